Background: an optimization exercise with open tools, aiming at small area. Do not read the settings as production practice.
RTL that was checked went through simulation tests only; none was proved equivalent to the original.
Order is by start time. A run may have started before the one above it ended, and the first run may already hold edits.
Some runs may be left out. An edit can pass the tests and still lose a function that they never use.
Only the layout flow was run in run 2; the RTL was not checked for function there.
In runs 8 to 14 the design's own scripts or RTL, not TritonCTS, make the clock network.
The flow treats the clock pin as an ideal source. Dropping or thinning the clock tree relies on that and would not hold on a real chip.
Power and IR drop assume default switching activity.

==> flow/design.v <==
module ChangingLED (
    input clk_24M,
    input rst,           
    output wire led_r,
    output wire led_g,
    output wire led_b,
    input wire btn_a_i,
    input wire btn_b_i
);
reg [1:0] ph;
always @(posedge clk_24M) begin
    if (rst) ph <= 2'b00;
    else     ph <= {ph[0], ~ph[1]};
end
wire tick = ~ph[1] & ph[0];
reg [6:0] a;
reg [2:0] b;
wire aEnd = a[6] & a[5] & a[1] & a[0];           
wire [6:0] aT = {&a[5:0], &a[4:0], &a[3:0], &a[2:0], &a[1:0], a[0], 1'b1};
always @(posedge clk_24M) begin
    if (rst) begin
        a <= 7'd0;
        b <= 3'd0;
    end else if (tick) begin
        a <= aEnd ? 7'd0 : a ^ aT;
        if (aEnd) b <= b[2] ? 3'd0 : {b[1] & b[0], b[1] ^ b[0], ~b[0]};
    end
end
wire slow = tick & ((a == 7'd62 && b == 3'd0) || (a == 7'd87 && b == 3'd1) ||
                    (a == 7'd12 && b == 3'd3) || (a == 7'd37 && b == 3'd4));
reg [3:0] sr;
reg [9:0] cnt;       
reg       btn;       
wire dirB = sr[0];
wire cntTop = (&cnt[9:5]) & (&cnt[2:0]);         
wire cntBot = ~(|cnt);
wire cntDone = dirB ? cntTop : cntBot;
wire stable = (&sr) | ~(|sr);
wire [9:0] cx = dirB ? cnt : ~cnt;
wire [9:0] cT = {&cx[8:0], &cx[7:0], &cx[6:0], &cx[5:0], &cx[4:0], &cx[3:0], &cx[2:0], &cx[1:0], cx[0], 1'b1};
always @(posedge clk_24M) begin
    if (rst) begin
        sr  <= 4'b1111;
        cnt <= 10'd999;
        btn <= 1'b1;
    end else if (tick) begin
        sr <= {sr[2:0], btn_b_i};
        if (!cntDone) cnt <= cnt ^ cT;
        if (cntDone && stable) btn <= dirB;
    end
end
reg [2:0] bin;
wire [2:0] gray = {bin[2], bin[2:1] ^ bin[1:0]};
wire [2:0] jsel = bin[0] ? 3'b001 : bin[1] ? 3'b010 : 3'b100;
wire xIn = |(jsel & gray);
wire yUsed = bin[2] | bin[1];
reg [5:0] rx, ry;
wire dirX = btn & xIn;
wire dirY = btn;
wire dX = dirX ? (rx[5] & rx[4] & rx[1]) : ~(|rx);
wire dY = dirY ? (ry[5] & ry[4] & ry[1]) : ~(|ry);
wire [5:0] xx = dirX ? rx : ~rx;
wire [5:0] xy = dirY ? ry : ~ry;
wire [5:0] tx = {&xx[4:0], &xx[3:0], &xx[2:0], &xx[1:0], xx[0], 1'b1};
wire [5:0] ty = {&xy[4:0], &xy[3:0], &xy[2:0], &xy[1:0], xy[0], 1'b1};
wire step = btn & dX & (dY | ~yUsed);
wire [2:0] nbin = bin ^ {bin[1] & bin[0], bin[0], 1'b1};
wire nxIn = (nbin == 3'd1) | (nbin == 3'd2) | (nbin == 3'd4) | (nbin == 3'd5);
always @(posedge clk_24M) begin
    if (rst) begin
        rx <= 6'd0;
        ry <= 6'd0;
        bin <= 3'd0;
    end else if (slow) begin
        if (step) begin
            bin <= nbin;
            rx <= nxIn ? 6'd0 : 6'd50;
            ry <= 6'd50;
        end else begin
            if (!dX) rx <= rx ^ tx;
            if (!dY) ry <= ry ^ ty;
        end
    end
end
wire [5:0] lx, ly;
assign lx[0] = ~a[0] & rx[0];
assign ly[0] = ~a[0] & ry[0];
genvar i;
generate
    for (i = 1; i < 6; i = i + 1) begin : cmp
        assign lx[i] = (~a[i] & rx[i]) | (~a[i] & lx[i-1]) | (rx[i] & lx[i-1]);
        assign ly[i] = (~a[i] & ry[i]) | (~a[i] & ly[i-1]) | (ry[i] & ly[i-1]);
    end
endgenerate
wire px = ~a[6] & lx[5];
wire py = ~a[6] & ly[5];
reg [2:0] pwm;
always @(posedge clk_24M) begin
    if (rst) pwm <= 3'b000;
    else if (tick) pwm <= (jsel & {3{px}}) | (~jsel & gray & {3{py}});
end
assign led_r = ~pwm[2];
assign led_g = ~pwm[1];
assign led_b = ~pwm[0];
endmodule
==> flow/run.sh <==
#!/bin/bash
# synth_recipe.tcl (not shown) runs the flow's synth.tcl, then flattens the netlist and writes it again
# the make line also repeats each setting of config.mk as NAME=value (left out here)
make -C /OpenROAD-flow-scripts/flow DESIGN_CONFIG=/design/flow/config.mk WORK_HOME=/design/flow/orfs CLKGATE_MAP_FILE= SYNTH_SCRIPT=/design/flow/synth_recipe.tcl finish
==> flow/config.mk <==
export PLATFORM = sky130hd
export DESIGN_NAME = ChangingLED
export DESIGN_NICKNAME = ChangingLED
export VERILOG_FILES = /design/flow/design.v
export SDC_FILE = /design/flow/constraint.sdc
export NUM_CORES = 4
export LEC_CHECK = 0
export CAP_MARGIN = 20
export CORE_MARGIN = 2
export CORE_UTILIZATION = 40
export SLEW_MARGIN = 20
==> flow/constraint.sdc <==
create_clock -name core_clock -period 20.0 [get_ports {clk_24M}]
set_input_delay 4.0000 -clock core_clock [delete_from_list [all_inputs] [get_ports {clk_24M}]]
set_output_delay 4.0000 -clock core_clock [all_outputs]
set_load 0.01 [all_outputs]
==> qor.txt, run 1 <==
DIE HEIGHT = 88.1 um
period utilisation layout = 26.9%
Mapped Nets = 364
critical path peak fanout = 29
fraction of layout cells with a size suffix above 1 = 7.02%
initial antenna violation count = 0
FF+latch count, synth = 45
final WL = 5960 um
grt met1 use = 22.2%
Area Overhead vs Synth = 7.07%
Gate power share = 12.5%
switching portion of total power = 28.5%
# diodes = 0
Post-Syn Area = 2830 um^2
endpoints failing hold = 0
H-tree levels = 2
CP Data Arrival Time = 5.61 ns
Avg Inst Size Synth = 8.20 um^2
initial DRC count = 75
first-pass GRT wire length = 9830 um
largest net degree at the start of global routing = 30
core area = 6830 um^2
most frequent cell after synthesis = dfxtp_1
worst hold slack = 0.439 ns
grt total ovfl = 0
Final min period = 5.38 ns
clock sink count = 45
Die Wd = 88.1 um
register clock-pin slew on the reported worst setup and hold paths = 0.09 ns
WS Path Type = input port to flip-flop
DR WL/cell = 13.6 um
clock buffer count from CTS = 5
vias per inst = 5.51
CP Launch Point = rst
clock latency on the worst-skew pair = 0.30 ns
Reg power frac = 55.2%
Post-CTS Hold Fix Bufs = 0
unrepaired setup endpoints after global routing = false
min-delay worst type = flip-flop to flip-flop
Setup crit end kind = flip-flop
f_max = 0.186 GHz
met3 usage = 3.68%
Total Power = 0.000178 W
# IOs = 7
Clock Tree Root = clkbuf_8
total number of vias = 2412
number of gates resized after CTS = 0
Post-synth EDFFs = 0
Longest Clk Path Bufs = 2
clock power share = 32.2%
drt pass-1 iters = 4
Die ar. = 7760 um^2
Startpoint Class = input port
Core Rows = 30
slew margin rel. = 53.0%
vias in the first global route = 2053
busiest metal layer after global routing = met2
register area share after synthesis = 31.8%
leak pwr = 1.09 nW
CTS tree = built
Post-DRT Antenna Nets = 0
Int Power = 0.000127 W
# DRC = 0
Synth area leaders = dfxtp_1 (32%), ha_1 (6.6%), a21oi_1 (5.0%), nand2_1 (4.9%), xnor2_1 (4.6%)
Worst R2R Start = bin[0]$_SDFFE_PP0P_
count of cell types in the netlist = 55
Port Buf Inserts = 5
Fin Setup TNS = 0 ns
Synth top area share = 31.8%
Mapped Cells = 345
area leader, netlist = dfxtp_1
status = finished clean
Async S/R FF share, synth = 0%
Worst Path Required = 20.23 ns
Worst-Margin Slew = 0.706 ns
Peak VDD IR = 0.0420 mV
total track usage = 16.1%
final setup fails = 0
Setup Skew = 0.00609 ns
PwrDens = 58.7 nW/um^2
top cells by count, synth = dfxtp_1 (45), nand2_1 (37), a21oi_1 (28)
Ys Warns = 1
Net Sw Power = 0.0000507 W
HPWL after DPL = 4210 um
GR Util met2 = 25.5%
Initial Utilization = 41.4%
fin cells = 438
dpl cells = 430
pins over their slew limit = 0
routability cong. = 0.864
MaxCap Viol Count = 0
Post-CTS Setup Bufs = 0
Nets = 360
Top FF cell, synth = dfxtp_1
hold path startpoint = ph[1]$_SDFF_PP0_
## final timing paths
| path | endpoint | slack, ns | depth (start not counted) |
|---|---|---|---|
| setup / recovery | a[2]$_SDFFE_PP0P_ | 14.62 | 5 |
| hold reg to reg | ph[0]$_SDFF_PP0_ | 0.44 | 1 |
| setup reg to reg | rx[3]$_SDFFE_PP0P_ | 17.14 | 8 |
| hold / removal | ph[0]$_SDFF_PP0_ | 0.44 | 1 |
## metrics by stage
| step | util [%] | cell area, um^2 | setup slack, ns |
|---|---|---|---|
| final | 44.4 | 3030 | 14.62 |
| after global routing | 44.4 | 3030 | 14.46 |
| after CTS | 44.4 | 3030 | 14.60 |
| after detailed placement | 43.0 | 2940 | 14.28 |
| after global placement | 43.0 | 2940 | 14.29 |
| after floorplan | - | 2830 | 15.24 |
## registers in the layout, summed over array words and instances, names as in the netlist
| signal | count |
|---|---|
| ph | 2 |
| ry | 6 |
| sr | 4 |
| rx | 6 |
| cnt | 10 |
| btn | 1 |
| bin | 3 |
| a | 7 |
| pwm | 3 |
| b | 3 |
## critical path, stage by stage
cell	delay, ns
clkdlybuf4s50_1	0.39
buf_4	0.24
inv_1	0.43
o21ai_0	0.35
a21oi_1	0.19
## layer usage
layer	share of wire (%)	up-vias
met5	0	-
met4	1.1	0
met3	5.2	6
met2	46	55
li1	-	1219
met1	48	1132
## logic make-up after synthesis
group,Yosys count,synth area share (%)
compound gates,75,19.9
xor+xnor,26,8.05
fa+ha+maj,15,6.63
buf+inv,40,5.75
flops,45,31.8
mux,6,2.17
simple gates,138,25.7
## power by group through the flow
stage	clock (W)	sequential [W]	combinational (W)
global route	0.0000633	0.0000989	0.0000253
global placement	0	0.000100	0.0000222
CTS	0.0000612	0.0000982	0.0000226
detailed placement	0	0.000100	0.0000224
finish	0.0000574	0.0000983	0.0000223
floorplan	0	0.0000977	0.0000194
## cell type report
type	count	area, um^2
Inverter	21	78.8
Clock inverter	3	22.5
Clock buffer	5	68.8
Sequential cell	45	901
Tap cell	96	120
Timing Repair Buffer	8	72.6
Fill cell	725	3800
Multi-Input combinational cell	260	1770
## cells in the final DEF (no fill, tap or decap), drive strengths merged, types with 6 or more instances in the layout
cell type	Yosys	final
ha	15	15
o21ai	12	12
dfxtp	45	45
xor2	11	11
nand3	6	6
nand2	37	37
nor2b	10	10
xnor2	15	15
nor3	17	17
inv	21	21
nor2	23	23
nor4	6	6
and3	8	8
nand2b	8	8
nand4	8	8
a21oi	28	28
==> inputs of run 2 (changes only) <==
--- a/flow/design.v
+++ b/flow/design.v
@@ -7,45 +7,44 @@
     input wire btn_a_i,
     input wire btn_b_i
 );
-reg [1:0] ph;
+reg [8:0] A;
+wire [6:0] a = A[8:2];
+wire tick = A[1] & A[0];
+wire aEnd = A[8] & A[7] & A[3] & A[2] & tick;    
+wire [8:0] AT = {&A[7:0], &A[6:0], &A[5:0], &A[4:0], &A[3:0], &A[2:0], &A[1:0], A[0], 1'b1};
 always @(posedge clk_24M) begin
-    if (rst) ph <= 2'b00;
-    else     ph <= {ph[0], ~ph[1]};
+    if (rst)       A <= 9'd2;
+    else if (aEnd) A <= 9'd0;
+    else           A <= A ^ AT;
 end
-wire tick = ~ph[1] & ph[0];
-reg [6:0] a;
-reg [2:0] b;
-wire aEnd = a[6] & a[5] & a[1] & a[0];           
-wire [6:0] aT = {&a[5:0], &a[4:0], &a[3:0], &a[2:0], &a[1:0], a[0], 1'b1};
+wire m = (a[5] & ~a[4] & ~a[3] & a[2] & ~a[1] & a[0]) |           
+         (a[5] & a[4] & a[3] & a[2] & a[1] & ~a[0]) |             
+         (a[6] & a[4] & ~a[3] & a[2] & a[1] & a[0]) |             
+         (~a[6] & ~a[5] & ~a[4] & a[3] & a[2] & ~a[1] & ~a[0]);   
+reg [2:0] c;
 always @(posedge clk_24M) begin
-    if (rst) begin
-        a <= 7'd0;
-        b <= 3'd0;
-    end else if (tick) begin
-        a <= aEnd ? 7'd0 : a ^ aT;
-        if (aEnd) b <= b[2] ? 3'd0 : {b[1] & b[0], b[1] ^ b[0], ~b[0]};
-    end
+    if (rst)           c <= 3'b000;
+    else if (tick & m) c <= {c[1], c[0], ~c[2] & ~c[1]};
 end
-wire slow = tick & ((a == 7'd62 && b == 3'd0) || (a == 7'd87 && b == 3'd1) ||
-                    (a == 7'd12 && b == 3'd3) || (a == 7'd37 && b == 3'd4));
+wire slow = tick & m & c[1] & c[0];
 reg [3:0] sr;
-reg [9:0] cnt;       
+reg [9:0] cnt;
 reg       btn;       
 wire dirB = sr[0];
-wire cntTop = (&cnt[9:5]) & (&cnt[2:0]);         
-wire cntBot = ~(|cnt);
+wire cntTop = ~cnt[0] & ~cnt[2] & ~cnt[3] & cnt[4] & ~cnt[5] & ~cnt[6] & ~cnt[8] & ~cnt[9];   
+wire cntBot = ~cnt[0] & ~cnt[2] & ~cnt[3] & ~cnt[4] & ~cnt[6] & ~cnt[7] & cnt[8] & ~cnt[9];   
 wire cntDone = dirB ? cntTop : cntBot;
 wire stable = (&sr) | ~(|sr);
-wire [9:0] cx = dirB ? cnt : ~cnt;
-wire [9:0] cT = {&cx[8:0], &cx[7:0], &cx[6:0], &cx[5:0], &cx[4:0], &cx[3:0], &cx[2:0], &cx[1:0], cx[0], 1'b1};
+wire [9:0] cntUp = {cnt[8:0], cnt[9] ^ cnt[6]};
+wire [9:0] cntDn = {cnt[0] ^ cnt[7], cnt[9:1]};
 always @(posedge clk_24M) begin
     if (rst) begin
         sr  <= 4'b1111;
-        cnt <= 10'd999;
+        cnt <= 10'h092;      
         btn <= 1'b1;
     end else if (tick) begin
         sr <= {sr[2:0], btn_b_i};
-        if (!cntDone) cnt <= cnt ^ cT;
+        if (!cntDone) cnt <= dirB ? cntUp : cntDn;
         if (cntDone && stable) btn <= dirB;
     end
 end
==> qor.txt, run 2 <==
f_max = 0.191 GHz (+3.0%)
most common cell after layout, fill and taps aside = dfxtp_1
DR WL/cell = 13.8 um (+1.2%)
HPWL after DPL = 3790 um (-10%)
Fin Setup TNS = 0 ns (unchanged)
H-tree levels = 2 (unchanged)
vias in the first global route = 1985 (-3.3%)
critical path peak fanout = 2 (-93%)
Core Rows = 29 (-3.3%)
clock sink count = 45 (unchanged)
DR top layer = met4
drt pass-1 iters = 4 (unchanged)
min-delay worst type = flip-flop to flip-flop
Post-DRT Antenna Nets = 0 (unchanged)
dpl cells = 380 (-12%)
# DRC = 0 (unchanged)
Startpoint Class = flip-flop
Initial Utilization = 41.3% (-0.17 points)
Longest Clk Path Bufs = 2 (unchanged)
Clock Tree Root = clkbuf_8
fraction of layout cells with a size suffix above 1 = 6.43% (-0.59 points)
fin cells = 388 (-11%)
Post-CTS Setup Bufs = 0 (unchanged)
slew margin rel. = 46.5% (-6.5 points)
# IOs = 7 (unchanged)
first-pass GRT wire length = 9320 um (-5.2%)
initial DRC count = 93 (+24%)
Worst Path Required = 16.00 ns (-4.23 ns)
Synth top area share = 34.4% (+2.6 points)
worst-path cell chain = inv_1 -> clkdlybuf4s50_1
Ys Warns = 1 (unchanged)
Mapped Nets = 327 (-10%)
DIE HEIGHT = 84.9 um (-3.6%)
MaxCap Viol Count = 0 (unchanged)
clock latency on the worst-skew pair = 0.31 ns (about the same)
# diodes = 0 (unchanged)
met3 WL post-DR = 120 um (-61%)
Worst-Margin Slew = 0.802 ns (+0.0969 ns)
Setup Skew = 0.0106 ns (+0.00449 ns)
total number of vias = 2113 (-12%)
worst hold slack = 0.426 ns (-0.0128 ns)
leak pwr = 0.965 nW (-11%)
final WL = 5340 um (-10%)
fin util = 44.3% (-0.083 points)
area leader, netlist = dfxtp_1
met2 WL = 2520 um (-7.3%)
Post-synth EDFFs = 0 (unchanged)
top cells by count, synth = dfxtp_1 (45), nor2_1 (38), nand2_1 (20)
Area Overhead vs Synth = 7.31%
largest net degree at the start of global routing = 39 (+30%)
filler instances = 629 (-13%)
Setup crit end kind = primary output
R2R Setup Slk = 17.01 ns (-0.13 ns)
PwrDens = 70.2 nW/um^2 (+19%)
grt total ovfl = 0 (unchanged)
core area = 6350 um^2 (-7.1%)
most frequent cells in the layout = dfxtp_1 (45), nor2_1 (38), nand2_1 (20)
clock buffer count from CTS = 5 (unchanged)
Port Buf Inserts = 5 (unchanged)
most frequent cell after synthesis = dfxtp_1
total track usage = 15.8% (-0.28 points)
Biggest register = cnt
CP Data Arrival Time = 1.23 ns (-4.38 ns)
initial antenna violation count = 0 (unchanged)
Avg Inst Size Synth = 8.32 um^2 (+1.4%)
largest registers = cnt (10), A (9)
WS Path Type = flip-flop to primary output
Nets = 322 (-11%)
CTS tree = built
final setup fails = 0 (unchanged)
routability cong. = 0.802 (-7.2%)
Die ar. = 7210 um^2 (-7.1%)
vias per inst = 5.45 (-1.1%)
Post-Syn Area = 2620 um^2 (-7.4%)
FF+latch count, synth = 45 (unchanged)
number of gates resized after CTS = 0 (unchanged)
max incr delay on CP = 0.53 ns (+0.10 ns)
endpoints failing hold = 0 (unchanged)
Post-CTS Hold Fix Bufs = 0 (unchanged)
status = finished clean
Mapped Cells = 315 (-8.7%)
placed inst area = 2700 um^2 (-8.3%)
pins over their slew limit = 0 (unchanged)
Async S/R FF share, synth = 0% (unchanged)
register area share after synthesis = 34.4% (+2.6 points)
design area = 2810 um^2 (-7.2%)
unrepaired setup endpoints after global routing = false
register clock-pin slew on the reported worst setup and hold paths = 0.08 ns (about the same)
Synth area leaders = dfxtp_1 (34%), nor2_1 (5.4%), xnor2_1 (5.0%), mux2i_1 (4.2%), ha_1 (3.8%)
Peak VDD IR = 0.0353 mV (-16%)
Top FF cell, synth = dfxtp_1
slowest CP cell = clkdlybuf4s50_1
max FFs per register = 10 (unchanged)
period utilisation layout = 26.1% (-0.78 points)
Final min period = 5.23 ns (-0.157 ns)
count of cell types in the netlist = 57 (+3.6%)
Die Wd = 84.9 um (-3.6%)
met1 wire length = 2650 um (-7.2%)
[run 2: cell types whose count changed after synthesis, sizes merged, moves of 5 or more]
cell,previous run,this run
nor2,23,38
xor2,11,2
a211o,0,9
and3,8,3
nand3,6,1
a21oi,28,17
nand2,37,20
a31oi,1,6
inv,21,16
mux2i,5,11
nor3,17,8
ha,15,8
[run 2: kinds of logic after synthesis]
group	count (synthesis)	share of synthesized area (%)
buf+inv	35	5.54
mux	11	4.20
xor+xnor	17	5.68
flops	45	34.4
simple gates	120	24.3
fa+ha+maj	12	5.35
compound gates	75	20.5
[run 2: layout make-up]
class	count	area (um^2)	share of cell area, %
inverters	16	60.1	2.14
clock buffers	5	68.8	2.45
multi-input cells	235	1570	56.0
well taps	77	96.3	3.43
flip-flops and latches	45	901	32.0
clock inverters	3	46.3	1.65
repair buffers	7	65.1	2.31
[run 2: worst paths after layout]
check | from | to | cells after the start
max reg2reg | bin[0]$_SDFFE_PP0P_ | ry[5]$_SDFFE_PP0P_ | 8
min reg2reg | A[0]$_SDFF_PP0_ | A[0]$_SDFF_PP0_ | 1
min | A[0]$_SDFF_PP0_ | A[0]$_SDFF_PP0_ | 1
max | pwm[2]$_SDFFE_PP0P_ | led_r | 2
[run 2: power by group]
| part | leakage [nW] | switching (W) | internal [W] |
|---|---|---|---|
| Clock | 0.0543 | 0.0000328 | 0.0000374 |
| Sequential | 0.366 | 0.00000687 | 0.0000948 |
| Combinational | 0.545 | 0.0000133 | 0.0000121 |
[run 2: metal layers]
| layer | GRT usage [%] | vias up |
|---|---|---|
| li1 | - | 1124 |
| met3 | 4.18 | 6 |
| met1 | 20.5 | 965 |
| met5 | 0 | - |
| met4 | 3.90 | 0 |
| met2 | 26.2 | 18 |
[run 2: metrics by stage]
step	power (W)	setup slack, ns
after floorplan	0.000124	15.27
final	0.000197	14.77
after CTS	0.000201	14.75
after global routing	0.000209	14.72
after global placement	0.000129	14.65
after detailed placement	0.000130	14.65
[run 2: worst max-delay path: cells and delay by family, from the launching register on]
kind / cells / cell delay, ns
buf+inv: 2 / 0.61
flops: 1 / 0.32
==> inputs of run 3 (changes only) <==
--- a/flow/design.v
+++ b/flow/design.v
@@ -17,16 +17,16 @@
     else if (aEnd) A <= 9'd0;
     else           A <= A ^ AT;
 end
-wire m = (a[5] & ~a[4] & ~a[3] & a[2] & ~a[1] & a[0]) |           
-         (a[5] & a[4] & a[3] & a[2] & a[1] & ~a[0]) |             
-         (a[6] & a[4] & ~a[3] & a[2] & a[1] & a[0]) |             
-         (~a[6] & ~a[5] & ~a[4] & a[3] & a[2] & ~a[1] & ~a[0]);   
+wire m = (a[5] & ~a[4] & ~a[3] & a[2] & a[1] & ~a[0]) |           
+         (a[5] & a[4] & a[3] & a[2] & a[1] & a[0]) |              
+         (a[6] & a[4] & a[3] & ~a[2] & ~a[1] & ~a[0]) |           
+         (~a[6] & ~a[5] & ~a[4] & a[3] & a[2] & ~a[1] & a[0]);    
 reg [2:0] c;
 always @(posedge clk_24M) begin
     if (rst)           c <= 3'b000;
     else if (tick & m) c <= {c[1], c[0], ~c[2] & ~c[1]};
 end
-wire slow = tick & m & c[1] & c[0];
+wire step1 = tick & m & c[1] & c[0];
 reg [3:0] sr;
 reg [9:0] cnt;
 reg       btn;       
@@ -48,21 +48,26 @@
         if (cntDone && stable) btn <= dirB;
     end
 end
+reg btnD;
+always @(posedge clk_24M) begin
+    if (rst)       btnD <= 1'b1;
+    else if (tick) btnD <= btn;
+end
 reg [2:0] bin;
 wire [2:0] gray = {bin[2], bin[2:1] ^ bin[1:0]};
 wire [2:0] jsel = bin[0] ? 3'b001 : bin[1] ? 3'b010 : 3'b100;
 wire xIn = |(jsel & gray);
 wire yUsed = bin[2] | bin[1];
 reg [5:0] rx, ry;
-wire dirX = btn & xIn;
-wire dirY = btn;
+wire dirX = btnD & xIn;
+wire dirY = btnD;
 wire dX = dirX ? (rx[5] & rx[4] & rx[1]) : ~(|rx);
 wire dY = dirY ? (ry[5] & ry[4] & ry[1]) : ~(|ry);
 wire [5:0] xx = dirX ? rx : ~rx;
 wire [5:0] xy = dirY ? ry : ~ry;
 wire [5:0] tx = {&xx[4:0], &xx[3:0], &xx[2:0], &xx[1:0], xx[0], 1'b1};
 wire [5:0] ty = {&xy[4:0], &xy[3:0], &xy[2:0], &xy[1:0], xy[0], 1'b1};
-wire step = btn & dX & (dY | ~yUsed);
+wire step = btnD & dX & (dY | ~yUsed);
 wire [2:0] nbin = bin ^ {bin[1] & bin[0], bin[0], 1'b1};
 wire nxIn = (nbin == 3'd1) | (nbin == 3'd2) | (nbin == 3'd4) | (nbin == 3'd5);
 always @(posedge clk_24M) begin
@@ -70,7 +75,7 @@
         rx <= 6'd0;
         ry <= 6'd0;
         bin <= 3'd0;
-    end else if (slow) begin
+    end else if (step1) begin
         if (step) begin
             bin <= nbin;
             rx <= nxIn ? 6'd0 : 6'd50;
@@ -82,8 +87,8 @@
     end
 end
 wire [5:0] lx, ly;
-assign lx[0] = ~a[0] & rx[0];
-assign ly[0] = ~a[0] & ry[0];
+assign lx[0] = ~a[0] | rx[0];
+assign ly[0] = ~a[0] | ry[0];
 genvar i;
 generate
     for (i = 1; i < 6; i = i + 1) begin : cmp
@@ -91,13 +96,10 @@
         assign ly[i] = (~a[i] & ry[i]) | (~a[i] & ly[i-1]) | (ry[i] & ly[i-1]);
     end
 endgenerate
-wire px = ~a[6] & lx[5];
-wire py = ~a[6] & ly[5];
-reg [2:0] pwm;
-always @(posedge clk_24M) begin
-    if (rst) pwm <= 3'b000;
-    else if (tick) pwm <= (jsel & {3{px}}) | (~jsel & gray & {3{py}});
-end
+wire aPos = ~a[6] & (|a[5:0]);
+wire px = aPos & lx[5];
+wire py = aPos & ly[5];
+wire [2:0] pwm = (jsel & {3{px}}) | (~jsel & gray & {3{py}});
 assign led_r = ~pwm[2];
 assign led_g = ~pwm[1];
 assign led_b = ~pwm[0];
==> qor.txt, run 3 <==
Fin Setup TNS = 0 ns (unchanged)
Net Sw Power = 0.0000526 W (-0.79%)
clock power share = 34.8% (-0.8 points)
total number of vias = 2114 (+0.047%)
Clock Tree Root = clkbuf_8
Post-CTS Setup Bufs = 0 (unchanged)
Setup crit end kind = primary output
Mapped Cells = 302 (-4.1%)
Post-Syn Area = 2540 um^2 (-2.9%)
Final min period = 6.37 ns (+1.14 ns)
vias per inst = 5.68 (+4.4%)
Synth top area share = 33.8% (-0.54 points)
Port Buf Inserts = 5 (unchanged)
Hold Path Depth = 1 (unchanged)
critical path peak fanout = 9 (+7)
WS Path Type = flip-flop to primary output
status = finished clean
register clock-pin slew on the reported worst setup and hold paths = 0.08 ns (about the same)
most frequent cell after synthesis = dfxtp_1
Post-CTS Hold Fix Bufs = 0 (unchanged)
Setup Skew = 0.00721 ns (-0.00337 ns)
drt pass-1 iters = 8 (+4)
PwrDens = 71.5 nW/um^2 (+1.9%)
core area = 6240 um^2 (-1.7%)
min-delay worst type = flip-flop to flip-flop
CTS tree = built
Ys Warns = 1 (unchanged)
DIE HEIGHT = 83.7 um (-1.4%)
top cells by count, synth = dfxtp_1 (43), nor2_1 (31), a21oi_1 (19)
Mapped Nets = 315 (-3.7%)
pins over their slew limit = 0 (unchanged)
grt total ovfl = 0 (unchanged)
initial DRC count = 149 (+60%)
clock buffer count from CTS = 5 (unchanged)
unrepaired setup endpoints after global routing = false
Avg Inst Size Synth = 8.42 um^2 (+1.3%)
Biggest register = cnt
FF-to-FF path depth = 8 (unchanged)
Async S/R FF share, synth = 0% (unchanged)
fraction of layout cells with a size suffix above 1 = 6.10% (-0.33 points)
clock sink count = 43 (-4.4%)
Core Rows = 29 (unchanged)
Die ar. = 7010 um^2 (-2.8%)
most frequent cells in the layout = dfxtp_1 (43), nor2_1 (31), a21oi_1 (19)
leak pwr = 1.01 nW (+4.4%)
HPWL after DPL = 3450 um (-8.9%)
Nets = 308 (-4.3%)
# IOs = 7 (unchanged)
initial antenna violation count = 0 (unchanged)
largest net degree at the start of global routing = 39 (unchanged)
max FFs per register = 10 (unchanged)
FF+latch count, synth = 43 (-4.4%)
Worst-Margin Slew = 0.826 ns (+0.0237 ns)
Startpoint Class = flip-flop
period utilisation layout = 31.8% (+5.7 points)
slew margin rel. = 44.8% (-1.7 points)
first-pass GRT wire length = 9200 um (-1.3%)
clock latency on the worst-skew pair = 0.30 ns (about the same)
Post-synth EDFFs = 0 (unchanged)
Top FF cell, synth = dfxtp_1
H-tree levels = 2 (unchanged)
final setup fails = 0 (unchanged)
Longest Clk Path Bufs = 2 (unchanged)
endpoints failing hold = 0 (unchanged)
Int Power = 0.000141 W (-2.1%)
total track usage = 15.8% (+0.020 points)
Reg power frac = 50.5% (-1.0 points)
final WL = 5210 um (-2.4%)
Die Wd = 83.7 um (-1.4%)
Worst Path Required = 16.00 ns (about the same)
MaxCap Viol Count = 0 (unchanged)
# DRC = 0 (unchanged)
routability cong. = 0.768 (-4.2%)
count of cell types in the netlist = 56 (-1.8%)
# diodes = 0 (unchanged)
number of gates resized after CTS = 0 (unchanged)
DR WL/cell = 14.0 um (+1.8%)
worst hold slack = 0.424 ns (-0.00183 ns)
Initial Utilization = 40.8% (-0.50 points)
register area share after synthesis = 33.8% (-0.54 points)
area leader, netlist = dfxtp_1
vias in the first global route = 1887 (-4.9%)
largest registers = cnt (10), A (9)
Area Overhead vs Synth = 6.54%
CP Data Arrival Time = 2.37 ns (+1.14 ns)
most common cell after layout, fill and taps aside = dfxtp_1
Synth area leaders = dfxtp_1 (34%), xnor2_1 (5.9%), mux2i_1 (5.1%), nor2_1 (4.6%), ha_1 (4.4%)
f_max = 0.157 GHz (-18%)
Peak VDD IR = 0.0369 mV (+4.5%)
switching portion of total power = 27.1% (+0.26 points)
Gate power share = 14.7% (+1.8 points)
Post-DRT Antenna Nets = 0 (unchanged)
-- run 3: worst paths after layout --
path	start	endpoint	slack, ns
setup / recovery	A[2]$_SDFF_PP0_	led_b	13.63
setup reg to reg	bin[0]$_SDFFE_PP0P_	bin[2]$_SDFFE_PP0P_	17.21
hold / removal	A[0]$_SDFF_PP0_	A[0]$_SDFF_PP0_	0.42
hold reg to reg	A[0]$_SDFF_PP0_	A[0]$_SDFF_PP0_	0.42
-- run 3: kinds of logic (layout without fill, tap and decap cells) --
family | Yosys count | in the layout | synth area share (%)
and+or+nand+nor | 113 | 113 | 23.7
AOI/OAI and AO/OA | 71 | 71 | 20.3
DFF | 43 | 43 | 33.8
buffers and inverters | 33 | 26 | 5.61
xor gates and xnor gates | 19 | 19 | 6.54
muxes | 14 | 14 | 5.56
adders and majority gates | 9 | 9 | 4.43
-- run 3: through the flow --
stage | area, um^2 | util (%) | setup slack, ns | instances | total power [W]
after detailed placement | 2600 | 41.7 | 13.98 | 365 | 0.000128
after CTS | 2710 | 43.4 | 13.64 | 372 | 0.000196
after floorplan | 2540 | - | 14.57 | 302 | 0.000122
after global routing | 2710 | 43.4 | 13.43 | 372 | 0.000205
final | 2710 | 43.4 | 13.63 | 372 | 0.000194
after global placement | 2600 | 41.7 | 13.98 | 365 | 0.000127
-- run 3: final cells by class --
cell class              instances  area [um^2]
multi-input cells             226         1540
clock inverters                 2         37.5
inverters                      13         48.8
clock buffers                   5         68.8
repair buffers                  6         57.6
flip-flops and latches         43          861
well taps                      77         96.3
fillers                       633         3530
-- run 3: per-layer routing --
metal	GRT usage, %	part of all wire [%]	vias to the layer above
met3	3.26	3.1	8
met5	0	0	-
li1	-	-	1075
met4	4.84	1.3	0
met2	23.9	45	35
met1	22.6	51	996
-- run 3: power by group through the flow --
stage / sequential (W) / clock [W] / combinational [W]
floorplan: 0.0000961 / 0 / 0.0000258
global placement: 0.0000995 / 0 / 0.0000279
detailed placement: 0.0000996 / 0 / 0.0000284
CTS: 0.0000977 / 0.0000700 / 0.0000286
global route: 0.0000989 / 0.0000738 / 0.0000323
finish: 0.0000978 / 0.0000675 / 0.0000285
-- run 3: worst max-delay path, cell delays in order, from the launching register on --
cell	delay, ns
dfxtp_1	0.48
nor2b_1	0.18
a221o_1	0.14
o221ai_1	0.10
a2bb2oi_1	0.31
nor2_1	0.11
a22oi_1	0.19
clkdlybuf4s50_1	0.56
==> inputs of run 4 (changes only) <==
==> flow/flow/run.sh (new file) <==
#!/bin/bash
# Own layout flow: the standard flow (standard.sh) with these changes to
# how the layout is made:
#  - synthesis maps the logic with an area-oriented ABC script
#    (flow/abc_area.script, in place of ORFS's abc_speed.script) and without
#    ORFS's separate half/full-adder cell step (ADDER_MAP_FILE empty);
#    registers, their names and cell types are those of the standard synthesis;
#  - the port buffers are buf_1 cells;
#  - clock tree synthesis adds no dummy loads.
# Each tool's output goes to ORFS's per-step logs under orfs/logs/, and make's
# output to flow_make.log here.
set -euo pipefail
W=$(pwd)
rm -rf "$W/scripts_area"
cp -r "$FLOW_HOME/scripts" "$W/scripts_area"
cp "$W/flow/abc_area.script" "$W/scripts_area/abc_speed.script"
export SCRIPTS_DIR="$W/scripts_area"
export ADDER_MAP_FILE=
export BUFFER_PORTS_ARGS="-buffer_cell sky130_fd_sc_hd__buf_1"
export CTS_ARGS="-sink_clustering_enable -repair_clock_nets -dont_use_dummy_load"
EXTRA=${EXTRA:-}
bash standard.sh SCRIPTS_DIR="$SCRIPTS_DIR" ADDER_MAP_FILE= \
    BUFFER_PORTS_ARGS="$BUFFER_PORTS_ARGS" CTS_ARGS="$CTS_ARGS" $EXTRA finish \
    > "$W/flow_make.log" 2>&1
==> flow/flow/abc_area.script (new file) <==
strash
ifraig
dc2
dch -f
amap
topo
==> flow/standard.sh (new file) <==
#!/bin/bash
# synth_recipe.tcl (not shown) runs the flow's synth.tcl, then flattens the netlist and writes it again
# the make line also repeats each setting of config.mk as NAME=value (left out here)
make -C /OpenROAD-flow-scripts/flow DESIGN_CONFIG=/design/flow/config.mk WORK_HOME=/design/flow/orfs CLKGATE_MAP_FILE= SYNTH_SCRIPT=/design/flow/synth_recipe.tcl "${@:-finish}"
removed: flow/run.sh
==> qor.txt, run 4 <==
status = finished clean
Reg power frac = 56.3% (+5.8 points)
register area share after synthesis = 41.0% (+7.2 points)
Startpoint Class = flip-flop
critical path peak fanout = 7 (-2)
vias in the first global route = 1734 (-8.1%)
Int Power = 0.000122 W (-14%)
area leader, netlist = dfxtp_1
DIE HEIGHT = 76.4 um (-8.7%)
Gate power share = 14.8% (about the same)
number of gates resized after CTS = 0 (unchanged)
period utilisation layout = 31.1% (-0.71 points)
Setup crit end kind = primary output
Post-DRT Antenna Nets = 0 (unchanged)
Worst R2R Start = A[0]$_SDFF_PP0_
# IOs = 7 (unchanged)
Worst Path Required = 16.00 ns (about the same)
# diodes = 0 (unchanged)
endpoints failing hold = 0 (unchanged)
most frequent cells in the layout = nor2_1 (55), dfxtp_1 (43), clkinv_1 (43)
clock latency on the worst-skew pair = 0.29 ns (about the same)
Post-Syn Area = 2100 um^2 (-18%)
Worst Path Buf+Inv = 2 (+1)
final setup fails = 0 (unchanged)
initial antenna violation count = 0 (unchanged)
Die Wd = 76.4 um (-8.7%)
DR WL/cell = 12.9 um (-8.0%)
PwrDens = 73.2 nW/um^2 (+2.3%)
max incr delay on CP = 0.46 ns (-0.10 ns)
Net Sw Power = 0.0000452 W (-14%)
Avg Inst Size Synth = 7.36 um^2 (-13%)
Port Buf Inserts = 5 (unchanged)
# DRC = 0 (unchanged)
Top delay family on crit path = compound AO/OA/AOI/OAI gates
slowest CP cell = dfxtp_1
Setup Skew = 0.00915 ns (+0.00194 ns)
final WL = 4720 um (-9.5%)
grt total ovfl = 0 (unchanged)
slew margin rel. = 54.0% (+9.2 points)
Hold Path Depth = 1 (unchanged)
count of cell types in the netlist = 27 (-52%)
pins over their slew limit = 0 (unchanged)
setup ws final = 13.78 ns (+0.141 ns)
Async S/R FF share, synth = 0% (unchanged)
WS Path Type = flip-flop to primary output
core area = 5070 um^2 (-19%)
vias per inst = 5.51 (-3.0%)
drt pass-1 iters = 4 (-4)
first-pass GRT wire length = 7870 um (-14%)
FF-to-FF End = ry[5]$_SDFFE_PP0P_
leak pwr = 0.745 nW (-26%)
R2R Setup Slk = 16.54 ns (-0.67 ns)
routability cong. = 0.857 (+12%)
clock sink count = 43 (unchanged)
Synth area leaders = dfxtp_1 (41%), nor2_1 (9.8%), clkinv_1 (7.7%), a21oi_1 (5.0%), o221ai_1 (4.6%)
Nets = 302 (-1.9%)
most frequent cell after synthesis = nor2_1
Mapped Nets = 289 (-8.3%)
Die ar. = 5840 um^2 (-17%)
Post-CTS Setup Bufs = 0 (unchanged)
dpl cells = 361 (-1.1%)
worst-path cell chain = clkinv_1 -> o22ai_1 -> o221ai_1 -> a31oi_1 -> a211oi_1 -> a21oi_1 -> or2_0 -> nor2_1 -> a22oi_1 -> buf_1
initial DRC count = 101 (-32%)
Final min period = 6.22 ns (-0.141 ns)
Post-CTS Hold Fix Bufs = 0 (unchanged)
Peak VDD IR = 0.0344 mV (-6.9%)
Core Rows = 26 (-10%)
Post-synth EDFFs = 0 (unchanged)
Initial Utilization = 41.3% (+0.59 points)
total track usage = 16.6% (+0.77 points)
Ys Warns = 1 (unchanged)
max FFs per register = 10 (unchanged)
largest registers = cnt (10), A (9)
worst hold slack = 0.449 ns (+0.0242 ns)
Clock Tree Root = clkbuf_8
unrepaired setup endpoints after global routing = false
H-tree levels = 2 (unchanged)
Top FF cell, synth = dfxtp_1
filler instances = 547 (-14%)
top cells by count, synth = nor2_1 (55), clkinv_1 (43), dfxtp_1 (43)
fraction of layout cells with a size suffix above 1 = 2.03% (-4.1 points)
min-delay worst type = flip-flop to flip-flop
clock buffer count from CTS = 5 (unchanged)
FF-to-FF path depth = 16 (+8)
largest net degree at the start of global routing = 24 (-38%)
CTS tree = built
Mapped Cells = 285 (-5.6%)
f_max = 0.161 GHz (+2.3%)
most common cell after layout, fill and taps aside = nor2_1
Area Overhead vs Synth = 8.71%
CP Data Arrival Time = 2.22 ns (-0.15 ns)
Total Power = 0.000167 W (-14%)
Worst-Margin Slew = 0.687 ns (-0.139 ns)
fin cells = 366 (-1.6%)
Synth top area share = 41.0% (+7.2 points)
Biggest register = cnt
clock power share = 28.8% (-6.0 points)
FF+latch count, synth = 43 (unchanged)
hold path startpoint = A[0]$_SDFF_PP0_
MaxCap Viol Count = 0 (unchanged)
total number of vias = 2017 (-4.6%)
Fin Setup TNS = 0 ns (unchanged)
HPWL after DPL = 3390 um (-1.7%)
Longest Clk Path Bufs = 2 (unchanged)
switching portion of total power = 27.0% (-0.066 points)
register clock-pin slew on the reported worst setup and hold paths = 0.08 ns (about the same)
hold endpoint = A[0]$_SDFF_PP0_
Setup WS pre-CTS = 14.07 ns (+0.0925 ns)
-- run 4: changes by cell type in the layout (fill, tap and decap cells not counted), sizes merged, moves of 11 or more --
cell,previous run,this run
mux2i,13,0
clkinv,0,43
o22ai,1,14
o21ai,6,17
inv,13,0
nor2,31,55
xnor2,17,0
-- run 4: power by group through the flow --
stage / Sequential, W / Combinational [W] / Clock (W)
floorplan: 0.0000950 / 0.0000193 / 0
global placement: 0.0000959 / 0.0000247 / 0
detailed placement: 0.0000959 / 0.0000248 / 0
CTS: 0.0000939 / 0.0000248 / 0.0000501
global route: 0.0000946 / 0.0000284 / 0.0000542
finish: 0.0000941 / 0.0000247 / 0.0000482
-- run 4: metrics by stage --
stage	area, um^2	util [%]
6_report	2280	44.9
3_3_place_gp	2210	43.6
4_1_cts	2280	44.9
5_1_grt	2280	44.9
3_5_place_dp	2210	43.6
2_1_floorplan	2100	-
-- run 4: how the worst max path moves through the flow --
stage	start	endpoint	slack [ns]	cells after the start
5_1_grt	A[3]$_SDFF_PP0_	led_g	13.55	10
6_report	A[3]$_SDFF_PP0_	led_g	13.78	10
3_3_place_gp	A[3]$_SDFF_PP0_	led_g	14.09	10
3_5_place_dp	A[3]$_SDFF_PP0_	led_g	14.07	10
2_1_floorplan	A[3]$_SDFF_PP0_	led_g	14.45	9
4_1_cts	A[3]$_SDFF_PP0_	led_g	13.74	10
-- run 4: layout make-up --
cell class	count	area (um^2)	area share, %
clock buffer	5	68.8	3.02
inverter	43	161	7.08
multi-input combinational	199	1080	47.2
sequential	43	861	37.7
tap	70	87.6	3.84
timing repair buffer	6	26.3	1.15
-- run 4: worst reg2reg max path: cells and delay by family (launching register included) --
| kind | cells | cell delay (ns) |
|---|---|---|
| AND/OR/NAND/NOR | 10 | 1.86 |
| AO/OA/AOI/OAI | 5 | 1.05 |
| flip-flops | 1 | 0.35 |
| buffers and inverters | 1 | 0.11 |
-- run 4: cell families after synthesis --
group / Yosys count / share of synthesized area, %
AO/OA/AOI/OAI: 102 / 32.1
AND/OR/NAND/NOR: 97 / 19.2
flip-flops: 43 / 41.0
buffers and inverters: 43 / 7.69
-- run 4: layer usage --
layer / global-route usage, % / part of all wire (%) / vias up
li1: - / - / 1066
met1: 23.8 / 52 / 902
met2: 24.0 / 41 / 42
met3: 4.27 / 5.2 / 7
met4: 5.82 / 1.4 / 0
met5: 0 / 0 / -
==> inputs of run 5 (changes only) <==
--- a/flow/flow/run.sh
+++ b/flow/flow/run.sh
@@ -17,8 +17,9 @@
 export SCRIPTS_DIR="$W/scripts_area"
 export ADDER_MAP_FILE=
 export BUFFER_PORTS_ARGS="-buffer_cell sky130_fd_sc_hd__buf_1"
-export CTS_ARGS="-sink_clustering_enable -repair_clock_nets -dont_use_dummy_load"
-EXTRA=${EXTRA:-}
+export CTS_ARGS="-repair_clock_nets -dont_use_dummy_load -buf_list sky130_fd_sc_hd__clkbuf_16"
+export RECOVER_POWER=100
+EXTRA="RECOVER_POWER=100"
 bash standard.sh SCRIPTS_DIR="$SCRIPTS_DIR" ADDER_MAP_FILE= \
     BUFFER_PORTS_ARGS="$BUFFER_PORTS_ARGS" CTS_ARGS="$CTS_ARGS" $EXTRA finish \
     > "$W/flow_make.log" 2>&1
==> qor.txt, run 5 <==
status = finished clean
register clock-pin slew on the reported worst setup and hold paths = 0.06 ns (-0.02 ns)
pins over their slew limit = 0 (unchanged)
Setup WS pre-CTS = 14.07 ns (unchanged)
H-tree levels = 2 (unchanged)
worst hold slack = 0.443 ns (-0.00554 ns)
Initial Utilization = 41.3% (unchanged)
final WL = 4700 um (-0.30%)
Setup Skew = 0.00659 ns (-0.00255 ns)
HPWL after DPL = 3390 um (unchanged)
Biggest register = cnt
critical path peak fanout = 7 (unchanged)
final setup fails = 0 (unchanged)
Worst-Margin Slew = 1.14 ns (+0.452 ns)
Die ar. = 5840 um^2 (unchanged)
most common cell after layout, fill and taps aside = nor2_1
Top FF cell, synth = dfxtp_1
# IOs = 7 (unchanged)
placed inst area = 2210 um^2 (unchanged)
Top delay family on crit path = compound AO/OA/AOI/OAI gates
Int Power = 0.000143 W (+18%)
top cells by count, synth = nor2_1 (55), clkinv_1 (43), dfxtp_1 (43)
unrepaired setup endpoints after global routing = false
worst-path cell chain = clkinv_1 -> o22ai_1 -> o221ai_1 -> a31oi_1 -> a211oi_1 -> a21oi_1 -> or2_0 -> nor2_1 -> a22oi_1 -> buf_1
f_max = 0.161 GHz (+0.34%)
Avg Inst Size Synth = 7.36 um^2 (unchanged)
Fin Setup TNS = 0 ns (unchanged)
Worst Path Required = 16.00 ns (about the same)
Mapped Cells = 285 (unchanged)
core area = 5070 um^2 (unchanged)
vias in the first global route = 1721 (-0.75%)
DR WL/cell = 12.9 um (-0.30%)
switching portion of total power = 24.9% (-2.1 points)
Startpoint Class = flip-flop
GR Util met2 = 23.9% (-0.088 points)
Synth area leaders = dfxtp_1 (41%), nor2_1 (9.8%), clkinv_1 (7.7%), a21oi_1 (5.0%), o221ai_1 (4.6%)
Setup crit end kind = primary output
Synth top area share = 41.0% (unchanged)
# DRC = 0 (unchanged)
Post-Syn Area = 2100 um^2 (unchanged)
Peak VDD IR = 0.0567 mV (+65%)
PwrDens = 81.9 nW/um^2 (+12%)
setup ws final = 13.80 ns (+0.0213 ns)
design area = 2330 um^2 (+2.3%)
clock power share = 37.7% (+8.9 points)
clock latency on the worst-skew pair = 0.27 ns (-0.02 ns)
Clock Tree Root = clkbuf_16
drt pass-1 iters = 4 (unchanged)
leak pwr = 0.767 nW (+3.0%)
first-pass GRT wire length = 7870 um (unchanged)
vias per inst = 5.50 (-0.25%)
Core Rows = 26 (unchanged)
fraction of layout cells with a size suffix above 1 = 1.69% (-0.34 points)
Post-synth EDFFs = 0 (unchanged)
Reg area = 861 um^2 (unchanged)
Final min period = 6.20 ns (-0.0213 ns)
Post-DRT Antenna Nets = 0 (unchanged)
largest net degree at the start of global routing = 24 (unchanged)
Net Sw Power = 0.0000476 W (+5.5%)
slew margin rel. = 24.0% (-30 points)
Async S/R FF share, synth = 0% (unchanged)
area of the multi-input gates = 1080 um^2 (unchanged)
total track usage = 16.4% (-0.18 points)
FF+latch count, synth = 43 (unchanged)
CTS tree = built
most frequent cell after synthesis = nor2_1
busiest metal layer after global routing = met1
Die Wd = 76.4 um (unchanged)
Mapped Nets = 289 (unchanged)
register area share after synthesis = 41.0% (unchanged)
clock buffer count from CTS = 5 (unchanged)
max incr delay on CP = 0.45 ns (about the same)
count of cell types in the netlist = 27 (unchanged)
grt total ovfl = 0 (unchanged)
Port Buf Inserts = 5 (unchanged)
max FFs per register = 10 (unchanged)
endpoints failing hold = 0 (unchanged)
Worst Path Buf+Inv = 2 (unchanged)
min-delay worst type = flip-flop to flip-flop
CP Data Arrival Time = 2.20 ns (-0.02 ns)
DIE HEIGHT = 76.4 um (unchanged)
Area Overhead vs Synth = 11.2%
clock sink count = 43 (unchanged)
Reg power frac = 49.3% (-7.0 points)
# diodes = 0 (unchanged)
area leader, netlist = dfxtp_1
most frequent cells in the layout = nor2_1 (55), dfxtp_1 (43), clkinv_1 (43)
Gate power share = 13.0% (-1.8 points)
met3 usage = 3.91% (-0.36 points)
Post-CTS Setup Bufs = 0 (unchanged)
Nets = 302 (unchanged)
number of gates resized after CTS = 0 (unchanged)
WS Path Type = flip-flop to primary output
Longest Clk Path Bufs = 2 (unchanged)
largest registers = cnt (10), A (9)
Post-CTS Hold Fix Bufs = 0 (unchanged)
total number of vias = 2012 (-0.25%)
MaxCap Viol Count = 0 (unchanged)
initial DRC count = 112 (+11%)
slowest CP cell = dfxtp_1
grt met1 use = 24.0% (+0.22 points)
period utilisation layout = 31.0% (-0.11 points)
routability cong. = 0.857 (unchanged)
filler instances = 540 (-1.3%)
Ys Warns = 1 (unchanged)
initial antenna violation count = 0 (unchanged)
==> run 5: cell counts after synthesis <==
Identical to the previous run, type by type.
==> run 5: path summary, 6_finish.rpt <==
path / end / start / cells past startpoint / slack [ns]
worst min-delay path: A[0]$_SDFF_PP0_ / A[0]$_SDFF_PP0_ / 1 / 0.44
worst max-delay path: led_g / A[3]$_SDFF_PP0_ / 10 / 13.80
worst min register to register: A[0]$_SDFF_PP0_ / A[0]$_SDFF_PP0_ / 1 / 0.44
worst max register to register: ry[5]$_SDFFE_PP0P_ / A[0]$_SDFF_PP0_ / 16 / 16.44
==> run 5: metal layers <==
| layer | up-vias | routed length (um) |
|---|---|---|
| met4 | 0 | 60 |
| met3 | 7 | 176 |
| met5 | - | 0 |
| li1 | 1064 | - |
| met1 | 904 | 2540 |
| met2 | 37 | 1930 |
==> run 5: cell families (layout without fill, tap and decap cells) <==
group,count (synthesis),after routing,synth area share [%]
AOI/OAI and AO/OA,102,102,32.1
buffers and inverters,43,54,7.69
DFF,43,43,41.0
and+or+nand+nor,97,97,19.2
==> run 5: through the flow <==
| step | utilization, % | instances | total power [W] |
|---|---|---|---|
| 2_1_floorplan | - | 285 | 0.000114 |
| 3_3_place_gp | 43.6 | 361 | 0.000121 |
| 3_5_place_dp | 43.6 | 361 | 0.000121 |
| 4_1_cts | 46.1 | 366 | 0.000193 |
| 5_1_grt | 46.0 | 366 | 0.000202 |
| 6_report | 46.0 | 366 | 0.000191 |
==> run 5: worst reg2reg max path, stage by stage, from the launching register on <==
cell,delay [ns]
dfxtp_1,0.35
nand2_1,0.23
nor2_1,0.33
nand2_1,0.12
nor2_1,0.16
nand2_1,0.11
nor2_1,0.19
nand2_1,0.11
o21ai_0,0.29
nand3_1,0.28
nor2_1,0.30
o221ai_1,0.22
clkinv_1,0.11
o221ai_1,0.18
o21ai_0,0.21
o311a_1,0.18
nor2_1,0.04
==> run 5: layout make-up <==
cell class / instances / share of cell area, %
Inverter: 43 / 6.92
Multi-Input combinational cell: 199 / 46.1
Tap cell: 70 / 3.75
Sequential cell: 43 / 36.9
Timing Repair Buffer: 6 / 0.965
Clock buffer: 5 / 5.36
==> run 5: power by group through the flow <==
| stage | Sequential, W | Clock (W) | Combinational (W) |
|---|---|---|---|
| 6_report | 0.0000942 | 0.0000720 | 0.0000248 |
| 3_5_place_dp | 0.0000959 | 0 | 0.0000248 |
| 5_1_grt | 0.0000948 | 0.0000785 | 0.0000283 |
| 3_3_place_gp | 0.0000959 | 0 | 0.0000247 |
| 4_1_cts | 0.0000941 | 0.0000740 | 0.0000248 |
| 2_1_floorplan | 0.0000950 | 0 | 0.0000193 |
==> inputs of run 6 (changes only) <==
--- a/flow/flow/run.sh
+++ b/flow/flow/run.sh
@@ -17,7 +17,7 @@
 export SCRIPTS_DIR="$W/scripts_area"
 export ADDER_MAP_FILE=
 export BUFFER_PORTS_ARGS="-buffer_cell sky130_fd_sc_hd__buf_1"
-export CTS_ARGS="-repair_clock_nets -dont_use_dummy_load -buf_list sky130_fd_sc_hd__clkbuf_16"
+export CTS_ARGS="-sink_clustering_enable -repair_clock_nets -dont_use_dummy_load -sink_clustering_size 50 -sink_clustering_max_diameter 300"
 export RECOVER_POWER=100
 EXTRA="RECOVER_POWER=100"
 bash standard.sh SCRIPTS_DIR="$SCRIPTS_DIR" ADDER_MAP_FILE= \
==> qor.txt, run 6 <==
drt pass-1 iters = 4 (unchanged)
Area Overhead vs Synth = 8.53%
f_max = 0.161 GHz (-0.35%)
Initial Utilization = 41.3% (unchanged)
mux cell area share after synthesis = 0% (unchanged)
Mapped Cells = 285 (unchanged)
Die ar. = 5840 um^2 (unchanged)
# DRC = 0 (unchanged)
leak pwr = 0.742 nW (-3.3%)
Worst Path Buf+Inv = 2 (unchanged)
Nets = 302 (unchanged)
unrepaired setup endpoints after global routing = false
vias in the first global route = 1734 (+0.76%)
DR WL/cell = 12.9 um (+0.30%)
Final min period = 6.22 ns (+0.0217 ns)
total track usage = 16.6% (+0.18 points)
grt total ovfl = 0 (unchanged)
Peak VDD IR = 0.0344 mV (-39%)
largest registers = cnt (10), A (9)
WS Path Type = flip-flop to primary output
Post-CTS Hold Fix Bufs = 0 (unchanged)
Ys Warns = 1 (unchanged)
endpoints failing hold = 0 (unchanged)
PwrDens = 73.3 nW/um^2 (-10%)
H-tree levels = 2 (unchanged)
most frequent cells in the layout = nor2_1 (55), dfxtp_1 (43), clkinv_1 (43)
Port Buf Inserts = 5 (unchanged)
Hold Path Depth = 1 (unchanged)
placed inst area = 2210 um^2 (unchanged)
xor/xnor share of the synthesized area = 0% (unchanged)
Setup WS pre-CTS = 14.07 ns (unchanged)
Post-CTS Setup Bufs = 0 (unchanged)
CP Data Arrival Time = 2.22 ns (+0.02 ns)
Worst-Margin Slew = 1.14 ns (-0.00107 ns)
clock latency on the worst-skew pair = 0.29 ns (+0.02 ns)
total number of vias = 2017 (+0.25%)
slew margin rel. = 24.1% (+0.071 points)
most common cell after layout, fill and taps aside = nor2_1
adder-cell share of the synthesized area = 0% (unchanged)
FF+latch count, synth = 43 (unchanged)
DIE HEIGHT = 76.4 um (unchanged)
Post-Syn Area = 2100 um^2 (unchanged)
routability cong. = 0.857 (unchanged)
FF-to-FF path depth = 16 (unchanged)
max FFs per register = 10 (unchanged)
largest family of logic cells by synthesized area = compound AO/OA/AOI/OAI gates
count of cell types in the netlist = 27 (unchanged)
Longest Clk Path Bufs = 2 (unchanged)
number of gates resized after CTS = 0 (unchanged)
CTS tree = built
core area = 5070 um^2 (unchanged)
critical path peak fanout = 7 (unchanged)
# IOs = 7 (unchanged)
Synth top area share = 41.0% (unchanged)
Biggest register = cnt
complex-gate fraction of the synthesized area = 32.1% (unchanged)
Setup crit end kind = primary output
max incr delay on CP = 0.46 ns (about the same)
vias per inst = 5.51 (+0.25%)
top cells by count, synth = nor2_1 (55), clkinv_1 (43), dfxtp_1 (43)
Die Wd = 76.4 um (unchanged)
# diodes = 0 (unchanged)
most frequent cell after synthesis = nor2_1
register clock-pin slew on the reported worst setup and hold paths = 0.08 ns (+0.02 ns)
final WL = 4720 um (+0.30%)
Top delay family on crit path = compound AO/OA/AOI/OAI gates
clock buffer count from CTS = 5 (unchanged)
Top FF cell, synth = dfxtp_1
Startpoint Class = flip-flop
Synth Area in Simple Gates = 19.2% (unchanged)
register area share after synthesis = 41.0% (unchanged)
Post-synth EDFFs = 0 (unchanged)
pins over their slew limit = 0 (unchanged)
Fin Setup TNS = 0 ns (unchanged)
initial antenna violation count = 0 (unchanged)
HPWL after DPL = 3390 um (unchanged)
Async S/R FF share, synth = 0% (unchanged)
status = finished clean
Worst Path Required = 16.00 ns (about the same)
MaxCap Viol Count = 0 (unchanged)
Setup Skew = 0.00916 ns (+0.00257 ns)
Synth area leaders = dfxtp_1 (41%), nor2_1 (9.8%), clkinv_1 (7.7%), a21oi_1 (5.0%), o221ai_1 (4.6%)
largest net degree at the start of global routing = 24 (unchanged)
Clock Tree Root = clkbuf_8
min-delay worst type = flip-flop to flip-flop
Avg Inst Size Synth = 7.36 um^2 (unchanged)
design area = 2280 um^2 (-2.4%)
initial DRC count = 101 (-9.8%)
WP depth = 10 (unchanged)
slowest CP cell = dfxtp_1
worst-path cell chain = clkinv_1 -> o22ai_1 -> o221ai_1 -> a31oi_1 -> a211oi_1 -> a21oi_1 -> or2_0 -> nor2_1 -> a22oi_1 -> buf_1
Mapped Nets = 289 (unchanged)
area leader, netlist = dfxtp_1
clock sink count = 43 (unchanged)
Post-DRT Antenna Nets = 0 (unchanged)
first-pass GRT wire length = 7870 um (unchanged)
fraction of layout cells with a size suffix above 1 = 1.69% (unchanged)
Core Rows = 26 (unchanged)
setup ws final = 13.78 ns (-0.0217 ns)
final setup fails = 0 (unchanged)
period utilisation layout = 31.1% (+0.11 points)
run 6: cell counts after synthesis:
No cell type changed its count.
run 6: worst paths after layout:
check | endpoint | slack [ns] | startpoint
worst max-delay path | led_g | 13.78 | A[3]$_SDFF_PP0_
worst min register to register | A[0]$_SDFF_PP0_ | 0.45 | A[0]$_SDFF_PP0_
worst max register to register | ry[5]$_SDFFE_PP0P_ | 16.50 | A[0]$_SDFF_PP0_
worst min-delay path | A[0]$_SDFF_PP0_ | 0.45 | A[0]$_SDFF_PP0_
run 6: kinds of logic after synthesis:
group / Yosys count
flops: 43
compound gates: 102
buf+inv: 43
simple gates: 97
run 6: layout make-up:
| type | instances | area, um^2 |
|---|---|---|
| Fill cell | 547 | 2800 |
| Multi-Input combinational cell | 199 | 1080 |
| Sequential cell | 43 | 861 |
| Clock buffer | 5 | 68.8 |
| Timing Repair Buffer | 6 | 22.5 |
| Inverter | 43 | 161 |
| Tap cell | 70 | 87.6 |
run 6: stage by stage:
stage,power (W),utilization (%),hold slack (ns),cells
2_1_floorplan,0.000114,-,0.413,285
6_report,0.000167,44.9,0.449,366
3_5_place_dp,0.000121,43.6,0.434,361
3_3_place_gp,0.000121,43.6,0.429,361
5_1_grt,0.000177,44.9,0.475,366
4_1_cts,0.000169,44.9,0.451,366
run 6: power by group:
group,switching [W],internal (W)
Clock,0.0000256,0.0000225
Sequential,0.00000389,0.0000902
Combinational,0.0000156,0.00000903
run 6: layer usage:
layer  track usage (%)  wire length [um]
met1              23.8              2470
met2              24.0              1940
met3              4.27               244
met4              5.82                65
met5                 0                 0
==> inputs of run 7 (changes only) <==
--- a/flow/flow/run.sh
+++ b/flow/flow/run.sh
@@ -17,7 +17,7 @@
 export SCRIPTS_DIR="$W/scripts_area"
 export ADDER_MAP_FILE=
 export BUFFER_PORTS_ARGS="-buffer_cell sky130_fd_sc_hd__buf_1"
-export CTS_ARGS="-sink_clustering_enable -repair_clock_nets -dont_use_dummy_load -sink_clustering_size 50 -sink_clustering_max_diameter 300"
+export CTS_ARGS="-sink_clustering_enable -repair_clock_nets -dont_use_dummy_load"
 export RECOVER_POWER=100
 EXTRA="RECOVER_POWER=100"
 bash standard.sh SCRIPTS_DIR="$SCRIPTS_DIR" ADDER_MAP_FILE= \
==> qor.txt, run 7 <==
# IOs = 7 (unchanged)
Final min period = 6.22 ns (unchanged)
Reg power frac = 56.4% (about the same)
largest registers = cnt (10), A (9)
most common cell after layout, fill and taps aside = nor2_1
Fin Setup TNS = 0 ns (unchanged)
Worst Path Required = 16.00 ns (about the same)
critical path peak fanout = 7 (unchanged)
WS Path Type = flip-flop to primary output
clock power share = 28.9% (about the same)
Post-CTS Setup Bufs = 0 (unchanged)
CTS tree = built
register area share after synthesis = 41.0% (unchanged)
status = finished clean
final setup fails = 0 (unchanged)
Top delay family on crit path = compound AO/OA/AOI/OAI gates
min-delay worst type = flip-flop to flip-flop
Worst-Margin Slew = 1.14 ns (unchanged)
total number of vias = 2017 (unchanged)
Top FF cell, synth = dfxtp_1
largest net degree at the start of global routing = 24 (unchanged)
met3 usage = 4.27% (unchanged)
fraction of layout cells with a size suffix above 1 = 1.69% (unchanged)
leak pwr = 0.742 nW (unchanged)
Area Overhead vs Synth = 8.53% (unchanged)
pins over their slew limit = 0 (unchanged)
Setup Skew = 0.00916 ns (unchanged)
final WL = 4720 um (unchanged)
total track usage = 16.6% (unchanged)
core area = 5070 um^2 (unchanged)
routability cong. = 0.857 (unchanged)
Post-Syn Area = 2100 um^2 (unchanged)
Clock Tree Root = clkbuf_8
MaxCap Viol Count = 0 (unchanged)
max incr delay on CP = 0.46 ns (about the same)
GR Util met2 = 24.0% (unchanged)
Biggest register = cnt
Nets = 302 (unchanged)
endpoints failing hold = 0 (unchanged)
drt pass-1 iters = 4 (unchanged)
Avg Inst Size Synth = 7.36 um^2 (unchanged)
Post-synth EDFFs = 0 (unchanged)
register clock-pin slew on the reported worst setup and hold paths = 0.08 ns (about the same)
Mapped Nets = 289 (unchanged)
initial antenna violation count = 0 (unchanged)
slew margin rel. = 24.1% (unchanged)
Net Sw Power = 0.0000452 W (unchanged)
Longest Clk Path Bufs = 2 (unchanged)
Startpoint Class = flip-flop
CP Data Arrival Time = 2.22 ns (about the same)
Worst Path Buf+Inv = 2 (unchanged)
Initial Utilization = 41.3% (unchanged)
Ys Warns = 1 (unchanged)
first-pass GRT wire length = 7870 um (unchanged)
most frequent cells in the layout = nor2_1 (55), dfxtp_1 (43), clkinv_1 (43)
period utilisation layout = 31.1% (unchanged)
Core Rows = 26 (unchanged)
most frequent cell after synthesis = nor2_1
slowest CP cell = dfxtp_1
initial DRC count = 101 (unchanged)
FF+latch count, synth = 43 (unchanged)
# diodes = 0 (unchanged)
number of gates resized after CTS = 0 (unchanged)
Peak VDD IR = 0.0344 mV (unchanged)
Die Wd = 76.4 um (unchanged)
vias in the first global route = 1734 (unchanged)
Gate power share = 14.8% (about the same)
Synth top area share = 41.0% (unchanged)
count of cell types in the netlist = 27 (unchanged)
area leader, netlist = dfxtp_1
Port Buf Inserts = 5 (unchanged)
clock buffer count from CTS = 5 (unchanged)
grt met1 use = 23.8% (unchanged)
DIE HEIGHT = 76.4 um (unchanged)
H-tree levels = 2 (unchanged)
f_max = 0.161 GHz (unchanged)
# DRC = 0 (unchanged)
DR WL/cell = 12.9 um (unchanged)
Mapped Cells = 285 (unchanged)
Async S/R FF share, synth = 0% (unchanged)
grt total ovfl = 0 (unchanged)
PwrDens = 73.3 nW/um^2 (unchanged)
Int Power = 0.000122 W (unchanged)
fin util = 44.9% (unchanged)
clock latency on the worst-skew pair = 0.29 ns (about the same)
busiest metal layer after global routing = met2
Die ar. = 5840 um^2 (unchanged)
clock sink count = 43 (unchanged)
top cells by count, synth = nor2_1 (55), clkinv_1 (43), dfxtp_1 (43)
filler instances = 547 (unchanged)
Synth area leaders = dfxtp_1 (41%), nor2_1 (9.8%), clkinv_1 (7.7%), a21oi_1 (5.0%), o221ai_1 (4.6%)
worst-path cell chain = clkinv_1 -> o22ai_1 -> o221ai_1 -> a31oi_1 -> a211oi_1 -> a21oi_1 -> or2_0 -> nor2_1 -> a22oi_1 -> buf_1
max FFs per register = 10 (unchanged)
unrepaired setup endpoints after global routing = false
Post-DRT Antenna Nets = 0 (unchanged)
vias per inst = 5.51 (unchanged)
Post-CTS Hold Fix Bufs = 0 (unchanged)
switching portion of total power = 27.1% (unchanged)
Setup crit end kind = primary output
HPWL after DPL = 3390 um (unchanged)
run 7: final cells by class:
cell class                 count  area, um^2  share of cell area [%]
multi-input combinational    199        1080                    47.3
sequential                    43         861                    37.8
inverter                      43         161                    7.09
tap                           70        87.6                    3.85
clock buffer                   5        68.8                    3.02
timing repair buffer           6        22.5                   0.989
run 7: final timing paths:
| check | from | cells after the start | slack, ns | endpoint |
|---|---|---|---|---|
| max | A[3]$_SDFF_PP0_ | 10 | 13.78 | led_g |
| min | A[0]$_SDFF_PP0_ | 1 | 0.45 | A[0]$_SDFF_PP0_ |
| max reg2reg | A[0]$_SDFF_PP0_ | 16 | 16.50 | ry[5]$_SDFFE_PP0P_ |
| min reg2reg | A[0]$_SDFF_PP0_ | 1 | 0.45 | A[0]$_SDFF_PP0_ |
run 7: power by group through the flow:
stage                      logic, W  clock network [W]  registers [W]
final                     0.0000247          0.0000482      0.0000941
after global placement    0.0000247                  0      0.0000959
after floorplan           0.0000193                  0      0.0000950
after detailed placement  0.0000248                  0      0.0000959
after CTS                 0.0000248          0.0000501      0.0000939
after global routing      0.0000283          0.0000542      0.0000946
run 7: kinds of logic (layout without fill, tap and decap cells):
| group | after synthesis | in the layout | synth area share (%) |
|---|---|---|---|
| compound gates | 102 | 102 | 32.1 |
| simple gates | 97 | 97 | 19.2 |
| buf+inv | 43 | 54 | 7.69 |
| flops | 43 | 43 | 41.0 |
run 7: layer usage:
metal | share of wire, % | vias up
li1 | - | 1066
met1 | 52 | 902
met2 | 41 | 42
met3 | 5.2 | 7
met4 | 1.4 | 0
met5 | 0 | -
run 7: stage by stage:
step	std cells	setup WS, ns	total power, W	hold WS (ns)	instance area [um^2]
finish	366	13.78	0.000167	0.449	2280
global route	366	13.55	0.000177	0.475	2280
CTS	366	13.74	0.000169	0.451	2280
detailed placement	361	14.07	0.000121	0.434	2210
global placement	361	14.09	0.000121	0.429	2210
floorplan	285	14.45	0.000114	0.413	2100
==> inputs of run 8 (changes only) <==
--- a/flow/flow/run.sh
+++ b/flow/flow/run.sh
@@ -6,7 +6,9 @@
 #    ORFS's separate half/full-adder cell step (ADDER_MAP_FILE empty);
 #    registers, their names and cell types are those of the standard synthesis;
 #  - the port buffers are buf_1 cells;
-#  - clock tree synthesis adds no dummy loads.
+#  - in place of clock tree synthesis, two clock buffers (flow/clock_buffer.tcl)
+#    drive the flip-flop clock pins;
+#  - timing repair after global routing may downsize cells (RECOVER_POWER).
 # Each tool's output goes to ORFS's per-step logs under orfs/logs/, and make's
 # output to flow_make.log here.
 set -euo pipefail
@@ -14,6 +16,8 @@
 rm -rf "$W/scripts_area"
 cp -r "$FLOW_HOME/scripts" "$W/scripts_area"
 cp "$W/flow/abc_area.script" "$W/scripts_area/abc_speed.script"
+sed -i "s|^log_cmd clock_tree_synthesis .*|source $W/flow/clock_buffer.tcl|" "$W/scripts_area/cts.tcl"
+grep -q clock_buffer.tcl "$W/scripts_area/cts.tcl"
 export SCRIPTS_DIR="$W/scripts_area"
 export ADDER_MAP_FILE=
 export BUFFER_PORTS_ARGS="-buffer_cell sky130_fd_sc_hd__buf_1"
==> flow/flow/clock_buffer.tcl (new file) <==
# Clock distribution in place of TritonCTS: the flip-flops are split into
# two halves by x position; in each half one clock buffer, placed at the
# centre of its flip-flops, drives their clock pins. Both buffers are the
# same cell and are driven straight from the clock port.
proc my_clock_buffers { } {
  set block [ord::get_db_block]
  set db [ord::get_db]
  set clk_net [$block findNet clk_24M]
  set master [$db findMaster sky130_fd_sc_hd__clkbuf_16]
  set sinks {}
  foreach it [$clk_net getITerms] {
    set box [[$it getInst] getBBox]
    lappend sinks [list [expr { ([$box xMin] + [$box xMax]) / 2 }] [expr { ([$box yMin] + [$box yMax]) / 2 }] $it]
  }
  set sinks [lsort -integer -index 0 $sinks]
  set n [llength $sinks]
  set half [expr { $n / 2 }]
  set groups [list [lrange $sinks 0 [expr { $half - 1 }]] [lrange $sinks $half end]]
  set k 0
  foreach group $groups {
    set buf [odb::dbInst_create $block $master clkbuf_0_clk_$k]
    set net [odb::dbNet_create $block clknet_0_clk_$k]
    $net setSigType CLOCK
    set sx 0
    set sy 0
    foreach s $group {
      lassign $s x y it
      set sx [expr { $sx + $x }]
      set sy [expr { $sy + $y }]
      $it disconnect
      $it connect $net
    }
    [$buf findITerm A] connect $clk_net
    [$buf findITerm X] connect $net
    set m [llength $group]
    $buf setLocation [expr { $sx / $m }] [expr { $sy / $m }]
    $buf setPlacementStatus PLACED
    puts "clock buffer $k drives $m clock pins"
    incr k
  }
  set_propagated_clock [all_clocks]
}
my_clock_buffers
==> qor.txt, run 8 <==
CP Data Arrival Time = 6.13 ns (+3.91 ns)
endpoints failing hold = 0 (unchanged)
Async S/R FF share, synth = 0% (unchanged)
Net Sw Power = 0.0000413 W (-8.6%)
count of cell types in the netlist = 27 (unchanged)
Int Power = 0.000117 W (-3.5%)
FF+latch count, synth = 43 (unchanged)
Mapped Nets = 289 (unchanged)
fraction of layout cells with a size suffix above 1 = 0.683% (-1.0 points)
most frequent cell after synthesis = nor2_1
Worst-Margin Slew = 1.13 ns (-0.00507 ns)
switching portion of total power = 26.0% (-1.1 points)
Top FF cell, synth = dfxtp_1
GR Util met2 = 24.1% (+0.088 points)
Total Power = 0.000159 W (-4.9%)
register clock-pin slew on the reported worst setup and hold paths = 0.08 ns (about the same)
Ys Warns = 1 (unchanged)
Nets = 299 (-0.99%)
grt total ovfl = 0 (unchanged)
vias in the first global route = 1706 (-1.6%)
routability cong. = 0.857 (unchanged)
Die Wd = 76.4 um (unchanged)
clock latency on the worst-skew pair = 0.15 ns (-0.14 ns)
Fin Setup TNS = 0 ns (unchanged)
Post-CTS Hold Fix Bufs = 0 (unchanged)
Startpoint Class = input port
critical path peak fanout = 23 (+16)
filler instances = 548 (+0.18%)
# DRC = 0 (unchanged)
f_max = 0.164 GHz (+2.0%)
status = finished clean
Initial Utilization = 41.3% (unchanged)
min-delay worst type = flip-flop to flip-flop
# diodes = 0 (unchanged)
Setup crit end kind = flip-flop
initial antenna violation count = 0 (unchanged)
top cells by count, synth = nor2_1 (55), clkinv_1 (43), dfxtp_1 (43)
Gate power share = 15.6% (+0.8 points)
most common cell after layout, fill and taps aside = nor2_1
largest net degree at the start of global routing = 24 (unchanged)
final WL = 4670 um (-1.0%)
MaxCap Viol Count = 0 (unchanged)
WS Path Type = input port to flip-flop
Worst Path Required = 20.03 ns (+4.03 ns)
register area share after synthesis = 41.0% (unchanged)
most frequent cells in the layout = nor2_1 (55), dfxtp_1 (43), clkinv_1 (43)
Peak VDD IR = 0.0474 mV (+38%)
Final min period = 6.10 ns (-0.121 ns)
drt pass-1 iters = 4 (unchanged)
PwrDens = 70.3 nW/um^2 (-4.1%)
final setup fails = 0 (unchanged)
largest registers = cnt (10), A (9)
vias per inst = 5.44 (-1.3%)
Die ar. = 5840 um^2 (unchanged)
number of gates resized after CTS = 0 (unchanged)
area leader, netlist = dfxtp_1
unrepaired setup endpoints after global routing = false
pins over their slew limit = 0 (unchanged)
Port Buf Inserts = 5 (unchanged)
total number of vias = 1975 (-2.1%)
DIE HEIGHT = 76.4 um (unchanged)
Area Overhead vs Synth = 7.63%
max FFs per register = 10 (unchanged)
HPWL after DPL = 3390 um (unchanged)
period utilisation layout = 30.5% (-0.60 points)
Post-Syn Area = 2100 um^2 (unchanged)
initial DRC count = 109 (+7.9%)
Post-DRT Antenna Nets = 0 (unchanged)
met3 usage = 0.948% (-3.3 points)
grt met1 use = 23.7% (-0.074 points)
Avg Inst Size Synth = 7.36 um^2 (unchanged)
Post-CTS Setup Bufs = 0 (unchanged)
Post-synth EDFFs = 0 (unchanged)
worst hold slack = 0.450 ns (+0.00129 ns)
busiest metal layer after global routing = met2
clock power share = 25.1% (-3.8 points)
slew margin rel. = 24.4% (+0.34 points)
DR WL/cell = 12.9 um (-0.20%)
core area = 5070 um^2 (unchanged)
Synth area leaders = dfxtp_1 (41%), nor2_1 (9.8%), clkinv_1 (7.7%), a21oi_1 (5.0%), o221ai_1 (4.6%)
leak pwr = 0.730 nW (-1.5%)
first-pass GRT wire length = 7780 um (-1.1%)
Synth top area share = 41.0% (unchanged)
total track usage = 15.4% (-1.2 points)
Core Rows = 26 (unchanged)
Reg area = 861 um^2 (unchanged)
Mapped Cells = 285 (unchanged)
Biggest register = cnt
# IOs = 7 (unchanged)
Setup Skew = 0.00999 ns (+0.000823 ns)
Reg power frac = 59.3% (+2.9 points)
area of the multi-input gates = 1080 um^2 (unchanged)
-- run 8: cell types whose count changed in the layout (fill, tap and decap cells not counted) --
cell,change
clkbuf_16,+2
clkbuf_8,-5
-- run 8: power by group through the flow --
stage	Combinational, W	Clock (W)	Sequential, W
floorplan	0.0000193	0	0.0000950
global placement	0.0000247	0	0.0000959
detailed placement	0.0000248	0	0.0000959
CTS	0.0000248	0.0000413	0.0000939
global route	0.0000283	0.0000448	0.0000947
finish	0.0000247	0.0000399	0.0000940
-- run 8: cell families (layout without fill, tap and decap cells) --
kind of cell    Yosys count  count (layout)  share of synthesized area (%)
compound gates          102             102                           32.1
simple gates             97              97                           19.2
flops                    43              43                           41.0
buf+inv                  43              51                           7.69
-- run 8: cell type report --
type                            instances  share of cell area [%]
Multi-Input combinational cell        199                    47.6
Sequential cell                        43                    38.1
Inverter                               43                    7.15
Tap cell                               70                    3.88
Buffer                                  2                    2.22
Timing Repair Buffer                    6                   0.997
-- run 8: worst paths after layout --
kind | from | end | slack (ns) | depth (start not counted)
worst max-delay path | rst | A[6]$_SDFF_PP0_ | 13.90 | 5
worst min-delay path | A[0]$_SDFF_PP0_ | A[0]$_SDFF_PP0_ | 0.45 | 1
worst max register to register | A[0]$_SDFF_PP0_ | ry[5]$_SDFFE_PP0P_ | 16.49 | 16
worst min register to register | A[0]$_SDFF_PP0_ | A[0]$_SDFF_PP0_ | 0.45 | 1
-- run 8: metrics by stage --
step / instance area [um^2] / setup slack, ns / cells / util [%]
final: 2260 / 13.90 / 363 / 44.5
after global routing: 2260 / 13.66 / 363 / 44.5
after floorplan: 2100 / 14.45 / 285 / -
after global placement: 2210 / 14.09 / 361 / 43.6
after CTS: 2260 / 13.88 / 363 / 44.6
after detailed placement: 2210 / 14.07 / 361 / 43.6
-- run 8: per-layer routing --
metal	vias up	routed length, um
li1	1054	-
met1	886	2520
met2	30	1930
met3	5	165
met4	0	46
met5	-	0
-- run 8: worst max-delay path, stage by stage --
cell and delay (ns):
buf_1 0.06, clkbuf_1 0.83, clkinv_1 0.75, nand2_1 0.40, a211oi_1 0.08
==> inputs of run 9 (changes only) <==
==> flow/flow/abc_area.script (replaced) <==
strash
ifraig
dc2
&get -n
&deepsyn -T 20
&put
dch -f
amap
topo
==> qor.txt, run 9 <==
status = finished clean
Initial Utilization = 40.9% (-0.49 points)
Async S/R FF share, synth = 0% (unchanged)
clock latency on the worst-skew pair = 0.16 ns (about the same)
Final min period = 6.14 ns (+0.0398 ns)
final setup fails = 0 (unchanged)
total track usage = 16.3% (+0.90 points)
initial antenna violation count = 0 (unchanged)
min-delay worst type = flip-flop to flip-flop
fraction of layout cells with a size suffix above 1 = 0.704% (+0.022 points)
FF+latch count, synth = 43 (unchanged)
DR WL/cell = 12.6 um (-2.2%)
MaxCap Viol Count = 0 (unchanged)
largest registers = cnt (10), A (9)
critical path peak fanout = 6 (-74%)
Setup WS pre-CTS = 14.06 ns (-0.00860 ns)
total number of vias = 1919 (-2.8%)
endpoints failing hold = 0 (unchanged)
Post-CTS Hold Fix Bufs = 0 (unchanged)
filler instances = 539 (-1.6%)
largest net degree at the start of global routing = 23 (-4.2%)
# DRC = 0 (unchanged)
vias per inst = 5.42 (-0.37%)
Post-DRT Antenna Nets = 0 (unchanged)
worst-path cell chain = clkinv_1 -> a211oi_1 -> a21oi_1 -> o22ai_1 -> o21ai_0 -> a222oi_1 -> nor2_1 -> o21ai_0 -> o22a_1 -> buf_1
grt total ovfl = 0 (unchanged)
count of cell types in the netlist = 28 (+3.7%)
Post-CTS Setup Bufs = 0 (unchanged)
Biggest register = cnt
pins over their slew limit = 0 (unchanged)
Die Wd = 75.5 um (-1.2%)
most frequent CP cell = o21ai_0
# diodes = 0 (unchanged)
WS Path Type = flip-flop to primary output
Peak VDD IR = 0.0697 mV (+47%)
Avg Inst Size Synth = 7.39 um^2 (+0.37%)
period utilisation layout = 30.7% (+0.20 points)
Worst Path Required = 16.00 ns (-4.03 ns)
Die ar. = 5710 um^2 (-2.3%)
Synth top area share = 42.1% (+1.0 points)
most common cell after layout, fill and taps aside = nor2_1
max FFs per register = 10 (unchanged)
area of the multi-input gates = 1010 um^2 (-6.5%)
Top delay family on crit path = compound AO/OA/AOI/OAI gates
PwrDens = 70.5 nW/um^2 (+0.28%)
vias in the first global route = 1755 (+2.9%)
Startpoint Class = flip-flop
Top FF cell, synth = dfxtp_1
most frequent cells in the layout = nor2_1 (55), clkinv_1 (48), dfxtp_1 (43)
Core Rows = 26 (unchanged)
Mapped Nets = 281 (-2.8%)
Reg area = 861 um^2 (unchanged)
CP Data Arrival Time = 2.14 ns (-3.99 ns)
number of gates resized after CTS = 0 (unchanged)
Synth area leaders = dfxtp_1 (42%), nor2_1 (10%), clkinv_1 (8.8%), o21ai_0 (6.1%), a211oi_1 (3.7%)
HPWL after DPL = 3440 um (+1.3%)
initial DRC count = 88 (-19%)
max incr delay on CP = 0.45 ns (-0.38 ns)
final WL = 4450 um (-4.7%)
area leader, netlist = dfxtp_1
drt pass-1 iters = 4 (unchanged)
dpl cells = 352 (-2.5%)
register clock-pin slew on the reported worst setup and hold paths = 0.10 ns (+0.02 ns)
setup ws final = 13.86 ns (-0.0398 ns)
Nets = 290 (-3.0%)
Mapped Cells = 277 (-2.8%)
Setup crit end kind = primary output
Area Overhead vs Synth = 7.64% (about the same)
Setup Skew = 0.0222 ns (+0.0122 ns)
Worst Path Buf+Inv = 2 (-1)
top cells by count, synth = nor2_1 (55), clkinv_1 (48), dfxtp_1 (43)
DIE HEIGHT = 75.5 um (-1.2%)
f_max = 0.163 GHz (-0.65%)
routability cong. = 0.886 (+3.5%)
# IOs = 7 (unchanged)
fin cells = 354 (-2.5%)
worst hold slack = 0.424 ns (-0.0260 ns)
slew margin rel. = 55.0% (+31 points)
Post-Syn Area = 2050 um^2 (-2.4%)
first-pass GRT wire length = 7590 um (-2.5%)
register area share after synthesis = 42.1% (+1.0 points)
leak pwr = 0.689 nW (-5.6%)
Worst-Margin Slew = 0.669 ns (-0.464 ns)
Ys Warns = 1 (unchanged)
most frequent cell after synthesis = nor2_1
Port Buf Inserts = 5 (unchanged)
Fin Setup TNS = 0 ns (unchanged)
Post-synth EDFFs = 0 (unchanged)
unrepaired setup endpoints after global routing = false
slowest CP cell = dfxtp_1
core area = 5010 um^2 (-1.3%)
-- run 9: changes by cell type after synthesis, sizes merged, moves of 7 or more --
cell    previous run  this run
a21oi             21         9
a22oi             10         2
o21ai             17        25
o221ai            11         3
o22a               0         7
o22ai             14         7
-- run 9: through the flow --
stage,instance area (um^2),power (W),utilization [%]
final,2200,0.000155,44.0
after global routing,2200,0.000162,44.0
after CTS,2200,0.000156,44.0
after detailed placement,2150,0.000116,43.0
after global placement,2150,0.000116,43.0
after floorplan,2050,0.000111,-
-- run 9: cells by family (layout without fill, tap and decap cells) --
| logic type | Yosys count | count (layout) | synth area share [%] |
|---|---|---|---|
| buf+inv | 48 | 55 | 8.80 |
| compound gates | 89 | 89 | 29.5 |
| simple gates | 97 | 97 | 19.7 |
| flops | 43 | 43 | 42.1 |
-- run 9: metal layers --
metal | track usage, % | vias to the layer above | routed length, um
met5 | 0 | - | 0
met4 | 1.36 | 0 | 45
met3 | 1.06 | 4 | 123
met2 | 31.2 | 21 | 2230
met1 | 20.7 | 891 | 2060
li1 | - | 1003 | -
-- run 9: area by class of cell --
| class | instances | share of cell area (%) |
|---|---|---|
| repair buffers | 5 | 0.852 |
| plain buffers | 2 | 2.27 |
| inverters | 48 | 8.18 |
| well taps | 70 | 3.98 |
| multi-input cells | 186 | 45.7 |
| flip-flops and latches | 43 | 39.1 |
-- run 9: path summary, 6_finish.rpt --
kind / startpoint / slack (ns) / cells after the start / endpoint
worst max-delay path: A[3]$_SDFF_PP0_ / 13.86 / 10 / led_b
worst min-delay path: A[0]$_SDFF_PP0_ / 0.42 / 1 / A[0]$_SDFF_PP0_
worst max register to register: A[0]$_SDFF_PP0_ / 16.23 / 17 / rx[5]$_SDFFE_PP0P_
worst min register to register: A[0]$_SDFF_PP0_ / 0.42 / 1 / A[0]$_SDFF_PP0_
-- run 9: report_power, final --
part | switching [W] | internal, W | leakage, nW
Combinational | 0.0000135 | 0.00000746 | 0.316
Sequential | 0.00000323 | 0.0000901 | 0.348
Clock | 0.0000227 | 0.0000183 | 0.0246
Total | 0.0000394 | 0.000116 | 0.689
==> inputs of run 10 (changes only) <==
--- a/flow/design.v
+++ b/flow/design.v
@@ -27,23 +27,27 @@
     else if (tick & m) c <= {c[1], c[0], ~c[2] & ~c[1]};
 end
 wire step1 = tick & m & c[1] & c[0];
-reg [3:0] sr;
+reg       s0;
+reg [1:0] run;
 reg [9:0] cnt;
 reg       btn;       
-wire dirB = sr[0];
+wire dirB = s0;
 wire cntTop = ~cnt[0] & ~cnt[2] & ~cnt[3] & cnt[4] & ~cnt[5] & ~cnt[6] & ~cnt[8] & ~cnt[9];   
 wire cntBot = ~cnt[0] & ~cnt[2] & ~cnt[3] & ~cnt[4] & ~cnt[6] & ~cnt[7] & cnt[8] & ~cnt[9];   
 wire cntDone = dirB ? cntTop : cntBot;
-wire stable = (&sr) | ~(|sr);
+wire stable = run[1] & run[0];
+wire same = ~(btn_b_i ^ s0);
 wire [9:0] cntUp = {cnt[8:0], cnt[9] ^ cnt[6]};
 wire [9:0] cntDn = {cnt[0] ^ cnt[7], cnt[9:1]};
 always @(posedge clk_24M) begin
     if (rst) begin
-        sr  <= 4'b1111;
+        s0  <= 1'b1;
+        run <= 2'b11;
         cnt <= 10'h092;      
         btn <= 1'b1;
     end else if (tick) begin
-        sr <= {sr[2:0], btn_b_i};
+        s0  <= btn_b_i;
+        run <= same ? {run[1] | run[0], run[1] | ~run[0]} : 2'b00;
         if (!cntDone) cnt <= dirB ? cntUp : cntDn;
         if (cntDone && stable) btn <= dirB;
     end
==> qor.txt, run 10 <==
worst-path cell chain = clkinv_1 -> o21ai_0 -> o22ai_1 -> a222oi_1 -> o22ai_1 -> o21a_1 -> a211o_1 -> o32a_1 -> buf_1
Fin Setup TNS = 0 ns (unchanged)
largest registers = cnt (10), A (9)
DR WL/cell = 12.4 um (-1.5%)
total number of vias = 1844 (-3.9%)
Synth area leaders = dfxtp_1 (42%), clkinv_1 (10%), nor2_1 (7.0%), o21ai_0 (5.0%), nand2_1 (4.5%)
count of cell types in the netlist = 28 (unchanged)
setup ws final = 13.82 ns (-0.0336 ns)
number of gates resized after CTS = 0 (unchanged)
Post-Syn Area = 2000 um^2 (-2.4%)
Mapped Nets = 273 (-2.8%)
Die Wd = 74.7 um (-1.1%)
fraction of layout cells with a size suffix above 1 = 0.725% (+0.020 points)
Synth top area share = 42.1% (about the same)
Area Overhead vs Synth = 7.64% (about the same)
design area = 2150 um^2 (-2.4%)
Setup crit end kind = primary output
Startpoint Class = flip-flop
leak pwr = 0.689 nW (about the same)
Avg Inst Size Synth = 7.43 um^2 (+0.52%)
pins over their slew limit = 0 (unchanged)
status = finished clean
slew margin rel. = 53.0% (-2.0 points)
WS Path Type = flip-flop to primary output
initial DRC count = 156 (+77%)
most frequent cell after synthesis = clkinv_1
PwrDens = 73.3 nW/um^2 (+4.0%)
total track usage = 15.8% (-0.50 points)
most frequent CP cell = o22ai_1
grt total ovfl = 0 (unchanged)
MaxCap Viol Count = 0 (unchanged)
Die ar. = 5580 um^2 (-2.3%)
Initial Utilization = 41.8% (+0.89 points)
Worst-Margin Slew = 0.699 ns (+0.0298 ns)
unrepaired setup endpoints after global routing = false
drt pass-1 iters = 4 (unchanged)
Setup WS pre-CTS = 14.00 ns (-0.0628 ns)
# DRC = 0 (unchanged)
# IOs = 7 (unchanged)
top cells by count, synth = clkinv_1 (55), dfxtp_1 (42), nor2_1 (37)
largest net degree at the start of global routing = 22 (-4.3%)
worst hold slack = 0.439 ns (+0.0148 ns)
vias in the first global route = 1602 (-8.7%)
min-delay worst type = flip-flop to flip-flop
Top delay family on crit path = compound AO/OA/AOI/OAI gates
area leader, netlist = dfxtp_1
initial antenna violation count = 0 (unchanged)
Core Rows = 25 (-3.8%)
final WL = 4250 um (-4.5%)
core area = 4790 um^2 (-4.5%)
max FFs per register = 10 (unchanged)
Peak VDD IR = 0.0582 mV (-16%)
Ys Warns = 1 (unchanged)
final setup fails = 0 (unchanged)
Post-CTS Setup Bufs = 0 (unchanged)
max incr delay on CP = 0.38 ns (-0.07 ns)
slowest CP cell = dfxtp_1
Port Buf Inserts = 5 (unchanged)
Biggest register = cnt
register clock-pin slew on the reported worst setup and hold paths = 0.09 ns (about the same)
FF+latch count, synth = 42 (-2.3%)
DIE HEIGHT = 74.7 um (-1.1%)
f_max = 0.162 GHz (-0.54%)
Worst Path Required = 16.00 ns (about the same)
register area share after synthesis = 42.1% (about the same)
HPWL after DPL = 3230 um (-6.0%)
CP Data Arrival Time = 2.18 ns (+0.04 ns)
vias per inst = 5.38 (-0.83%)
endpoints failing hold = 0 (unchanged)
Nets = 282 (-2.8%)
fin util = 44.9% (+0.96 points)
Mapped Cells = 269 (-2.9%)
clock latency on the worst-skew pair = 0.15 ns (about the same)
Async S/R FF share, synth = 0% (unchanged)
routability cong. = 0.809 (-8.8%)
placed inst area = 2100 um^2 (-2.4%)
critical path peak fanout = 5 (-1)
# diodes = 0 (unchanged)
Post-synth EDFFs = 0 (unchanged)
Post-CTS Hold Fix Bufs = 0 (unchanged)
period utilisation layout = 30.9% (+0.17 points)
first-pass GRT wire length = 7330 um (-3.5%)
Worst Path Buf+Inv = 2 (unchanged)
Post-DRT Antenna Nets = 0 (unchanged)
Setup Skew = 0.00484 ns (-0.0173 ns)
most common cell after layout, fill and taps aside = clkinv_1
Final min period = 6.18 ns (+0.0336 ns)
Top FF cell, synth = dfxtp_1
most frequent cells in the layout = clkinv_1 (55), dfxtp_1 (42), nor2_1 (37)
## run 10: final cells by class
type                    count  area, um^2
repair buffers              5        18.8
multi-input cells         172         951
inverters                  55         206
fillers                   486        2640
well taps                  67        83.8
flip-flops and latches     42         841
plain buffers               2        50.0
## run 10: final timing paths
kind                                         start                  to  slack [ns]  depth (start not counted)
worst min-delay path               A[0]$_SDFF_PP0_     A[0]$_SDFF_PP0_        0.44                          1
worst max-delay path            rx[1]$_SDFFE_PP0P_               led_r       13.82                          9
worst max register to register     A[0]$_SDFF_PP0_  ry[5]$_SDFFE_PP0P_       16.33                         19
worst min register to register     A[0]$_SDFF_PP0_     A[0]$_SDFF_PP0_        0.44                          1
## run 10: logic make-up (layout without fill, tap and decap cells)
| family | Yosys count | in the layout | synth area share, % |
|---|---|---|---|
| DFF | 42 | 42 | 42.1 |
| and+or+nand+nor | 80 | 80 | 16.5 |
| buffers and inverters | 55 | 62 | 10.3 |
| AOI/OAI and AO/OA | 92 | 92 | 31.1 |
## run 10: stage by stage
step | std cells | power (W)
after floorplan | 269 | 0.000114
after global placement | 341 | 0.000120
after detailed placement | 341 | 0.000120
after CTS | 343 | 0.000159
after global routing | 343 | 0.000166
final | 343 | 0.000158
## run 10: report_power, final
group          switching, W  internal (W)   total, W  leakage, nW
Sequential       0.00000473     0.0000896  0.0000943        0.341
Clock             0.0000216     0.0000182  0.0000398       0.0246
Combinational     0.0000139    0.00000953  0.0000235        0.323
## run 10: layer usage
metal  vias to the layer above  track usage, %  wire length (um)
met5                         -               0                 0
met4                         0           0.794                26
met3                         2           0.937               162
met2                        30            24.8              1870
met1                       830            25.0              2190
li1                        982               -                 -
## run 10: worst reg2reg max path: stages (launching register included)
cell	delay, ns
dfxtp_1	0.35
clkinv_1	0.08
nor2_1	0.15
clkinv_1	0.18
nor2_1	0.20
nand2_1	0.14
nor2_1	0.18
nand2_1	0.11
nor2_1	0.18
nand2_1	0.11
o21ai_0	0.12
clkinv_1	0.11
nor3_1	0.40
o311ai_0	0.29
clkinv_1	0.11
o221ai_1	0.18
nor2_1	0.17
o21ai_0	0.14
or2_0	0.22
a31oi_1	0.15
==> inputs of run 11 (changes only) <==
--- a/flow/flow/run.sh
+++ b/flow/flow/run.sh
@@ -6,7 +6,7 @@
 #    ORFS's separate half/full-adder cell step (ADDER_MAP_FILE empty);
 #    registers, their names and cell types are those of the standard synthesis;
 #  - the port buffers are buf_1 cells;
-#  - in place of clock tree synthesis, two clock buffers (flow/clock_buffer.tcl)
+#  - in place of clock tree synthesis, three clock buffers (flow/clock_buffer.tcl)
 #    drive the flip-flop clock pins;
 #  - timing repair after global routing may downsize cells (RECOVER_POWER).
 # Each tool's output goes to ORFS's per-step logs under orfs/logs/, and make's
==> flow/flow/clock_buffer.tcl (replaced) <==
# Clock distribution in place of TritonCTS: the flip-flops are split into
# three groups by x position; in each group one clock buffer, placed at the
# centre of its flip-flops, drives their clock pins. All the buffers are the
# same cell and are driven straight from the clock port.
proc my_clock_buffers { ngroups cell } {
  set block [ord::get_db_block]
  set db [ord::get_db]
  set clk_net [$block findNet clk_24M]
  set master [$db findMaster $cell]
  set sinks {}
  foreach it [$clk_net getITerms] {
    set box [[$it getInst] getBBox]
    lappend sinks [list [expr { ([$box xMin] + [$box xMax]) / 2 }] [expr { ([$box yMin] + [$box yMax]) / 2 }] $it]
  }
  set sinks [lsort -integer -index 0 $sinks]
  set n [llength $sinks]
  for { set k 0 } { $k < $ngroups } { incr k } {
    set group [lrange $sinks [expr { $k * $n / $ngroups }] [expr { ($k + 1) * $n / $ngroups - 1 }]]
    set buf [odb::dbInst_create $block $master clkbuf_0_clk_$k]
    set net [odb::dbNet_create $block clknet_0_clk_$k]
    $net setSigType CLOCK
    set sx 0
    set sy 0
    foreach s $group {
      lassign $s x y it
      set sx [expr { $sx + $x }]
      set sy [expr { $sy + $y }]
      $it disconnect
      $it connect $net
    }
    [$buf findITerm A] connect $clk_net
    [$buf findITerm X] connect $net
    set m [llength $group]
    $buf setLocation [expr { $sx / $m }] [expr { $sy / $m }]
    $buf setPlacementStatus PLACED
    puts "clock buffer $k ($cell) drives $m clock pins"
  }
  set_propagated_clock [all_clocks]
}
my_clock_buffers 3 sky130_fd_sc_hd__clkbuf_8
==> qor.txt, run 11 <==
most frequent CP cell = o22ai_1
top cells by count, synth = clkinv_1 (55), dfxtp_1 (42), nor2_1 (37)
Core Rows = 25 (unchanged)
first-pass GRT wire length = 7400 um (+0.94%)
status = finished clean
Avg Inst Size Synth = 7.43 um^2 (unchanged)
Post-CTS Hold Fix Bufs = 0 (unchanged)
crit path to = led_r
clock power share = 23.3% (-2.0 points)
FF+latch count, synth = 42 (unchanged)
Mapped Cells = 269 (unchanged)
initial antenna violation count = 0 (unchanged)
setup ws final = 13.82 ns (-0.00470 ns)
fin cells = 344 (+0.29%)
vias in the first global route = 1605 (+0.19%)
register clock-pin slew on the reported worst setup and hold paths = 0.09 ns (about the same)
Area Overhead vs Synth = 7.20%
drt pass-1 iters = 4 (unchanged)
number of gates resized after CTS = 0 (unchanged)
largest registers = cnt (10), A (9)
final setup fails = 0 (unchanged)
WS Path Type = flip-flop to primary output
max FFs per register = 10 (unchanged)
critical path peak fanout = 5 (unchanged)
period utilisation layout = 30.9% (about the same)
Setup crit end kind = primary output
pins over their slew limit = 0 (unchanged)
most common cell after layout, fill and taps aside = clkinv_1
worst hold slack = 0.438 ns (-0.00120 ns)
Hold Path Depth = 1 (unchanged)
Worst-Margin Slew = 0.697 ns (-0.00213 ns)
max incr delay on CP = 0.39 ns (about the same)
core area = 4790 um^2 (unchanged)
Synth area leaders = dfxtp_1 (42%), clkinv_1 (10%), nor2_1 (7.0%), o21ai_0 (5.0%), nand2_1 (4.5%)
Net Sw Power = 0.0000406 W (+0.89%)
count of cell types in the netlist = 28 (unchanged)
initial DRC count = 164 (+5.1%)
total track usage = 16.0% (+0.20 points)
Peak VDD IR = 0.0393 mV (-32%)
FF-to-FF path depth = 19 (unchanged)
min-delay worst type = flip-flop to flip-flop
filler instances = 487 (+0.21%)
endpoints failing hold = 0 (unchanged)
Async S/R FF share, synth = 0% (unchanged)
Worst Path Buf+Inv = 2 (unchanged)
fraction of layout cells with a size suffix above 1 = 1.08% (+0.36 points)
Int Power = 0.000113 W (-3.7%)
dpl cells = 341 (unchanged)
DR WL/cell = 12.4 um (-0.34%)
Reg power frac = 61.4% (+1.6 points)
# diodes = 0 (unchanged)
# IOs = 7 (unchanged)
R2R Setup Slk = 16.35 ns (+0.02 ns)
Ys Warns = 1 (unchanged)
Port Buf Inserts = 5 (unchanged)
leak pwr = 0.686 nW (-0.45%)
total number of vias = 1855 (+0.60%)
Startpoint Class = flip-flop
Die ar. = 5580 um^2 (unchanged)
slew margin rel. = 53.2% (+0.14 points)
# DRC = 0 (unchanged)
most frequent cells in the layout = clkinv_1 (55), dfxtp_1 (42), nor2_1 (37)
routability cong. = 0.809 (unchanged)
Worst Path Required = 16.00 ns (about the same)
Initial Utilization = 41.8% (unchanged)
HPWL after DPL = 3230 um (unchanged)
FF-to-FF End = ry[5]$_SDFFE_PP0P_
MaxCap Viol Count = 0 (unchanged)
worst-path cell chain = clkinv_1 -> o21ai_0 -> o22ai_1 -> a222oi_1 -> o22ai_1 -> o21a_1 -> a211o_1 -> o32a_1 -> buf_1
Worst R2R Start = A[0]$_SDFF_PP0_
Biggest register = cnt
area leader, netlist = dfxtp_1
Top delay family on crit path = compound AO/OA/AOI/OAI gates
Synth top area share = 42.1% (unchanged)
Die Wd = 74.7 um (unchanged)
Total Power = 0.000154 W (-2.6%)
WP depth = 9 (unchanged)
Top FF cell, synth = dfxtp_1
vias per inst = 5.39 (+0.30%)
CP Data Arrival Time = 2.18 ns (about the same)
Setup WS pre-CTS = 14.00 ns (unchanged)
CP Launch Point = rx[1]$_SDFFE_PP0P_
f_max = 0.162 GHz (about the same)
Fin Setup TNS = 0 ns (unchanged)
most frequent cell after synthesis = clkinv_1
Post-CTS Setup Bufs = 0 (unchanged)
grt total ovfl = 0 (unchanged)
Final min period = 6.18 ns (+0.00470 ns)
Post-synth EDFFs = 0 (unchanged)
slowest CP cell = dfxtp_1
Post-Syn Area = 2000 um^2 (unchanged)
Gate power share = 15.3% (+0.4 points)
Nets = 283 (+0.35%)
Post-DRT Antenna Nets = 0 (unchanged)
unrepaired setup endpoints after global routing = false
largest net degree at the start of global routing = 15 (-32%)
PwrDens = 71.7 nW/um^2 (-2.2%)
register area share after synthesis = 42.1% (unchanged)
Mapped Nets = 273 (unchanged)
switching portion of total power = 26.4% (+0.90 points)
clock latency on the worst-skew pair = 0.15 ns (about the same)
DIE HEIGHT = 74.7 um (unchanged)
final WL = 4250 um (about the same)
Setup Skew = 0.00540 ns (+0.000561 ns)
[run 11: power groups by stage]
stage,clock (W),combinational (W),sequential [W]
after floorplan,0,0.0000187,0.0000950
after global placement,0,0.0000233,0.0000962
after detailed placement,0,0.0000234,0.0000961
after CTS,0.0000380,0.0000235,0.0000943
after global routing,0.0000401,0.0000270,0.0000952
final,0.0000358,0.0000235,0.0000943
[run 11: cell type report]
| class | count | area, um^2 | share of cell area, % |
|---|---|---|---|
| Buffer | 3 | 41.3 | 1.93 |
| Multi-Input combinational cell | 172 | 951 | 44.4 |
| Tap cell | 67 | 83.8 | 3.91 |
| Inverter | 55 | 206 | 9.64 |
| Sequential cell | 42 | 841 | 39.3 |
| Timing Repair Buffer | 5 | 18.8 | 0.876 |
[run 11: cell families (layout without fill, tap and decap cells)]
logic type | after synthesis | count (layout) | synth area share (%)
compound gates | 92 | 92 | 31.1
simple gates | 80 | 80 | 16.5
buf+inv | 55 | 63 | 10.3
flops | 42 | 42 | 42.1
[run 11: per-layer routing]
| metal | track usage, % | part of all wire (%) | vias to the layer above |
|---|---|---|---|
| met4 | 0.992 | 0.75 | 0 |
| met3 | 1.07 | 3.8 | 3 |
| li1 | - | - | 993 |
| met1 | 25.1 | 51 | 829 |
| met2 | 25.2 | 44 | 30 |
| met5 | 0 | 0 | - |
[run 11: worst min-delay path by stage]
| stage | start | end | slack (ns) |
|---|---|---|---|
| after global routing | A[0]$_SDFF_PP0_ | A[0]$_SDFF_PP0_ | 0.47 |
| after CTS | A[0]$_SDFF_PP0_ | A[0]$_SDFF_PP0_ | 0.45 |
| final | A[0]$_SDFF_PP0_ | A[0]$_SDFF_PP0_ | 0.44 |
| after floorplan | A[0]$_SDFF_PP0_ | A[0]$_SDFF_PP0_ | 0.40 |
| after detailed placement | A[0]$_SDFF_PP0_ | A[0]$_SDFF_PP0_ | 0.44 |
| after global placement | A[0]$_SDFF_PP0_ | A[0]$_SDFF_PP0_ | 0.41 |
[run 11: metrics by stage]
stage / utilization [%] / instance area [um^2]
CTS: 44.8 / 2140
global placement: 43.9 / 2100
detailed placement: 43.9 / 2100
global route: 44.8 / 2140
finish: 44.8 / 2140
floorplan: - / 2000
==> inputs of run 12 (changes only) <==
--- a/flow/design.v
+++ b/flow/design.v
@@ -61,17 +61,16 @@
 wire [2:0] gray = {bin[2], bin[2:1] ^ bin[1:0]};
 wire [2:0] jsel = bin[0] ? 3'b001 : bin[1] ? 3'b010 : 3'b100;
 wire xIn = |(jsel & gray);
-wire yUsed = bin[2] | bin[1];
 reg [5:0] rx, ry;
 wire dirX = btnD & xIn;
-wire dirY = btnD;
+wire dirY = btnD & (|bin);
 wire dX = dirX ? (rx[5] & rx[4] & rx[1]) : ~(|rx);
 wire dY = dirY ? (ry[5] & ry[4] & ry[1]) : ~(|ry);
 wire [5:0] xx = dirX ? rx : ~rx;
 wire [5:0] xy = dirY ? ry : ~ry;
 wire [5:0] tx = {&xx[4:0], &xx[3:0], &xx[2:0], &xx[1:0], xx[0], 1'b1};
 wire [5:0] ty = {&xy[4:0], &xy[3:0], &xy[2:0], &xy[1:0], xy[0], 1'b1};
-wire step = btnD & dX & (dY | ~yUsed);
+wire step = btnD & dX & dY;
 wire [2:0] nbin = bin ^ {bin[1] & bin[0], bin[0], 1'b1};
 wire nxIn = (nbin == 3'd1) | (nbin == 3'd2) | (nbin == 3'd4) | (nbin == 3'd5);
 always @(posedge clk_24M) begin
@@ -83,7 +82,6 @@
         if (step) begin
             bin <= nbin;
             rx <= nxIn ? 6'd0 : 6'd50;
-            ry <= 6'd50;
         end else begin
             if (!dX) rx <= rx ^ tx;
             if (!dY) ry <= ry ^ ty;
==> qor.txt, run 12 <==
Die ar. = 5560 um^2 (-0.24%)
Post-CTS Setup Bufs = 0 (unchanged)
first-pass GRT wire length = 6920 um (-6.4%)
clock latency on the worst-skew pair = 0.16 ns (about the same)
vias per inst = 5.39 (about the same)
unrepaired setup endpoints after global routing = false
Worst Path Required = 20.06 ns (+4.06 ns)
# IOs = 7 (unchanged)
Post-DRT Antenna Nets = 0 (unchanged)
design area = 2140 um^2 (about the same)
Synth top area share = 42.2% (+0.11 points)
initial antenna violation count = 0 (unchanged)
f_max = 0.158 GHz (-2.2%)
initial DRC count = 122 (-26%)
Setup crit end kind = flip-flop
count of cell types in the netlist = 23 (-18%)
CP Data Arrival Time = 6.39 ns (+4.21 ns)
Startpoint Class = input port
filler instances = 518 (+6.4%)
Initial Utilization = 41.9% (+0.17 points)
Nets = 284 (+0.35%)
Top FF cell, synth = dfxtp_1
HPWL after DPL = 3160 um (-2.2%)
fin cells = 345 (+0.29%)
max FFs per register = 10 (unchanged)
Port Buf Inserts = 5 (unchanged)
Final min period = 6.32 ns (+0.141 ns)
endpoints failing hold = 0 (unchanged)
min-delay worst type = flip-flop to flip-flop
total track usage = 15.0% (-0.99 points)
R2R Setup Slk = 16.88 ns (+0.53 ns)
register clock-pin slew on the reported worst setup and hold paths = 0.10 ns (about the same)
Post-Syn Area = 1990 um^2 (-0.25%)
routability cong. = 0.817 (+1.0%)
FF+latch count, synth = 42 (unchanged)
Worst R2R Start = bin[1]$_SDFFE_PP0P_
Area Overhead vs Synth = 7.41%
Post-CTS Hold Fix Bufs = 0 (unchanged)
# diodes = 0 (unchanged)
register area share after synthesis = 42.2% (+0.11 points)
vias in the first global route = 1538 (-4.2%)
number of gates resized after CTS = 0 (unchanged)
hold path startpoint = A[0]$_SDFF_PP0_
Mapped Cells = 269 (unchanged)
Core Rows = 25 (unchanged)
Synth area leaders = dfxtp_1 (42%), nor2_1 (9.4%), clkinv_1 (8.9%), o21ai_0 (7.5%), a21oi_1 (3.8%)
Setup Skew = 0.0155 ns (+0.0101 ns)
dpl cells = 342 (+0.29%)
critical path peak fanout = 16 (+11)
Total Power = 0.000156 W (+1.7%)
top cells by count, synth = nor2_1 (50), clkinv_1 (47), dfxtp_1 (42)
Biggest register = cnt
Post-synth EDFFs = 0 (unchanged)
Setup WS pre-CTS = 14.12 ns (+0.120 ns)
Int Power = 0.000113 W (+0.24%)
FF-to-FF End = rx[1]$_SDFFE_PP0P_
final setup fails = 0 (unchanged)
PwrDens = 72.9 nW/um^2 (+1.7%)
core area = 4750 um^2 (-0.65%)
setup ws final = 13.68 ns (-0.141 ns)
leak pwr = 0.696 nW (+1.5%)
Avg Inst Size Synth = 7.41 um^2 (-0.25%)
Mapped Nets = 273 (unchanged)
Peak VDD IR = 0.0604 mV (+53%)
status = finished clean
Net Sw Power = 0.0000429 W (+5.7%)
crit path to = cnt[8]$_SDFFE_PP0P_
most common cell after layout, fill and taps aside = nor2_1
clock power share = 22.9% (-0.4 points)
Async S/R FF share, synth = 0% (unchanged)
period utilisation layout = 31.6% (+0.71 points)
Die Wd = 74.6 um (-0.12%)
final WL = 4170 um (-1.9%)
placed inst area = 2100 um^2 (+0.12%)
Worst-Margin Slew = 0.794 ns (+0.0976 ns)
area leader, netlist = dfxtp_1
Fin Setup TNS = 0 ns (unchanged)
Reg power frac = 61.3% (about the same)
total number of vias = 1859 (+0.22%)
grt total ovfl = 0 (unchanged)
MaxCap Viol Count = 0 (unchanged)
DIE HEIGHT = 74.6 um (-0.12%)
FF-to-FF path depth = 12 (-7)
Gate power share = 15.7% (+0.4 points)
drt pass-1 iters = 4 (unchanged)
# DRC = 0 (unchanged)
DR WL/cell = 12.1 um (-2.2%)
Ys Warns = 1 (unchanged)
fraction of layout cells with a size suffix above 1 = 1.08% (-0.0039 points)
CP Launch Point = rst
pins over their slew limit = 0 (unchanged)
largest net degree at the start of global routing = 17 (+2)
largest registers = cnt (10), A (9)
slew margin rel. = 47.0% (-6.1 points)
most frequent cell after synthesis = nor2_1
switching portion of total power = 27.5% (+1.0 points)
WS Path Type = input port to flip-flop
most frequent cells in the layout = nor2_1 (50), clkinv_1 (47), dfxtp_1 (42)
-- run 12: cell count changes after synthesis, sizes merged, moves of 2 or more --
cell	before	now
nor2	37	50
o221ai	4	8
clkinv	55	47
o21a	2	0
o21ai	20	30
a221oi	5	7
a222oi	5	3
nand2	24	16
o22ai	11	5
nand3	3	5
nor3	11	9
a22oi	3	7
a31oi	9	5
-- run 12: logic make-up (layout without fill, tap and decap cells) --
| logic type | after synthesis | after routing | share of synthesized area [%] |
|---|---|---|---|
| flops | 42 | 42 | 42.2 |
| simple gates | 84 | 84 | 17.2 |
| buf+inv | 47 | 56 | 8.85 |
| compound gates | 96 | 96 | 31.8 |
-- run 12: worst min path at each step --
stage                           end  slack (ns)  cells after the start
floorplan           A[0]$_SDFF_PP0_        0.40                      1
global route        A[0]$_SDFF_PP0_        0.44                      1
global placement    A[0]$_SDFF_PP0_        0.42                      1
detailed placement  A[0]$_SDFF_PP0_        0.42                      1
CTS                 A[0]$_SDFF_PP0_        0.43                      1
finish              A[0]$_SDFF_PP0_        0.42                      1
-- run 12: critical path: stages --
cell and delay (ns):
buf_1 0.06, clkbuf_1 0.60, clkinv_1 0.52, nand2_1 0.32
nor2_1 0.09, nor2_1 0.34, clkinv_1 0.22, o221ai_1 0.22
-- run 12: cell type report --
class,instances,area [um^2],area share [%]
Buffer,3,41.3,1.93
Inverter,47,176,8.24
Multi-Input combinational cell,180,976,45.6
Sequential cell,42,841,39.3
Tap cell,67,83.8,3.92
Timing Repair Buffer,6,22.5,1.05
-- run 12: power groups by stage --
stage | clock (W) | sequential (W) | combinational, W
global placement | 0 | 0.0000978 | 0.0000244
CTS | 0.0000372 | 0.0000958 | 0.0000246
finish | 0.0000358 | 0.0000958 | 0.0000246
floorplan | 0 | 0.0000962 | 0.0000193
detailed placement | 0 | 0.0000976 | 0.0000246
global route | 0.0000395 | 0.0000968 | 0.0000281
-- run 12: routing by layer --
metal / vias up / GRT usage, % / part of all wire, % / wire (um)
li1: 994 / - / - / -
met4: 0 / 1.79 / 1.3 / 55
met3: 6 / 1.08 / 3.1 / 130
met1: 837 / 22.2 / 52 / 2160
met2: 22 / 24.6 / 44 / 1820
met5: - / 0 / 0 / 0
-- run 12: through the flow --
| step | hold WS, ns | util, % |
|---|---|---|
| 3_5_place_dp | 0.415 | 44.2 |
| 5_1_grt | 0.444 | 45.0 |
| 6_report | 0.424 | 45.0 |
| 4_1_cts | 0.430 | 45.1 |
| 3_3_place_gp | 0.420 | 44.2 |
| 2_1_floorplan | 0.401 | - |
==> inputs of run 13 (changes only) <==
--- a/flow/flow/clock_buffer.tcl
+++ b/flow/flow/clock_buffer.tcl
@@ -37,4 +37,4 @@
   }
   set_propagated_clock [all_clocks]
 }
-my_clock_buffers 3 sky130_fd_sc_hd__clkbuf_8
+my_clock_buffers 2 sky130_fd_sc_hd__clkbuf_8
==> qor.txt, run 13 <==
# diodes = 0 (unchanged)
vias per inst = 5.41 (+0.43%)
Synth top area share = 41.9% (-0.29 points)
Setup Skew = 0.0125 ns (-0.00305 ns)
filler instances = 488 (-5.8%)
initial antenna violation count = 0 (unchanged)
fraction of layout cells with a size suffix above 1 = 0.719% (-0.36 points)
# IOs = 7 (unchanged)
Fin Setup TNS = 0 ns (unchanged)
Mapped Nets = 275 (+0.73%)
Ys Warns = 1 (unchanged)
DIE HEIGHT = 74.8 um (+0.32%)
Synth area leaders = dfxtp_1 (42%), nor2_1 (11%), clkinv_1 (8.6%), o21ai_0 (5.2%), a211oi_1 (4.5%)
FF+latch count, synth = 42 (unchanged)
Total Power = 0.000150 W (-3.9%)
worst-path cell chain = clkinv_1 -> nand2_1 -> a32oi_1 -> o22ai_1 -> o21a_1 -> a211oi_1 -> a221oi_1 -> nor2_1 -> o21ai_0 -> o22a_1 -> buf_1
register area share after synthesis = 41.9% (-0.29 points)
total track usage = 15.9% (+0.90 points)
Avg Inst Size Synth = 7.41 um^2 (about the same)
Peak VDD IR = 0.0749 mV (+24%)
slowest CP cell = dfxtp_1
unrepaired setup endpoints after global routing = false
Int Power = 0.000109 W (-3.6%)
register clock-pin slew on the reported worst setup and hold paths = 0.12 ns (+0.02 ns)
switching portion of total power = 27.3% (-0.20 points)
clock latency on the worst-skew pair = 0.18 ns (+0.02 ns)
Post-DRT Antenna Nets = 0 (unchanged)
endpoints failing hold = 0 (unchanged)
Reg power frac = 63.9% (+2.6 points)
Post-CTS Setup Bufs = 0 (unchanged)
count of cell types in the netlist = 28 (+22%)
Worst-Margin Slew = 0.742 ns (-0.0522 ns)
area of the multi-input gates = 993 um^2 (+1.8%)
Core Rows = 25 (unchanged)
top cells by count, synth = nor2_1 (57), clkinv_1 (46), dfxtp_1 (42)
drt pass-1 iters = 6 (+2)
slew margin rel. = 50.0% (+3.0 points)
status = finished clean
total number of vias = 1867 (+0.43%)
f_max = 0.163 GHz (+3.1%)
Mapped Cells = 271 (+0.74%)
pins over their slew limit = 0 (unchanged)
CP Data Arrival Time = 2.13 ns (-4.26 ns)
Post-synth EDFFs = 0 (unchanged)
core area = 4790 um^2 (+0.66%)
Final min period = 6.13 ns (-0.191 ns)
dpl cells = 343 (+0.29%)
final setup fails = 0 (unchanged)
period utilisation layout = 30.7% (-0.96 points)
Post-CTS Hold Fix Bufs = 0 (unchanged)
max incr delay on CP = 0.47 ns (-0.13 ns)
Reg area = 841 um^2 (unchanged)
MaxCap Viol Count = 0 (unchanged)
critical path peak fanout = 7 (-9)
Port Buf Inserts = 5 (unchanged)
Area Overhead vs Synth = 6.48%
clock power share = 20.0% (-2.9 points)
HPWL after DPL = 3250 um (+2.9%)
Biggest register = cnt
final WL = 4240 um (+1.6%)
number of gates resized after CTS = 0 (unchanged)
min-delay worst type = flip-flop to flip-flop
Setup crit end kind = primary output
max FFs per register = 10 (unchanged)
area leader, netlist = dfxtp_1
Net Sw Power = 0.0000409 W (-4.6%)
DR WL/cell = 12.3 um (+1.6%)
routability cong. = 0.862 (+5.5%)
vias in the first global route = 1602 (+4.2%)
Gate power share = 16.0% (+0.3 points)
most frequent cell after synthesis = nor2_1
most common cell after layout, fill and taps aside = nor2_1
leak pwr = 0.703 nW (+1.0%)
largest net degree at the start of global routing = 22 (+5)
# DRC = 0 (unchanged)
Initial Utilization = 41.9% (about the same)
Die Wd = 74.8 um (+0.32%)
Die ar. = 5600 um^2 (+0.64%)
Top FF cell, synth = dfxtp_1
Nets = 284 (unchanged)
WS Path Type = flip-flop to primary output
fin cells = 345 (unchanged)
fin util = 44.7% (-0.37 points)
Worst Path Required = 16.00 ns (-4.06 ns)
initial DRC count = 167 (+37%)
largest registers = cnt (10), A (9)
Post-Syn Area = 2010 um^2 (+0.69%)
Startpoint Class = flip-flop
first-pass GRT wire length = 7380 um (+6.6%)
most frequent cells in the layout = nor2_1 (57), clkinv_1 (46), dfxtp_1 (42)
grt total ovfl = 0 (unchanged)
PwrDens = 70.2 nW/um^2 (-3.7%)
Async S/R FF share, synth = 0% (unchanged)
run 13: area by class of cell:
class                           count  area share (%)
Multi-Input combinational cell    183            46.5
Sequential cell                    42            39.3
Inverter                           46            8.08
Tap cell                           67            3.92
Buffer                              2            1.29
Timing Repair Buffer                5           0.878
run 13: through the flow:
| step | cell area, um^2 | hold WS [ns] | setup WS [ns] |
|---|---|---|---|
| CTS | 2140 | 0.443 | 13.86 |
| detailed placement | 2110 | 0.416 | 13.89 |
| finish | 2140 | 0.439 | 13.87 |
| floorplan | 2010 | 0.401 | 14.45 |
| global route | 2140 | 0.452 | 13.60 |
| global placement | 2110 | 0.411 | 13.85 |
run 13: final timing paths:
kind,from,end,slack [ns],cells past startpoint
setup / recovery,A[3]$_SDFF_PP0_,led_g,13.87,11
hold / removal,A[0]$_SDFF_PP0_,A[0]$_SDFF_PP0_,0.44,1
setup reg to reg,bin[2]$_SDFFE_PP0P_,rx[1]$_SDFFE_PP0P_,16.30,13
hold reg to reg,A[0]$_SDFF_PP0_,A[0]$_SDFF_PP0_,0.44,1
run 13: metal layers:
metal | share of wire (%) | vias to the layer above | global-route usage [%]
li1 | - | 991 | -
met1 | 54 | 835 | 26.1
met3 | 4.5 | 2 | 1.20
met2 | 41 | 39 | 23.5
met5 | 0 | - | 0
met4 | 0.68 | 0 | 0.992
run 13: critical path: cells and delay by family, from the launching register on:
kind                   cells  cell delay, ns
AO/OA/AOI/OAI              7            1.02
flip-flops                 1            0.47
AND/OR/NAND/NOR            2            0.16
buffers and inverters      2            0.32
run 13: logic make-up (layout without fill, tap and decap cells):
logic type	Yosys count	after routing	share of synthesized area, %
AOI/OAI and AO/OA	93	93	31.2
buffers and inverters	46	53	8.60
DFF	42	42	41.9
and+or+nand+nor	90	90	18.3
run 13: power groups by stage:
stage	clock network (W)	registers (W)	logic (W)
2_1_floorplan	0	0.0000960	0.0000194
3_3_place_gp	0	0.0000978	0.0000238
3_5_place_dp	0	0.0000976	0.0000240
4_1_cts	0.0000324	0.0000958	0.0000241
5_1_grt	0.0000341	0.0000968	0.0000283
6_report	0.0000300	0.0000960	0.0000241
==> inputs of run 14 (changes only) <==
--- a/flow/design.v
+++ b/flow/design.v
@@ -7,15 +7,18 @@
     input wire btn_a_i,
     input wire btn_b_i
 );
-reg [8:0] A;
-wire [6:0] a = A[8:2];
-wire tick = A[1] & A[0];
-wire aEnd = A[8] & A[7] & A[3] & A[2] & tick;    
-wire [8:0] AT = {&A[7:0], &A[6:0], &A[5:0], &A[4:0], &A[3:0], &A[2:0], &A[1:0], A[0], 1'b1};
+reg [1:0] ph;
 always @(posedge clk_24M) begin
-    if (rst)       A <= 9'd2;
-    else if (aEnd) A <= 9'd0;
-    else           A <= A ^ AT;
+    if (rst) ph <= 2'b00;
+    else     ph <= {ph[0], ~ph[1]};
+end
+wire tick = ~ph[1] & ph[0];
+reg [6:0] a;
+wire aEnd = a[6] & a[5] & a[1] & a[0];           
+wire [6:0] aT = {&a[5:0], &a[4:0], &a[3:0], &a[2:0], &a[1:0], a[0], 1'b1};
+always @(posedge clk_24M) begin
+    if (rst)       a <= 7'd0;
+    else if (tick) a <= aEnd ? 7'd0 : a ^ aT;
 end
 wire m = (a[5] & ~a[4] & ~a[3] & a[2] & a[1] & ~a[0]) |           
          (a[5] & a[4] & a[3] & a[2] & a[1] & a[0]) |              
--- a/flow/flow/clock_buffer.tcl
+++ b/flow/flow/clock_buffer.tcl
@@ -37,4 +37,4 @@
   }
   set_propagated_clock [all_clocks]
 }
-my_clock_buffers 2 sky130_fd_sc_hd__clkbuf_8
+my_clock_buffers 3 sky130_fd_sc_hd__clkbuf_8
==> qor.txt, run 14 <==
Peak VDD IR = 0.0685 mV (-8.5%)
dpl cells = 333 (-2.9%)
Nets = 275 (-3.2%)
min-delay worst type = flip-flop to flip-flop
Worst-Margin Slew = 0.879 ns (+0.137 ns)
Post-synth EDFFs = 0 (unchanged)
largest registers = cnt (10), a (7)
f_max = 0.163 GHz (+0.20%)
unrepaired setup endpoints after global routing = false
WS Path Type = input port to flip-flop
slew margin rel. = 40.7% (-9.4 points)
leak pwr = 0.688 nW (-2.2%)
# DRC = 0 (unchanged)
number of gates resized after CTS = 0 (unchanged)
Total Power = 0.000160 W (+6.8%)
fraction of layout cells with a size suffix above 1 = 1.12% (+0.40 points)
Mapped Nets = 264 (-4.0%)
Avg Inst Size Synth = 7.59 um^2 (+2.5%)
final setup fails = 0 (unchanged)
vias in the first global route = 1625 (+1.4%)
Initial Utilization = 41.5% (-0.43 points)
# IOs = 7 (unchanged)
Post-DRT Antenna Nets = 0 (unchanged)
Synth top area share = 42.6% (+0.72 points)
MaxCap Viol Count = 0 (unchanged)
register area share after synthesis = 42.6% (+0.72 points)
Biggest register = cnt
switching portion of total power = 27.1% (-0.19 points)
Final min period = 6.12 ns (-0.0124 ns)
Post-Syn Area = 1970 um^2 (-1.7%)
register clock-pin slew on the reported worst setup and hold paths = 0.08 ns (-0.04 ns)
Reg power frac = 61.3% (-2.6 points)
vias per inst = 5.46 (+0.86%)
Setup crit end kind = flip-flop
FF+latch count, synth = 42 (unchanged)
Async S/R FF share, synth = 0% (unchanged)
count of cell types in the netlist = 26 (-7.1%)
most frequent cell after synthesis = clkinv_1
initial DRC count = 115 (-31%)
pins over their slew limit = 0 (unchanged)
Core Rows = 25 (unchanged)
Setup Skew = 0.00790 ns (-0.00456 ns)
status = finished clean
Mapped Cells = 260 (-4.1%)
CP Data Arrival Time = 6.15 ns (+4.02 ns)
fin util = 44.6% (-0.048 points)
PwrDens = 75.6 nW/um^2 (+7.6%)
drt pass-1 iters = 4 (-2)
Synth area leaders = dfxtp_1 (43%), clkinv_1 (9.3%), nor2_1 (8.4%), a221oi_1 (5.8%), o21ai_0 (4.1%)
most common cell after layout, fill and taps aside = clkinv_1
Area Overhead vs Synth = 7.48%
HPWL after DPL = 3140 um (-3.5%)
Port Buf Inserts = 5 (unchanged)
DIE HEIGHT = 74.2 um (-0.80%)
Int Power = 0.000117 W (+7.1%)
Startpoint Class = input port
Ys Warns = 1 (unchanged)
grt total ovfl = 0 (unchanged)
Die ar. = 5510 um^2 (-1.6%)
Worst Path Required = 20.03 ns (+4.03 ns)
Post-CTS Setup Bufs = 0 (unchanged)
endpoints failing hold = 0 (unchanged)
total track usage = 15.4% (-0.49 points)
largest net degree at the start of global routing = 18 (-18%)
DR WL/cell = 12.2 um (-1.0%)
critical path peak fanout = 17 (+10)
Post-CTS Hold Fix Bufs = 0 (unchanged)
initial antenna violation count = 0 (unchanged)
top cells by count, synth = clkinv_1 (49), nor2_1 (44), dfxtp_1 (42)
Gate power share = 17.2% (+1.2 points)
most frequent cells in the layout = clkinv_1 (49), nor2_1 (44), dfxtp_1 (42)
period utilisation layout = 30.6% (-0.062 points)
max FFs per register = 10 (unchanged)
core area = 4750 um^2 (-0.65%)
# diodes = 0 (unchanged)
clock power share = 21.6% (+1.6 points)
clock latency on the worst-skew pair = 0.15 ns (-0.03 ns)
Die Wd = 74.2 um (-0.80%)
final WL = 4080 um (-3.6%)
fin cells = 336 (-2.6%)
Top FF cell, synth = dfxtp_1
Net Sw Power = 0.0000434 W (+6.0%)
Fin Setup TNS = 0 ns (unchanged)
routability cong. = 0.850 (-1.4%)
area leader, netlist = dfxtp_1
total number of vias = 1834 (-1.8%)
filler instances = 518 (+6.1%)
first-pass GRT wire length = 7100 um (-3.7%)
==> run 14: cells by family after synthesis <==
family / Yosys count / share of synthesized area (%)
and+or+nand+nor: 81 / 17.1
buffers and inverters: 49 / 9.32
DFF: 42 / 42.6
AOI/OAI and AO/OA: 88 / 31.0
==> run 14: path summary, 6_finish.rpt <==
kind                                     startpoint                  end  slack (ns)  cells past startpoint
worst max-delay path                            rst  cnt[0]$_SDFFE_PP0P_       13.88                      7
worst min-delay path               ph[1]$_SDFF_PP0_     ph[0]$_SDFF_PP0_        0.41                      1
worst max register to register  bin[0]$_SDFFE_PP0P_  bin[2]$_SDFFE_PP0P_       16.23                     16
worst min register to register     ph[1]$_SDFF_PP0_     ph[0]$_SDFF_PP0_        0.41                      1
==> run 14: cell type report <==
type,count,area [um^2],area share [%]
sequential,42,841,39.6
inverter,49,184,8.67
timing repair buffer,6,22.5,1.06
buffer,3,41.3,1.95
tap,67,83.8,3.95
multi-input combinational,169,948,44.7
==> run 14: critical path: stages <==
cell,delay [ns]
buf_1,0.07
clkbuf_1,0.58
clkinv_1,0.49
nand2_1,0.34
clkinv_1,0.19
a222oi_1,0.37
clkinv_1,0.11
==> run 14: metrics by stage <==
| step | hold slack [ns] | area [um^2] | worst slack (ns) |
|---|---|---|---|
| global route | 0.435 | 2120 | 13.59 |
| floorplan | 0.389 | 1970 | 14.37 |
| detailed placement | 0.402 | 2080 | 14.06 |
| finish | 0.414 | 2120 | 13.88 |
| global placement | 0.400 | 2080 | 14.05 |
| CTS | 0.417 | 2120 | 13.86 |
==> run 14: metal layers <==
layer  track usage [%]  wire, um  up-vias  part of all wire (%)
li1                  -         -      964                     -
met1              21.4      2050      845                    50
met2              27.4      1900       21                    46
met3             0.949       101        4                   2.5
met4              1.39        39        0                  0.96
met5                 0         0        -                     0
==> run 14: power groups by stage <==
stage / logic, W / registers (W) / clock network (W)
3_5_place_dp: 0.0000277 / 0.000100 / 0
6_report: 0.0000275 / 0.0000983 / 0.0000345
5_1_grt: 0.0000310 / 0.0000995 / 0.0000400
2_1_floorplan: 0.0000218 / 0.0000986 / 0
3_3_place_gp: 0.0000278 / 0.000100 / 0
4_1_cts: 0.0000276 / 0.0000982 / 0.0000363

-- afterwards: timing with drivers on the ports --
How much do the figures lean on ideal ports? The routed layouts below were timed once more, with nothing changed but the port constraints.
Step 1 (the two cells are an assumption about what drives the block):
set clk [get_ports {clk_24M}]
set_driving_cell -lib_cell sky130_fd_sc_hd__clkbuf_16 $clk
set_driving_cell -lib_cell sky130_fd_sc_hd__buf_2 [delete_from_list [all_inputs] $clk]
Step 2 adds t to the input delays and takes it off the output delays; t is the mean of the earliest and latest rising clock arrival at the registers after step 1. Input paths then give back, and output paths get back, about the clock's delay inside the block.
Slacks: ideal / step 1 / step 2; pairs: ideal / step 1.
run | t, ns | slack for setup (ns) | worst setup path at the end | worst register clock-pin slew, ns
run 1 | 0.322 | 14.615 / 14.623 / 14.301 | input to register | 0.09 / 0.09
run 2 | 0.332 | 14.772 / 14.745 / 14.654 | input to register | 0.09 / 0.09
run 3 | 0.322 | 13.635 / 13.608 / 13.929 | register to output | 0.09 / 0.09
run 4 | 0.309 | 13.776 / 13.748 / 14.057 | register to output | 0.08 / 0.08
run 5 | 0.302 | 13.797 / 13.767 / 13.725 | input to register | 0.06 / 0.06
run 6 | 0.309 | 13.775 / 13.747 / 13.726 | input to register | 0.08 / 0.08
run 7 | 0.309 | 13.775 / 13.747 / 13.726 | input to register | 0.08 / 0.08
run 8 | 0.194 | 13.896 / 13.875 / 13.725 | input to register | 0.09 / 0.09
run 9 | 0.199 | 13.856 / 13.810 / 14.009 | register to output | 0.10 / 0.10
run 10 | 0.194 | 13.823 / 13.777 / 13.970 | register to output | 0.09 / 0.09
run 11 | 0.193 | 13.818 / 13.773 / 13.966 | register to output | 0.09 / 0.09
run 12 | 0.194 | 13.677 / 13.700 / 13.506 | input to register | 0.10 / 0.10
run 13 | 0.206 | 13.868 / 13.832 / 13.937 | input to register | 0.12 / 0.12
run 14 | 0.190 | 13.880 / 13.846 / 13.709 | input to register | 0.09 / 0.09
After both steps setup and hold are still met in every run listed. The setup slack of run 1, which loses most, moves by +0.008 ns with the drivers and by -0.314 ns with both steps.
